This design comes from an exercise in tuning for small area on the open sky130 flow, not from production work. Function was checked by simulation only, so behaviour that the tests miss may differ from the original. The runs stand in the order in which they began. Some may have run side by side, so a run need not build on the results above it, and the first need not be the original design. Not every run is shown, and edits may drop behaviour that the tests do not exercise. No driver is modelled on the clock port, so clock power and skew are understated where the tree is cut down; a real chip needs a root buffer or a tree. Power figures rest on the tool's default switching activity, not on a simulated workload.

$ cat design.v
`timescale  1ns/1ns
`default_nettype wire
module parser_wrapper #(
  parameter C_BUS_DATA_WIDTH = 512                 ,
  parameter C_BUS_KEEP_WIDTH = (C_BUS_DATA_WIDTH/8)
) (
  input  wire                        CLK              ,
  input  wire                        RST_N            ,
  input  wire [C_BUS_DATA_WIDTH-1:0] IN_PACKET_TDATA  ,
  output wire                        IN_PACKET_TREADY ,
  input  wire                        IN_PACKET_TVALID ,
  input  wire                        IN_PACKET_TLAST  ,
  input  wire [C_BUS_KEEP_WIDTH-1:0] IN_PACKET_TKEEP  ,
  output wire [C_BUS_DATA_WIDTH-1:0] OUT_PACKET_TDATA ,
  input  wire                        OUT_PACKET_TREADY,
  output wire                        OUT_PACKET_TVALID,
  output wire                        OUT_PACKET_TLAST ,
  output wire [C_BUS_KEEP_WIDTH-1:0] OUT_PACKET_TKEEP ,
  output wire                        RULE_TDATA       ,
  output wire                        RULE_TVALID
);
  assign OUT_PACKET_TDATA  = IN_PACKET_TDATA;
  assign IN_PACKET_TREADY  = OUT_PACKET_TREADY;
  assign OUT_PACKET_TVALID = IN_PACKET_TVALID;
  assign OUT_PACKET_TLAST  = IN_PACKET_TLAST;
  assign OUT_PACKET_TKEEP  = IN_PACKET_TKEEP;
  reg [C_BUS_DATA_WIDTH-1:0] data ;
  reg                        valid;
  reg                        last ;
  always @(posedge CLK or negedge RST_N) begin : proc_reg_data
    if(~RST_N) begin
      data  <= 0;
      valid <= 0;
      last  <= 0;
    end else begin
      if(IN_PACKET_TVALID&IN_PACKET_TREADY) begin
        last  <= IN_PACKET_TLAST;
        data  <= IN_PACKET_TDATA;
        valid <= 1'b1;
      end else begin
        valid <= 1'b0;
      end
    end
  end
  reg new_pkt;
  always @(posedge CLK or negedge RST_N) begin : proc_new_pkt
    if(~RST_N) begin
      new_pkt <= 1'b1;
    end else begin
      if(valid&last) begin
        new_pkt <= 1'b1;
      end else if(valid) begin
        new_pkt <= 1'b0;
      end
    end
  end
  localparam LENGTH_ETHERNET = 14*8                       ;
  localparam LENGTH_IPV4     = 20*8                       ;
  localparam LENGTH_TCP      = 20*8                       ;
  localparam OFFSET_IP       = LENGTH_ETHERNET            ;
  localparam OFFSET_TCP_IPV4 = LENGTH_ETHERNET+LENGTH_IPV4;
  reg        rule                                         ;
  reg        candidate                                    ;
  reg        rule_asserted                                ;
  reg        rule_valid                                   ;
  wire       has_vlan                                     ;
  wire is_ipv4;
  assign is_ipv4 = data[96+:16]==16'h0008;
  wire is_tcp_ipv4;
  assign is_tcp_ipv4 = data[OFFSET_IP+72+:8]==8'h06;
  wire is_tcp_ipv4_port_443;
  assign is_tcp_ipv4_port_443 = data[OFFSET_TCP_IPV4+:16]==16'hbb01||data[OFFSET_TCP_IPV4+16+:16]==16'hbb01;
  wire [8:0] tcp_offset;
  assign tcp_offset = {data[OFFSET_TCP_IPV4+100+:4], 5'h0};
  reg [7:0] ssl_offset_r;
  wire [7:0] ssl_offset;
  assign ssl_offset  = tcp_offset+OFFSET_TCP_IPV4;
  wire is_content_type_22;
  assign is_content_type_22  = data[ssl_offset_r+:8]==8'd22;
  wire is_handshake_type_01;
  assign is_handshake_type_01  = data[ssl_offset_r+40+:8]==8'd01;
  assign RULE_TDATA  = rule;
  assign RULE_TVALID = rule_valid;
  always @(posedge CLK or negedge RST_N) begin : proc_rule
    if(~RST_N) begin
      rule       <= 0;
      rule_valid <= 0;
      rule_asserted <= 0;
      ssl_offset_r  <= 0;
    end else begin
      if(valid&new_pkt) begin
        candidate <= (is_ipv4 && is_tcp_ipv4 && is_tcp_ipv4_port_443);  
        ssl_offset_r <= ssl_offset;
        rule_asserted <= 1'b0;
        if(last) begin  
          rule <= 1'b0;
          rule_valid <= 1'b1;
        end else begin
          rule_valid <= 1'b0;
        end
      end else if(valid&!rule_asserted) begin
        if(candidate) begin
          rule <= is_content_type_22 & is_handshake_type_01;
        end else begin
          rule <= 1'b0;
        end
        rule_valid <= 1'b1;
        rule_asserted <= 1'b1;
      end else if(rule_valid) begin
        rule_valid <= 1'b0;
      end
    end
  end
endmodule
$ cat run.sh
#!/bin/bash
# synth_recipe.tcl (not shown) runs the flow's synth.tcl, then flattens the netlist and writes it again
# the make line also repeats each setting of config.mk as NAME=value (left out here)
make -C /OpenROAD-flow-scripts/flow DESIGN_CONFIG=/design/flow/config.mk WORK_HOME=/design/flow/orfs CLKGATE_MAP_FILE= SYNTH_SCRIPT=/design/flow/synth_recipe.tcl finish
$ cat config.mk
export PLATFORM = sky130hd
export DESIGN_NAME = parser_wrapper
export DESIGN_NICKNAME = parser_wrapper
export VERILOG_FILES = /design/flow/design.v
export SDC_FILE = /design/flow/constraint.sdc
export NUM_CORES = 4
export LEC_CHECK = 0
export CAP_MARGIN = 20
export CORE_AREA = 5 5 435 435
export DIE_AREA = 0 0 440 440
export SLEW_MARGIN = 20
$ cat constraint.sdc
create_clock -name core_clock -period 5.0 [get_ports {CLK}]
set_input_delay 1.0000 -clock core_clock [delete_from_list [all_inputs] [get_ports {CLK}]]
set_output_delay 1.0000 -clock core_clock [all_outputs]
set_load 0.01 [all_outputs]
==> results by group, run 1 <==
Timing
  – Final Setup Violations: 0
  – Final hold viol count: 0
  – Actual transition at the worst max-transition pin: 1050 ps
  – Setup ws final: 1470 ps
  – Post-Route Skew: 26.9 ps
  – RSZ-0062 raised after global routing: false
  – Final setup TNS: 0 ps
  – F_max: 283 MHz
  – Worst slew margin relative to its limit: 29.6%
  – Time the final worst path needs with I/O delays and setup: 3530 ps
  – Final Slew Violations: 0
  – Final cycle utilization of the critical path: 70.6%

Drt
  – Via density per instance: 2.54
  – Sum of routed wire length over all layers: 91,400 um
  – DRC: 0
  – Drt first-iter violations: 483
  – Vias post-DR: 9,874
  – Antenna-violating nets left: 0
  – Wirelength per Cell: 23.5 um
  – Count of TritonRoute iterations in the first routing pass: 4

Critical path
  – Required time at the worst-slack endpoint: 4000 ps
  – CP delay by family, top: buffers and inverters
  – Worst path bufs/invs: 2
  – Maximum net fanout on the critical path: 2
  – Critical R2R Launch: data[153]
  – CP Launch Point: IN_PACKET_TDATA[98]
  – Cell-by-cell listing of the critical path: clkdlybuf4s50_1 > clkdlybuf4s50_1
  – Arrival time of the worst setup path: 2530 ps
  – Nature of the critical path startpoint: input port
  – Cell mode on critical path: sky130_fd_sc_hd__clkdlybuf4s50_1
  – Delay of the slowest cell on the worst path: 840 ps
  – Worst Setup Path Type: in -> out
  – Kind of capture point of the worst setup path: output pin
  – Critical path's slowest cell: sky130_fd_sc_hd__clkdlybuf4s50_1

Place
  – Post-Place Worst Slack: 1430 ps
  – IO Port Bufs: 575
  – Placed wire-length estimate after detailed placement: 79,000 um
  – Final weighted congestion of routability-driven global placement: 0.798
  – Inst Count DP: 3,822

Power
  – Peak supply drop: 0.000181 V
  – Leakage power total: 7.79 nW
  – Power per standard cell area: 323 mW/mm2

Synth
  – Mean cell area of the mapped netlist: 11.9 um2
  – Cell with the most instances after synthesis: sky130_fd_sc_hd__buf_4
  – Cell count after synthesis: 1,375
  – Fraction of synthesized cell area taken by the top area cell type: 44.7%
  – Async set-or-reset flop fraction in the synthesized netlist: 99.7%
  – Post-synth net total: 1,956
  – Post-synthesis cell type with the largest combined area: sky130_fd_sc_hd__dfrtp_1
  – Post-synthesis instance area: 0.0164 mm2
  – Most used DFF post-synth: sky130_fd_sc_hd__dfrtp_1
  – Sequential area share after synthesis: 45.0%
  – Count of flip-flops with a built-in enable after synthesis: 1
  – Top cells by instance count after synthesis: 581 x sky130_fd_sc_hd__buf_4, 292 x sky130_fd_sc_hd__dfrtp_1, 288 x sky130_fd_sc_hd__mux2_2
  – Yosys cell types: 48
  – Syn. warnings: 1
  – Leading cell types by total area after synthesis: sky130_fd_sc_hd__dfrtp_1 45%, sky130_fd_sc_hd__buf_4 27%, sky130_fd_sc_hd__mux2_2 20%
  – Synthesis-stage register bit count: 294

Global routing
  – Gr ovfl total: 0
  – Wire length of the first global-routing pass: 113,000 um
  – Number of global-route vias before repair: 10,900
  – Number of antenna violations at the first check in global routing: 11
  – Pin count of the biggest net entering global routing: 108
  – Global router's overall resource usage: 8.90%

Clocking
  – Deepest clock path buffer count: 3
  – Number of buffers inserted by post-CTS setup repair: 0
  – Root buffer cell: sky130_fd_sc_hd__clkbuf_16
  – Insertion delay to the later sink of the worst-skew pair: 580 ps
  – H-Tree Level Count: 2
  – Clock tree from TritonCTS: yes
  – Hold bufs inserted after CTS: 0
  – TritonCTS Buffers: 37
  – Clock slew at the register clock pins of the worst setup and hold paths: 50 ps
  – Sink Count: 294
  – Quantity of gates resized following cts: 0

Floorplanning
  – Die ar.: 0.194 mm2
  – Area inside the core boundary: 0.183 mm2
  – Die outline width: 440 um
  – Chip height: 440 um
  – Ports: 1,162
  – Initial core utilization: 8.91%
  – FP Rows: 157

Outcome
  – Status: finished clean

Min path
  – Hold Path Class: in -> async

Final layout
  – Number of fillers in the final layout: 20,800
  – Fin cells: 3,891
  – Area growth from synthesis to layout: 35.6%
  – Final net count: 1,978
  – Layout cells sized above 1: 27.7%

Job
  – Count of maximum capacitance violations: 0
-- cells in the final DEF, fill, tap and decap left out, drive strengths merged, types with 3 or more instances in the layout --
master           n
nor2             6
clkinv           7
mux2           288
nand3            3
dfrtp          292
nand4b           4
a21oi           11
clkdlybuf4s50  574
nor4            32
inv              6
nand3b           4
nand2           27
mux4             4
o21ai            7
clkbuf          50
nor4bb           9
nor3             9
nand4            3
diode            3
clkinvlp         3
nand2b           8
nor3b            3
buf             28
nor4b           17
-- area by class of cell --
type | count | area [um2] | area share, %
sequential | 294 | 7370 | 33.2
timing repair buffer | 602 | 6040 | 27.2
multi-input combinational | 460 | 4480 | 20.2
tap | 2464 | 3080 | 13.9
clock buffer | 50 | 1020 | 4.62
clock inverter | 16 | 171 | 0.773
inverter | 2 | 7.51 | 0.0338
antenna | 3 | 7.51 | 0.0338
-- sequential cells by signal, indices dropped and copies added, names as in the netlist --
signal,count
rule_asserted,1
data,283
new_pkt,1
rule_valid,1
candidate,1
valid,1
rule,1
last,1
ssl_offset_r,4
-- final timing paths --
kind	cells past startpoint	slack, ps	endpoint
worst max-delay path	2	1470	OUT_PACKET_TDATA[98]
worst min-delay path	1	410	data[238]
worst max register to register	7	2180	rule
worst min register to register	1	480	rule_asserted
max in group asynchronous	2	3420	data[81]
min in group core_clock	1	480	rule_asserted
-- per-stage QoR --
stage / total power [mW] / instance area (um2) / hold slack (ps) / utilization, %
5_1_grt: 7.57 / 22200 / 433 / 12.1
4_1_cts: 7.38 / 22200 / 405 / 12.1
2_1_floorplan: 3.97 / 16400 / 452 / -
3_5_place_dp: 4.60 / 21000 / 468 / 11.4
6_report: 7.16 / 22200 / 409 / 12.1
3_3_place_gp: 4.57 / 21000 / 464 / 11.4
-- report_power, final --
part | internal, mW | total, mW | switching (mW)
combinational | 0.803 | 1.48 | 0.678
sequential | 2.74 | 3.01 | 0.268
clock | 1.56 | 2.67 | 1.12
total | 5.10 | 7.16 | 2.06
-- routing by layer --
layer	track usage, %	wire (um)	vias to the layer above
li1	-	-	4174
met3	5.27	11700	237
met2	15.5	46600	569
met4	4.27	4340	4
met5	0.353	90	-
met1	8.26	28600	4890
-- cells by family (layout without fill, tap and decap cells) --
kind of cell	count (synthesis)	after routing	share of synthesized area (%)
compound gates	34	34	1.42
other cells	0	3	0
simple gates	134	134	5.37
flops	294	294	45.0
mux	292	292	20.4
buf+inv	621	670	27.8
==> run 2: changes to the inputs <==
==> design.v (replaced) <==
`timescale  1ns/1ns
`default_nettype wire
module parser_wrapper #(
  parameter C_BUS_DATA_WIDTH = 512                 ,
  parameter C_BUS_KEEP_WIDTH = (C_BUS_DATA_WIDTH/8)
) (
  input  wire                        CLK              ,
  input  wire                        RST_N            ,
  input  wire [C_BUS_DATA_WIDTH-1:0] IN_PACKET_TDATA  ,
  output wire                        IN_PACKET_TREADY ,
  input  wire                        IN_PACKET_TVALID ,
  input  wire                        IN_PACKET_TLAST  ,
  input  wire [C_BUS_KEEP_WIDTH-1:0] IN_PACKET_TKEEP  ,
  output wire [C_BUS_DATA_WIDTH-1:0] OUT_PACKET_TDATA ,
  input  wire                        OUT_PACKET_TREADY,
  output wire                        OUT_PACKET_TVALID,
  output wire                        OUT_PACKET_TLAST ,
  output wire [C_BUS_KEEP_WIDTH-1:0] OUT_PACKET_TKEEP ,
  output wire                        RULE_TDATA       ,
  output wire                        RULE_TVALID
);
  assign OUT_PACKET_TDATA  = IN_PACKET_TDATA;
  assign IN_PACKET_TREADY  = OUT_PACKET_TREADY;
  assign OUT_PACKET_TVALID = IN_PACKET_TVALID;
  assign OUT_PACKET_TLAST  = IN_PACKET_TLAST;
  assign OUT_PACKET_TKEEP  = IN_PACKET_TKEEP;
  wire [C_BUS_DATA_WIDTH-1:0] d = IN_PACKET_TDATA;
  wire take = IN_PACKET_TVALID & OUT_PACKET_TREADY;
  reg       first;       
  reg       second;      
  reg       candidate;
  reg [2:0] off;         
  reg       pend_valid, pend_rule;
  reg       rule_valid, rule;
  assign RULE_TDATA  = rule;
  assign RULE_TVALID = rule_valid;
  wire is_cand = (d[96+:16] == 16'h0008) && (d[184+:8] == 8'h06) &&
                 (d[272+:16] == 16'hbb01 || d[288+:16] == 16'hbb01);
  wire [7:0] hit;
  genvar k;
  generate
    for (k = 0; k < 8; k = k + 1) begin : g_hit
      assign hit[k] = (d[16+32*k+:8] == 8'd22) && (d[56+32*k+:8] == 8'd1);
    end
  endgenerate
  always @(posedge CLK or negedge RST_N) begin
    if (~RST_N) begin
      first      <= 1'b1;
      pend_valid <= 1'b0;
      rule_valid <= 1'b0;
    end else begin
      if (take)
        first <= IN_PACKET_TLAST;
      pend_valid <= take & (first ? IN_PACKET_TLAST : second);
      rule_valid <= pend_valid;
    end
  end
  always @(posedge CLK) begin
    if (take) begin
      second <= first & ~IN_PACKET_TLAST;
      if (first) begin
        candidate <= is_cand;
        off       <= d[372+:3];
      end
    end
    pend_rule <= ~first & candidate & hit[off];
    rule      <= pend_rule;
  end
endmodule
==> run 2 against run 1 <==
Combinational power down 62%. Global-route usage up 5.0 points. First-iteration DRC count up 7.2%. Worst setup slack worse by 48 ps. Synthesized cell count down 51%. Sequential power down 97%. Count of clock-buffer cells in the layout down 47. Clock skew down 26 ps. Critical path depth unchanged. Cell area down 66%.
==> results by group, run 2 <==
Global routing
  – Wire length of the first global-routing pass: 151,000 um
  – Pin count of the biggest net entering global routing: 7
  – Number of antenna violations at the first check in global routing: 45
  – Global router's overall resource usage: 13.9%
  – Gr ovfl total: 0
  – Number of global-route vias before repair: 3,727

Drt
  – Drt first-iter violations: 518
  – DRC: 0
  – Count of TritonRoute iterations in the first routing pass: 5
  – Wirelength per Cell: 48.8 um
  – Antenna-violating nets left: 0
  – Vias post-DR: 4,196
  – Sum of routed wire length over all layers: 142,000 um
  – Via density per instance: 1.44

Clocking
  – Clock slew at the register clock pins of the worst setup and hold paths: 40 ps
  – Sink Count: 10
  – TritonCTS Buffers: 3
  – Number of buffers inserted by post-CTS setup repair: 0
  – Root buffer cell: sky130_fd_sc_hd__clkbuf_16
  – H-Tree Level Count: 1
  – Clock tree from TritonCTS: yes
  – Insertion delay to the later sink of the worst-skew pair: 240 ps
  – Hold bufs inserted after CTS: 0
  – Quantity of gates resized following cts: 0
  – Deepest clock path buffer count: 2

Min path
  – Hold worst-path end: rule
  – Worst hold path startpoint: pend_rule
  – Number of cells on the worst hold path: 0
  – Hold Path Class: reg -> reg

Critical path
  – Delay of the slowest cell on the worst path: 980 ps
  – Critical path's slowest cell: sky130_fd_sc_hd__clkdlybuf4s50_1
  – Worst reg-to-reg setup slack: 2300 ps
  – Crit Reg-Reg Endpoint: pend_rule
  – Arrival time of the worst setup path: 2580 ps
  – Cell-by-cell listing of the critical path: clkdlybuf4s50_1 > clkdlybuf4s50_1
  – Worst Setup Path Type: in -> out
  – Worst path bufs/invs: 2
  – Maximum net fanout on the critical path: 2
  – CP delay by family, top: buffers and inverters
  – Critical R2R Launch: off[0]
  – Depth of the most critical reg-to-reg path: 6
  – Required time at the worst-slack endpoint: 4000 ps
  – Nature of the critical path startpoint: input port
  – Kind of capture point of the worst setup path: output pin
  – Cell mode on critical path: sky130_fd_sc_hd__clkdlybuf4s50_1

Final layout
  – Register with the most flip-flops: off
  – Area growth from synthesis to layout: 46.0%
  – Largest register FFs: 3
  – Leading cell type in the layout, fill and taps excluded: sky130_fd_sc_hd__clkdlybuf4s50_1
  – Layout cells sized above 1: 3.56%
  – Final net count: 1,031
  – Leading cell types in the layout, fill and taps excluded: 351 x sky130_fd_sc_hd__clkdlybuf4s50_1, 19 x sky130_fd_sc_hd__nor4b_1, 6 x sky130_fd_sc_hd__nor3_1, 6 x sky130_fd_sc_hd__nand3_1, 6 x sky130_fd_sc_hd__nand4_1

Floorplanning
  – Die ar.: 0.194 mm2
  – Initial core utilization: 2.85%
  – FP Rows: 157
  – Ports: 1,162
  – Area inside the core boundary: 0.183 mm2
  – Chip height: 440 um
  – Die outline width: 440 um

Synth
  – Most used DFF post-synth: sky130_fd_sc_hd__edfxtp_1
  – Syn. warnings: 1
  – Top cells by instance count after synthesis: 579 x sky130_fd_sc_hd__buf_4, 20 x sky130_fd_sc_hd__nor4b_1, 7 x sky130_fd_sc_hd__nor4_1
  – Cell with the most instances after synthesis: sky130_fd_sc_hd__buf_4
  – Synthesis-stage register bit count: 10
  – Async set-or-reset flop fraction in the synthesized netlist: 30.0%
  – Mean cell area of the mapped netlist: 7.81 um2
  – Post-synth net total: 1,251
  – Yosys cell types: 31
  – Leading cell types by total area after synthesis: sky130_fd_sc_hd__buf_4 83%, sky130_fd_sc_hd__nor4b_1 3.3%, sky130_fd_sc_hd__edfxtp_1 2.9%
  – Count of flip-flops with a built-in enable after synthesis: 5
  – Fraction of synthesized cell area taken by the top area cell type: 83.1%
  – Post-synthesis instance area: 0.00523 mm2
  – Cell count after synthesis: 670
  – Sequential area share after synthesis: 5.09%
  – Post-synthesis cell type with the largest combined area: sky130_fd_sc_hd__buf_4

Power
  – Leakage power total: 1.66 nW
  – Power per standard cell area: 106 mW/mm2
  – Peak supply drop: 0.0000763 V

Timing
  – Worst slew margin relative to its limit: 34.2%
  – Post-Route Skew: 1.22 ps
  – Final cycle utilization of the critical path: 71.6%
  – Smallest hold slack: 331 ps
  – Time the final worst path needs with I/O delays and setup: 3580 ps
  – Actual transition at the worst max-transition pin: 987 ps
  – Final Slew Violations: 0
  – Final hold viol count: 0
  – Final Setup Violations: 0
  – Final setup TNS: 0 ps
  – F_max: 279 MHz
  – RSZ-0062 raised after global routing: false

Place
  – Placed wire-length estimate after detailed placement: 138,000 um
  – Final weighted congestion of routability-driven global placement: 1.02
  – IO Port Bufs: 351

Outcome
  – Status: finished clean

Job
  – Count of maximum capacitance violations: 0
## run 2: changes by cell type after synthesis, sizes merged, moves of 4 or more
cell    change
nor4b       +5
dfrtp     -290
o21ai       -7
nand2b      -8
a21oi      -10
mux4        -4
edfxtp      +4
clkbuf     -10
buf        -30
nor4       -25
mux2      -287
nand2      -25
nor4bb      -5
## run 2: routing by layer
metal | vias up | GRT usage (%) | wire length [um] | part of all wire (%)
li1 | 1129 | - | - | -
met1 | 1779 | 7.88 | 27200 | 19
met2 | 1081 | 21.0 | 60300 | 42
met3 | 183 | 23.1 | 49900 | 35
met4 | 24 | 3.02 | 4530 | 3.2
met5 | - | 1.36 | 438 | 0.31
## run 2: worst max path at each step
stage / start / to / depth (start not counted) / slack, ps
5_1_grt: IN_PACKET_TDATA[51] / OUT_PACKET_TDATA[51] / 2 / 1390
3_5_place_dp: IN_PACKET_TDATA[51] / OUT_PACKET_TDATA[51] / 2 / 1330
6_report: IN_PACKET_TDATA[51] / OUT_PACKET_TDATA[51] / 2 / 1420
3_3_place_gp: IN_PACKET_TDATA[219] / pend_rule / 6 / 700
4_1_cts: IN_PACKET_TDATA[51] / OUT_PACKET_TDATA[51] / 2 / 1320
2_1_floorplan: OUT_PACKET_TREADY / IN_PACKET_TREADY / 1 / 2880
## run 2: layout make-up
cell class | count | area (um2)
multi-input combinational | 80 | 653
timing repair buffer | 354 | 3550
antenna | 3 | 7.51
inverter | 1 | 3.75
clock buffer | 3 | 75.1
sequential | 10 | 267
fill | 21800 | 176000
tap | 2464 | 3080
clock inverter | 1 | 3.75
## run 2: kinds of logic (layout without fill, tap and decap cells)
logic type	after synthesis	in the layout	share of synthesized area, %
AOI/OAI and AO/OA	5	5	0.836
buffers and inverters	580	359	83.1
DFF	10	10	5.09
muxes	2	2	0.406
other	0	3	0
and+or+nand+nor	73	73	10.5
## run 2: power by group
| group | internal (mW) | switching (mW) | total, mW |
|---|---|---|---|
| clock | 0.105 | 0.0429 | 0.148 |
| combinational | 0.254 | 0.308 | 0.562 |
| sequential | 0.0932 | 0.00750 | 0.101 |
| total | 0.452 | 0.359 | 0.811 |
## run 2: per-stage QoR
step,worst slack (ps),std cells,area (um2),utilization (%),power [mW]
after floorplan,2880,670,5230,-,0.593
after global placement,703,2907,7500,4.09,0.662
after detailed placement,1330,2909,7560,4.12,0.663
after CTS,1320,2913,7640,4.16,0.819
after global routing,1390,2913,7640,4.16,0.835
final,1420,2916,7640,4.17,0.811
==> run 3: changes to the inputs <==
==> flow/run.sh (new file) <==
#!/bin/bash
set -euo pipefail
bash standard.sh "BUFFER_PORTS_ARGS=-buffer_cell sky130_fd_sc_hd__buf_1" finish > flow_make.log 2>&1
==> standard.sh (new file) <==
#!/bin/bash
# synth_recipe.tcl (not shown) runs the flow's synth.tcl, then flattens the netlist and writes it again
# the make line also repeats each setting of config.mk as NAME=value (left out here)
make -C /OpenROAD-flow-scripts/flow DESIGN_CONFIG=/design/flow/config.mk WORK_HOME=/design/flow/orfs CLKGATE_MAP_FILE= SYNTH_SCRIPT=/design/flow/synth_recipe.tcl "${@:-finish}"
removed: run.sh
==> run 3 against run 2 <==
Combinational power is 31% lower. Final cell count is 0.31% higher. Sequential cell count is the same. Still clean on timing, DRC and antenna. Critical path type unchanged. Maximum frequency is 24% higher. Hold slack better by 21 ps. Worst setup slack improved by 690 ps.
==> results by group, run 3 <==
Floorplanning
  – Die ar.: 0.194 mm2
  – Ports: 1,162
  – Area inside the core boundary: 0.183 mm2
  – Die outline width: 440 um
  – Chip height: 440 um
  – FP Rows: 157
  – Initial core utilization: 2.85%

Critical path
  – Nature of the critical path startpoint: input port
  – Kind of capture point of the worst setup path: output pin
  – Critical path's slowest cell: sky130_fd_sc_hd__buf_1
  – CP Launch Point: IN_PACKET_TDATA[125]
  – Maximum net fanout on the critical path: 2
  – Cell mode on critical path: sky130_fd_sc_hd__buf_1
  – Critical R2R Launch: off[0]
  – Required time at the worst-slack endpoint: 4000 ps
  – CP delay by family, top: buffers and inverters
  – Crit Reg-Reg Endpoint: pend_rule
  – Arrival time of the worst setup path: 1890 ps
  – Cell-by-cell listing of the critical path: buf_1 > buf_1
  – Worst path bufs/invs: 2
  – Delay of the slowest cell on the worst path: 750 ps
  – Worst Setup Path Type: in -> out
  – Depth of the most critical reg-to-reg path: 6
  – Worst reg-to-reg setup slack: 2470 ps

Timing
  – Final Slew Violations: 0
  – Worst slew margin relative to its limit: 33.9%
  – Time the final worst path needs with I/O delays and setup: 2890 ps
  – Final hold viol count: 0
  – RSZ-0062 raised after global routing: false
  – Post-Route Skew: 1.67 ps
  – Smallest hold slack: 352 ps
  – Final cycle utilization of the critical path: 57.9%
  – Actual transition at the worst max-transition pin: 996 ps
  – Final setup TNS: 0 ps
  – Final Setup Violations: 0
  – F_max: 346 MHz

Global routing
  – Gr ovfl total: 0
  – Wire length of the first global-routing pass: 150,000 um
  – Pin count of the biggest net entering global routing: 7
  – Number of global-route vias before repair: 3,565
  – Number of antenna violations at the first check in global routing: 56
  – Global router's overall resource usage: 13.9%

Synth
  – Fraction of synthesized cell area taken by the top area cell type: 83.1%
  – Mean cell area of the mapped netlist: 7.81 um2
  – Cell with the most instances after synthesis: sky130_fd_sc_hd__buf_4
  – Synthesis-stage register bit count: 10
  – Syn. warnings: 1
  – Post-synthesis instance area: 0.00523 mm2
  – Async set-or-reset flop fraction in the synthesized netlist: 30.0%
  – Yosys cell types: 31
  – Post-synth net total: 1,251
  – Post-synthesis cell type with the largest combined area: sky130_fd_sc_hd__buf_4
  – Cell count after synthesis: 670
  – Leading cell types by total area after synthesis: sky130_fd_sc_hd__buf_4 83%, sky130_fd_sc_hd__nor4b_1 3.3%, sky130_fd_sc_hd__edfxtp_1 2.9%
  – Top cells by instance count after synthesis: 579 x sky130_fd_sc_hd__buf_4, 20 x sky130_fd_sc_hd__nor4b_1, 7 x sky130_fd_sc_hd__nor4_1
  – Sequential area share after synthesis: 5.09%
  – Count of flip-flops with a built-in enable after synthesis: 5
  – Most used DFF post-synth: sky130_fd_sc_hd__edfxtp_1

Place
  – Placed wire-length estimate after detailed placement: 138,000 um
  – Area after detailed placement: 0.00534 mm2
  – Final weighted congestion of routability-driven global placement: 0.972
  – Inst Count DP: 2,908
  – IO Port Bufs: 351

Final layout
  – Leading cell type in the layout, fill and taps excluded: sky130_fd_sc_hd__buf_1
  – Leading cell types in the layout, fill and taps excluded: 351 x sky130_fd_sc_hd__buf_1, 19 x sky130_fd_sc_hd__nor4b_1
  – Fin cells: 2,925
  – Area growth from synthesis to layout: 4.09%
  – Reg area: 267 um2
  – Final non-filler cell area: 0.00545 mm2
  – Layout cells sized above 1: 3.13%
  – Number of fillers in the final layout: 22,100
  – Final core area utilization: 2.97%
  – Register with the most flip-flops: off
  – Final net count: 1,030
  – Largest register FFs: 3
  – Area used by multi-input combinational logic: 647 um2

Drt
  – Antenna-violating nets left: 0
  – Sum of routed wire length over all layers: 142,000 um
  – Via density per instance: 1.52
  – Drt first-iter violations: 478
  – DRC: 0
  – Wirelength per Cell: 48.5 um
  – Vias post-DR: 4,437
  – Count of TritonRoute iterations in the first routing pass: 5

Clocking
  – H-Tree Level Count: 1
  – Deepest clock path buffer count: 2
  – Sink Count: 10
  – Clock slew at the register clock pins of the worst setup and hold paths: 50 ps
  – Root buffer cell: sky130_fd_sc_hd__clkbuf_16
  – TritonCTS Buffers: 3
  – Number of buffers inserted by post-CTS setup repair: 0
  – Clock tree from TritonCTS: yes
  – Insertion delay to the later sink of the worst-skew pair: 250 ps
  – Quantity of gates resized following cts: 0
  – Hold bufs inserted after CTS: 0

Min path
  – Number of cells on the worst hold path: 0
  – Hold worst-path end: rule_valid
  – Worst hold path startpoint: pend_valid
  – Hold Path Class: reg -> reg

Power
  – Power per standard cell area: 118 mW/mm2
  – Leakage power total: 0.691 nW
  – Peak supply drop: 0.0000779 V

Outcome
  – Status: finished clean

Job
  – Count of maximum capacitance violations: 0
-- run 3: changes by cell type in the layout (fill, tap and decap cells not counted), sizes merged --
cell and delta:
buf +350, clkdlybuf4s50 -351, diode +10
-- run 3: worst max path at each step --
stage	end	slack, ps	cells past startpoint
floorplan	IN_PACKET_TREADY	2880	1
global placement	pend_rule	1450	6
detailed placement	candidate	1920	5
CTS	OUT_PACKET_TDATA[125]	1980	2
global route	OUT_PACKET_TDATA[125]	2020	2
finish	OUT_PACKET_TDATA[125]	2110	2
-- run 3: per-layer routing --
layer | vias up | global-route usage, % | share of wire [%]
li1 | 1141 | - | -
met1 | 1887 | 7.87 | 19
met2 | 1196 | 21.2 | 43
met3 | 203 | 23.3 | 36
met4 | 10 | 1.96 | 2.1
met5 | - | 1.26 | 0.30
-- run 3: cell families (layout without fill, tap and decap cells) --
logic type | Yosys count | after routing | share of synthesized area, %
simple gates | 73 | 73 | 10.5
other cells | 0 | 13 | 0
compound gates | 5 | 5 | 0.836
mux | 2 | 2 | 0.406
flops | 10 | 10 | 5.09
buf+inv | 580 | 358 | 83.1
-- run 3: per-stage QoR --
step,setup slack [ps],total power [mW]
finish,2110,0.645
global route,2020,0.672
CTS,1980,0.656
global placement,1450,0.494
detailed placement,1920,0.495
floorplan,2880,0.593
-- run 3: final cells by class --
class | count | share of cell area, %
flip-flops and latches | 10 | 4.89
clock inverters | 1 | 0.0689
clock buffers | 3 | 1.38
repair buffers | 353 | 24.5
inverters | 1 | 0.0689
multi-input cells | 80 | 11.9
diodes | 13 | 0.597
well taps | 2464 | 56.6
-- run 3: where the power goes --
group	switching (mW)	leakage (nW)	internal, mW	total [mW]
clock	0.0484	0.0386	0.106	0.154
sequential	0.00823	0.0998	0.0932	0.101
combinational	0.318	0.553	0.0723	0.390
total	0.374	0.691	0.271	0.645
==> run 4: changes to the inputs <==
--- a/config.mk
+++ b/config.mk
@@ -6,6 +6,7 @@
 export NUM_CORES = 4
 export LEC_CHECK = 0
 export CAP_MARGIN = 20
-export CORE_AREA = 5 5 435 435
-export DIE_AREA = 0 0 440 440
+export CORE_AREA = 5 5 195 195
+export CTS_BUF_LIST = sky130_fd_sc_hd__clkbuf_4
+export DIE_AREA = 0 0 200 200
 export SLEW_MARGIN = 20
==> run 4 against run 3 <==
The run now fails in I/O pin placement (3_2_place_iop). Synthesized area unchanged. Synthesized cell count unchanged.
==> results by group, run 4 <==
Outcome
  – First logged error message: [ERROR PPL-0024] Number of IO pins (1162) exceeds maximum number of available positions (718). Increase the die perimeter from 800.00um to 1580.32um.
  – Status: stopped before the end
  – Stopping stage: I/O pin placement (3_2_place_iop)

Synth
  – Cell with the most instances after synthesis: sky130_fd_sc_hd__buf_4
  – Leading cell types by total area after synthesis: sky130_fd_sc_hd__buf_4 83%, sky130_fd_sc_hd__nor4b_1 3.3%, sky130_fd_sc_hd__edfxtp_1 2.9%
  – Count of flip-flops with a built-in enable after synthesis: 5
  – Yosys cell types: 31
  – Synthesis-stage register bit count: 10
  – Sequential area share after synthesis: 5.09%
  – Mean cell area of the mapped netlist: 7.81 um2
  – Post-synthesis cell type with the largest combined area: sky130_fd_sc_hd__buf_4
  – Post-synthesis instance area: 0.00523 mm2
  – Most used DFF post-synth: sky130_fd_sc_hd__edfxtp_1
  – Post-synth net total: 1,251
  – Async set-or-reset flop fraction in the synthesized netlist: 30.0%
  – Syn. warnings: 1
  – Top cells by instance count after synthesis: 579 x sky130_fd_sc_hd__buf_4, 20 x sky130_fd_sc_hd__nor4b_1, 7 x sky130_fd_sc_hd__nor4_1
  – Fraction of synthesized cell area taken by the top area cell type: 83.1%
  – Cell count after synthesis: 670

Floorplanning
  – Die outline width: 200 um
  – FP Rows: 69
  – Chip height: 200 um
  – Initial core utilization: 14.7%
## run 4: cell counts after synthesis
No cell type changed its count.
## run 4: cell families after synthesis
logic type / count (synthesis) / synth area share [%]
AND/OR/NAND/NOR: 73 / 10.5
AO/OA/AOI/OAI: 5 / 0.836
flip-flops: 10 / 5.09
multiplexers: 2 / 0.406
buffers and inverters: 580 / 83.1
==> run 5: changes to the inputs <==
--- a/config.mk
+++ b/config.mk
@@ -7,6 +7,6 @@
 export LEC_CHECK = 0
 export CAP_MARGIN = 20
 export CORE_AREA = 5 5 195 195
-export CTS_BUF_LIST = sky130_fd_sc_hd__clkbuf_4
+export CTS_BUF_LIST = sky130_fd_sc_hd__clkbuf_2
 export DIE_AREA = 0 0 200 200
 export SLEW_MARGIN = 20
==> run 5 against run 4 <==
The flow again stops in I/O pin placement (3_2_place_iop). Synthesized area is the same. Synthesized cell count unchanged.
==> results by group, run 5 <==
Synth
  – Yosys cell types: 31
  – Top cells by instance count after synthesis: 579 x sky130_fd_sc_hd__buf_4, 20 x sky130_fd_sc_hd__nor4b_1, 7 x sky130_fd_sc_hd__nor4_1
  – Cell with the most instances after synthesis: sky130_fd_sc_hd__buf_4
  – Async set-or-reset flop fraction in the synthesized netlist: 30.0%
  – Post-synthesis cell type with the largest combined area: sky130_fd_sc_hd__buf_4
  – Fraction of synthesized cell area taken by the top area cell type: 83.1%
  – Leading cell types by total area after synthesis: sky130_fd_sc_hd__buf_4 83%, sky130_fd_sc_hd__nor4b_1 3.3%, sky130_fd_sc_hd__edfxtp_1 2.9%
  – Cell count after synthesis: 670
  – Most used DFF post-synth: sky130_fd_sc_hd__edfxtp_1
  – Post-synthesis instance area: 0.00523 mm2
  – Post-synth net total: 1,251
  – Sequential area share after synthesis: 5.09%
  – Synthesis-stage register bit count: 10
  – Syn. warnings: 1
  – Mean cell area of the mapped netlist: 7.81 um2
  – Count of flip-flops with a built-in enable after synthesis: 5

Floorplanning
  – FP Rows: 69
  – Initial core utilization: 14.7%
  – Die outline width: 200 um
  – Chip height: 200 um

Outcome
  – Status: stopped before the end
  – Stopping stage: I/O pin placement (3_2_place_iop)
  – First logged error message: [ERROR PPL-0024] Number of IO pins (1162) exceeds maximum number of available positions (718). Increase the die perimeter from 800.00um to 1580.32um.
## run 5: cell counts after synthesis
No cell type changed its count.
## run 5: cell families after synthesis
| logic type | count (synthesis) | synth area share [%] |
|---|---|---|
| flops | 10 | 5.09 |
| buf+inv | 580 | 83.1 |
| simple gates | 73 | 10.5 |
| compound gates | 5 | 0.836 |
| mux | 2 | 0.406 |
==> run 6: changes to the inputs <==
--- a/config.mk
+++ b/config.mk
@@ -6,7 +6,7 @@
 export NUM_CORES = 4
 export LEC_CHECK = 0
 export CAP_MARGIN = 20
-export CORE_AREA = 5 5 195 195
-export CTS_BUF_LIST = sky130_fd_sc_hd__clkbuf_2
-export DIE_AREA = 0 0 200 200
+export CORE_AREA = 5 5 435 435
+export CTS_BUF_LIST = sky130_fd_sc_hd__clkbuf_4
+export DIE_AREA = 0 0 440 440
 export SLEW_MARGIN = 20
==> run 6 against run 5 <==
Now clean on timing, DRC and antenna. Synthesized cell count unchanged. Synthesized area unchanged.
==> results by group, run 6 <==
Outcome
  – Status: finished clean

Timing
  – RSZ-0062 raised after global routing: false
  – Final setup TNS: 0 ps
  – Final hold viol count: 0
  – Final cycle utilization of the critical path: 57.8%
  – Actual transition at the worst max-transition pin: 996 ps
  – Time the final worst path needs with I/O delays and setup: 2890 ps
  – Post-Route Skew: 6.54 ps
  – Worst slew margin relative to its limit: 33.8%
  – Final Slew Violations: 0
  – Setup ws final: 2110 ps
  – F_max: 346 MHz
  – Final Setup Violations: 0

Floorplanning
  – Ports: 1,162
  – Area inside the core boundary: 0.183 mm2
  – Die ar.: 0.194 mm2
  – Die outline width: 440 um
  – Initial core utilization: 2.85%
  – Chip height: 440 um
  – FP Rows: 157

Clocking
  – Clock tree from TritonCTS: yes
  – Root buffer cell: sky130_fd_sc_hd__clkbuf_4
  – Deepest clock path buffer count: 2
  – H-Tree Level Count: 1
  – Sink Count: 10
  – Quantity of gates resized following cts: 0
  – TritonCTS Buffers: 3
  – Insertion delay to the later sink of the worst-skew pair: 300 ps
  – Clock slew at the register clock pins of the worst setup and hold paths: 90 ps
  – Number of buffers inserted by post-CTS setup repair: 0
  – Hold bufs inserted after CTS: 0

Drt
  – Sum of routed wire length over all layers: 142,000 um
  – Count of TritonRoute iterations in the first routing pass: 5
  – Vias post-DR: 4,381
  – DRC: 0
  – Antenna-violating nets left: 0
  – Via density per instance: 1.50
  – Drt first-iter violations: 430
  – Wirelength per Cell: 48.5 um

Synth
  – Cell count after synthesis: 670
  – Fraction of synthesized cell area taken by the top area cell type: 83.1%
  – Syn. warnings: 1
  – Yosys cell types: 31
  – Async set-or-reset flop fraction in the synthesized netlist: 30.0%
  – Post-synthesis instance area: 0.00523 mm2
  – Synthesis-stage register bit count: 10
  – Sequential area share after synthesis: 5.09%
  – Most used DFF post-synth: sky130_fd_sc_hd__edfxtp_1
  – Cell with the most instances after synthesis: sky130_fd_sc_hd__buf_4
  – Post-synth net total: 1,251
  – Leading cell types by total area after synthesis: sky130_fd_sc_hd__buf_4 83%, sky130_fd_sc_hd__nor4b_1 3.3%, sky130_fd_sc_hd__edfxtp_1 2.9%
  – Count of flip-flops with a built-in enable after synthesis: 5
  – Post-synthesis cell type with the largest combined area: sky130_fd_sc_hd__buf_4
  – Top cells by instance count after synthesis: 579 x sky130_fd_sc_hd__buf_4, 20 x sky130_fd_sc_hd__nor4b_1, 7 x sky130_fd_sc_hd__nor4_1
  – Mean cell area of the mapped netlist: 7.81 um2

Global routing
  – Wire length of the first global-routing pass: 150,000 um
  – Global router's overall resource usage: 13.9%
  – Pin count of the biggest net entering global routing: 7
  – Gr ovfl total: 0
  – Number of global-route vias before repair: 3,555
  – Number of antenna violations at the first check in global routing: 58

Final layout
  – Leading cell type in the layout, fill and taps excluded: sky130_fd_sc_hd__buf_1
  – Final core area utilization: 2.94%
  – Area used by multi-input combinational logic: 647 um2
  – Leading cell types in the layout, fill and taps excluded: 351 x sky130_fd_sc_hd__buf_1, 19 x sky130_fd_sc_hd__nor4b_1
  – Area growth from synthesis to layout: 3.13%
  – Number of fillers in the final layout: 22,100
  – Register with the most flip-flops: off
  – Reg area: 267 um2
  – Final net count: 1,030
  – Layout cells sized above 1: 3.13%
  – Largest register FFs: 3

Critical path
  – Kind of capture point of the worst setup path: output pin
  – Nature of the critical path startpoint: input port
  – Cell-by-cell listing of the critical path: buf_1 > buf_1
  – Critical path's slowest cell: sky130_fd_sc_hd__buf_1
  – Worst path bufs/invs: 2
  – Worst Setup Path Type: in -> out
  – CP delay by family, top: buffers and inverters
  – Delay of the slowest cell on the worst path: 750 ps
  – Required time at the worst-slack endpoint: 4000 ps
  – Maximum net fanout on the critical path: 2
  – Cell mode on critical path: sky130_fd_sc_hd__buf_1
  – Arrival time of the worst setup path: 1890 ps

Power
  – Leakage power total: 0.668 nW
  – Peak supply drop: 0.0000713 V
  – Power per standard cell area: 104 mW/mm2

Place
  – Post-Place Worst Slack: 1920 ps
  – Final weighted congestion of routability-driven global placement: 0.972
  – IO Port Bufs: 351
  – Placed wire-length estimate after detailed placement: 138,000 um

Job
  – Count of maximum capacitance violations: 0

Min path
  – Hold Path Class: reg -> reg
-- run 6: cell counts after synthesis --
No cell type changed its count.
-- run 6: worst paths after layout --
kind	endpoint	depth (start not counted)	start	slack (ps)
max	OUT_PACKET_TDATA[125]	2	IN_PACKET_TDATA[125]	2110
min	rule	0	pend_rule	360
max reg2reg	pend_rule	6	off[0]	2430
min reg2reg	rule	0	pend_rule	360
max in group asynchronous	first	1	RST_N	4280
min in group asynchronous	rule_valid	1	RST_N	500
-- run 6: layer usage --
layer  vias up  wire, um  GRT usage, %
met5         -       306          1.26
met2      1204     61500          21.2
met3       205     50700          23.3
li1       1140         -             -
met4        10      2760          1.90
met1      1822     26800          7.87
-- run 6: logic make-up (layout without fill, tap and decap cells) --
logic type | after synthesis | after routing | share of synthesized area [%]
muxes | 2 | 2 | 0.406
buffers and inverters | 580 | 358 | 83.1
other | 0 | 14 | 0
DFF | 10 | 10 | 5.09
AOI/OAI and AO/OA | 5 | 5 | 0.836
and+or+nand+nor | 73 | 73 | 10.5
-- run 6: metrics by stage --
stage / hold slack, ps / total power, mW / instance area, um2 / cells
finish: 363 / 0.560 / 5400 / 2926
global placement: 346 / 0.494 / 5310 / 2907
floorplan: 310 / 0.593 / 5230 / 670
CTS: 366 / 0.571 / 5360 / 2912
global route: 374 / 0.588 / 5370 / 2915
detailed placement: 337 / 0.495 / 5340 / 2908
-- run 6: where the power goes --
group | internal [mW] | switching (mW)
Clock | 0.0291 | 0.0408
Combinational | 0.0723 | 0.317
Sequential | 0.0928 | 0.00811
-- run 6: area by class of cell --
class | count | area share, %
Sequential cell | 10 | 4.94
Timing Repair Buffer | 353 | 24.8
Inverter | 1 | 0.0695
Clock inverter | 1 | 0.0695
Antenna cell | 14 | 0.649
Multi-Input combinational cell | 80 | 12.0
Clock buffer | 3 | 0.417
Tap cell | 2464 | 57.1
==> run 7: changes to the inputs <==
--- a/config.mk
+++ b/config.mk
@@ -7,6 +7,6 @@
 export LEC_CHECK = 0
 export CAP_MARGIN = 20
 export CORE_AREA = 5 5 435 435
-export CTS_BUF_LIST = sky130_fd_sc_hd__clkbuf_4
+export CTS_BUF_LIST = sky130_fd_sc_hd__clkbuf_8
 export DIE_AREA = 0 0 440 440
 export SLEW_MARGIN = 20
==> run 7 against run 6 <==
Still clean on timing, DRC and antenna. Combinational power is essentially flat. First-iteration DRC count fell by 1.2%. Worst setup slack is essentially flat. Sequential power hardly changed. Sequential cell count is the same. Wire length about the same. Die area did not move. Via count grew 0.94%. Final cell count unchanged. Critical endpoint unchanged.
==> results by group, run 7 <==
Clocking
  – Root buffer cell: sky130_fd_sc_hd__clkbuf_8
  – Deepest clock path buffer count: 2
  – Insertion delay to the later sink of the worst-skew pair: 260 ps
  – Number of buffers inserted by post-CTS setup repair: 0
  – Sink Count: 10
  – Clock slew at the register clock pins of the worst setup and hold paths: 60 ps
  – Quantity of gates resized following cts: 0
  – TritonCTS Buffers: 3
  – Clock tree from TritonCTS: yes
  – Hold bufs inserted after CTS: 0
  – H-Tree Level Count: 1

Timing
  – RSZ-0062 raised after global routing: false
  – Final setup TNS: 0 ps
  – Final Setup Violations: 0
  – Setup ws final: 2110 ps
  – Worst slew margin relative to its limit: 33.8%
  – Final Slew Violations: 0
  – Actual transition at the worst max-transition pin: 996 ps
  – F_max: 346 MHz
  – Final hold viol count: 0
  – Final cycle utilization of the critical path: 57.8%
  – Post-Route Skew: 2.04 ps
  – Time the final worst path needs with I/O delays and setup: 2890 ps

Job
  – Count of maximum capacitance violations: 0

Drt
  – Vias post-DR: 4,422
  – DRC: 0
  – Via density per instance: 1.51
  – Wirelength per Cell: 48.5 um
  – Sum of routed wire length over all layers: 142,000 um
  – Drt first-iter violations: 425
  – Antenna-violating nets left: 0
  – Count of TritonRoute iterations in the first routing pass: 5

Synth
  – Post-synthesis instance area: 0.00523 mm2
  – Xor/xnor cell area share of the yosys netlist: 0%
  – Post-synthesis cell type with the largest combined area: sky130_fd_sc_hd__buf_4
  – Leading cell types by total area after synthesis: sky130_fd_sc_hd__buf_4 83%, sky130_fd_sc_hd__nor4b_1 3.3%, sky130_fd_sc_hd__edfxtp_1 2.9%
  – Cell with the most instances after synthesis: sky130_fd_sc_hd__buf_4
  – Sequential area share after synthesis: 5.09%
  – Syn. warnings: 1
  – Cell count after synthesis: 670
  – Most used DFF post-synth: sky130_fd_sc_hd__edfxtp_1
  – Yosys cell types: 31
  – Post-synth net total: 1,251
  – Synthesis-stage register bit count: 10
  – Synthesized-area fraction occupied by and/or/nand/nor cells: 10.5%
  – Share of synthesized area spent on multiplexers: 0.406%
  – Main combinational cell family by area after synthesis: buffers and inverters
  – Async set-or-reset flop fraction in the synthesized netlist: 30.0%
  – Count of flip-flops with a built-in enable after synthesis: 5
  – Fraction of synthesized cell area taken by the top area cell type: 83.1%
  – Top cells by instance count after synthesis: 579 x sky130_fd_sc_hd__buf_4, 20 x sky130_fd_sc_hd__nor4b_1, 7 x sky130_fd_sc_hd__nor4_1
  – Synthesized-area fraction occupied by adder cells: 0%
  – Compound-Gate Fraction of Synth Area: 0.837%
  – Mean cell area of the mapped netlist: 7.81 um2

Final layout
  – Leading cell types in the layout, fill and taps excluded: 351 x sky130_fd_sc_hd__buf_1, 19 x sky130_fd_sc_hd__nor4b_1
  – Final non-filler cell area: 0.00542 mm2
  – Number of fillers in the final layout: 22,100
  – Fin cells: 2,926
  – Area growth from synthesis to layout: 3.49%
  – Layout cells sized above 1: 3.13%
  – Largest register FFs: 3
  – Leading cell type in the layout, fill and taps excluded: sky130_fd_sc_hd__buf_1
  – Register with the most flip-flops: off
  – Final net count: 1,030

Floorplanning
  – FP Rows: 157
  – Die ar.: 0.194 mm2
  – Area inside the core boundary: 0.183 mm2
  – Chip height: 440 um
  – Initial core utilization: 2.85%
  – Ports: 1,162
  – Die outline width: 440 um

Global routing
  – Number of global-route vias before repair: 3,555
  – Wire length of the first global-routing pass: 150,000 um
  – Pin count of the biggest net entering global routing: 7
  – Number of antenna violations at the first check in global routing: 58
  – Global router's overall resource usage: 13.9%
  – Gr ovfl total: 0

Place
  – Area after detailed placement: 0.00534 mm2
  – Inst Count DP: 2,908
  – IO Port Bufs: 351
  – Placed wire-length estimate after detailed placement: 138,000 um
  – Post-Place Worst Slack: 1920 ps
  – Final weighted congestion of routability-driven global placement: 0.972

Critical path
  – Arrival time of the worst setup path: 1890 ps
  – Maximum net fanout on the critical path: 2
  – Cell mode on critical path: sky130_fd_sc_hd__buf_1
  – Critical path's slowest cell: sky130_fd_sc_hd__buf_1
  – CP delay by family, top: buffers and inverters
  – Required time at the worst-slack endpoint: 4000 ps
  – Kind of capture point of the worst setup path: output pin
  – Nature of the critical path startpoint: input port
  – Worst Setup Path Type: in -> out
  – Worst path bufs/invs: 2
  – Cell-by-cell listing of the critical path: buf_1 > buf_1
  – Delay of the slowest cell on the worst path: 750 ps

Min path
  – Hold Path Class: reg -> reg

Power
  – Leakage power total: 0.676 nW
  – Power per standard cell area: 109 mW/mm2
  – Total power: 590 uW
  – Peak supply drop: 0.0000715 V

Outcome
  – Status: finished clean
-- run 7: cell type report --
cell class / count / area, um2 / share of cell area (%)
diodes: 14 / 35.0 / 0.647
clock inverters: 1 / 3.75 / 0.0693
clock buffers: 3 / 41.3 / 0.762
repair buffers: 353 / 1340 / 24.7
inverters: 1 / 3.75 / 0.0693
flip-flops and latches: 10 / 267 / 4.92
well taps: 2464 / 3080 / 56.9
multi-input cells: 80 / 647 / 11.9
-- run 7: metrics by stage --
stage / utilization [%] / hold WS [ps]
3_3_place_gp: 2.89 / 346
2_1_floorplan: - / 310
5_1_grt: 2.94 / 369
6_report: 2.95 / 359
3_5_place_dp: 2.91 / 337
4_1_cts: 2.93 / 360
-- run 7: power by group --
part	switching (mW)	total [mW]	internal [mW]	leakage (nW)
clock	0.0444	0.0991	0.0546	0.0232
combinational	0.317	0.389	0.0723	0.553
sequential	0.00813	0.101	0.0929	0.0998
total	0.370	0.590	0.220	0.676
-- run 7: routing by layer --
metal  global-route usage, %  part of all wire [%]  up-vias
li1                        -                     -     1138
met1                    7.87                    19     1846
met2                    21.2                    43     1219
met3                    23.3                    35      205
met4                    1.90                   1.9       14
met5                    1.26                  0.32        -
-- run 7: path summary, 6_finish.rpt --
| kind | startpoint | end | slack, ps | cells past startpoint |
|---|---|---|---|---|
| worst min register to register | pend_rule | rule | 360 | 0 |
| worst min-delay path | pend_rule | rule | 360 | 0 |
| min in group asynchronous | RST_N | rule_valid | 540 | 1 |
| worst max-delay path | IN_PACKET_TDATA[125] | OUT_PACKET_TDATA[125] | 2110 | 2 |
| max in group asynchronous | RST_N | first | 4240 | 1 |
| worst max register to register | off[0] | pend_rule | 2440 | 6 |
-- run 7: cells by family (layout without fill, tap and decap cells) --
kind of cell | count (synthesis) | count (layout)
AOI/OAI and AO/OA | 5 | 5
buffers and inverters | 580 | 358
other | 0 | 14
DFF | 10 | 10
and+or+nand+nor | 73 | 73
muxes | 2 | 2
==> run 8: changes to the inputs <==
--- a/design.v
+++ b/design.v
@@ -1,5 +1,46 @@
 `timescale  1ns/1ns
 `default_nettype wire
+module ch_nor4 (input a, input b, input c, input d, output y);
+  assign y = ~(a | b | c | d);
+endmodule
+module ch_nand4 (input a, input b, input c, input d, output y);
+  assign y = ~(a & b & c & d);
+endmodule
+module ch_nand4b (input an, input b, input c, input d, output y);
+  assign y = ~(~an & b & c & d);
+endmodule
+module ch_nand4bb (input an, input bn, input c, input d, output y);
+  assign y = ~(~an & ~bn & c & d);
+endmodule
+module ch_and4bb (input an, input bn, input c, input d, output y);
+  assign y = ~an & ~bn & c & d;
+endmodule
+module ch_nand2 (input a, input b, output y);
+  assign y = ~(a & b);
+endmodule
+module ch_mux4 (input [3:0] a, input [1:0] s, output y);
+  assign y = a[s];
+endmodule
+module ch_mux2i (input a0, input a1, input s, output y);
+  assign y = ~(s ? a1 : a0);
+endmodule
+module ch_hit #(parameter P = 16) (input [511:0] d, output g);
+  localparam Q = P + 40;
+  wire h1, h2, h3, l1;
+  ch_nor4   u_h1 (.a(d[P+0]), .b(d[P+3]), .c(d[P+5]), .d(d[P+6]), .y(h1));
+  ch_nor4   u_h2 (.a(d[P+7]), .b(d[Q+1]), .c(d[Q+2]), .d(d[Q+3]), .y(h2));
+  ch_nor4   u_h3 (.a(d[Q+4]), .b(d[Q+5]), .c(d[Q+6]), .d(d[Q+7]), .y(h3));
+  ch_nand4  u_l1 (.a(d[P+1]), .b(d[P+2]), .c(d[P+4]), .d(d[Q+0]), .y(l1));
+  ch_nand4b u_g  (.an(l1), .b(h1), .c(h2), .d(h3), .y(g));
+endmodule
+module ch_port443 #(parameter P = 272) (input [511:0] d, output n);
+  wire w1, w2, l1, l2;
+  ch_nor4   u_w1 (.a(d[P+1]), .b(d[P+2]), .c(d[P+3]), .d(d[P+4]), .y(w1));
+  ch_nor4   u_w2 (.a(d[P+5]), .b(d[P+6]), .c(d[P+7]), .d(d[P+10]), .y(w2));
+  ch_nand4  u_l1 (.a(d[P+0]), .b(d[P+8]), .c(d[P+9]), .d(d[P+11]), .y(l1));
+  ch_nand4b u_l2 (.an(d[P+14]), .b(d[P+12]), .c(d[P+13]), .d(d[P+15]), .y(l2));
+  ch_nand4bb u_n (.an(l1), .bn(l2), .c(w1), .d(w2), .y(n));
+endmodule
 module parser_wrapper #(
   parameter C_BUS_DATA_WIDTH = 512                 ,
   parameter C_BUS_KEEP_WIDTH = (C_BUS_DATA_WIDTH/8)
@@ -24,7 +65,7 @@
   assign OUT_PACKET_TVALID = IN_PACKET_TVALID;
   assign OUT_PACKET_TLAST  = IN_PACKET_TLAST;
   assign OUT_PACKET_TKEEP  = IN_PACKET_TKEEP;
-  wire [C_BUS_DATA_WIDTH-1:0] d = IN_PACKET_TDATA;
+  wire [511:0] d = IN_PACKET_TDATA;
   wire take = IN_PACKET_TVALID & OUT_PACKET_TREADY;
   reg       first;       
   reg       second;      
@@ -34,15 +75,29 @@
   reg       rule_valid, rule;
   assign RULE_TDATA  = rule;
   assign RULE_TVALID = rule_valid;
-  wire is_cand = (d[96+:16] == 16'h0008) && (d[184+:8] == 8'h06) &&
-                 (d[272+:16] == 16'hbb01 || d[288+:16] == 16'hbb01);
-  wire [7:0] hit;
+  wire e1, e2, e3, e4, e5, le, n34, n36, p443, ne, is_cand;
+  ch_nor4    u_e1 (.a(d[96]),  .b(d[97]),  .c(d[98]),  .d(d[100]), .y(e1));
+  ch_nor4    u_e2 (.a(d[101]), .b(d[102]), .c(d[103]), .d(d[104]), .y(e2));
+  ch_nor4    u_e3 (.a(d[105]), .b(d[106]), .c(d[107]), .d(d[108]), .y(e3));
+  ch_nor4    u_e4 (.a(d[109]), .b(d[110]), .c(d[111]), .d(d[184]), .y(e4));
+  ch_nor4    u_e5 (.a(d[187]), .b(d[188]), .c(d[189]), .d(d[190]), .y(e5));
+  ch_nand4b  u_le (.an(d[191]), .b(d[99]), .c(d[185]), .d(d[186]), .y(le));
+  ch_port443 #(.P(272)) u_p34 (.d(d), .n(n34));
+  ch_port443 #(.P(288)) u_p36 (.d(d), .n(n36));
+  ch_nand2   u_p  (.a(n34), .b(n36), .y(p443));
+  ch_nand4   u_ne (.a(e1), .b(e2), .c(e3), .d(e4), .y(ne));
+  ch_and4bb  u_c  (.an(ne), .bn(le), .c(e5), .d(p443), .y(is_cand));
+  wire [7:0] g;
   genvar k;
   generate
     for (k = 0; k < 8; k = k + 1) begin : g_hit
-      assign hit[k] = (d[16+32*k+:8] == 8'd22) && (d[56+32*k+:8] == 8'd1);
+      ch_hit #(.P(16+32*k)) u_hit (.d(d), .g(g[k]));
     end
   endgenerate
+  wire m0, m1, hit;
+  ch_mux4  u_m0 (.a(g[3:0]), .s(off[1:0]), .y(m0));
+  ch_mux4  u_m1 (.a(g[7:4]), .s(off[1:0]), .y(m1));
+  ch_mux2i u_m  (.a0(m0), .a1(m1), .s(off[2]), .y(hit));
   always @(posedge CLK or negedge RST_N) begin
     if (~RST_N) begin
       first      <= 1'b1;
@@ -63,7 +118,7 @@
         off       <= d[372+:3];
       end
     end
-    pend_rule <= ~first & candidate & hit[off];
+    pend_rule <= ~first & candidate & hit;
     rule      <= pend_rule;
   end
 endmodule
==> flow/run.sh (replaced) <==
#!/bin/bash
# The standard layout with three changes:
#  - ports are buffered with the smallest buffer (buffer_ports -buffer_cell);
#  - after the floorplan, combinational cells are swapped for the smallest
#    cell of their family (flow/downsize.tcl); later repair sizes up as needed;
#  - CTS builds one cluster of sinks with small clock buffers.
# Each step's output goes to a log of its own in this folder.
set -euo pipefail
export RESULTS=$PWD/orfs/results/$FLOW_PLATFORM/parser_wrapper/base
ARGS=(
  "BUFFER_PORTS_ARGS=-buffer_cell sky130_fd_sc_hd__buf_1"
  "CTS_ARGS=-sink_clustering_enable -repair_clock_nets -buf_list sky130_fd_sc_hd__clkbuf_4 -sink_clustering_size 30 -sink_clustering_max_diameter 200 -dont_use_dummy_load"
)
bash standard.sh "${ARGS[@]}" floorplan > flow_floorplan.log 2>&1
openroad -no_init -exit flow/downsize.tcl > flow_downsize.log 2>&1
bash standard.sh "${ARGS[@]}" finish > flow_finish.log 2>&1
==> flow/downsize.tcl (new file) <==
# Swap every combinational cell of the floorplan for the smallest cell of the
# same family (nor4_2 -> nor4_1, ...): synthesis sizes them for a load they
# do not have here, and later repair sizes up whatever needs it.
# Flip-flops and the cells the flow itself places are left alone.
set odb $::env(RESULTS)/2_floorplan.odb
read_db $odb
set db [ord::get_db]
set block [ord::get_db_block]
set smallest [dict create]
foreach lib [$db getLibs] {
  foreach m [$lib getMasters] {
    if {![regexp {^(sky130_fd_sc_hd__[a-z0-9]+)_[0-9]+$} [$m getName] -> base]} { continue }
    if {[$m getType] ne "CORE"} { continue }
    set a [expr {[$m getWidth] * [$m getHeight]}]
    if {![dict exists $smallest $base] || $a < [lindex [dict get $smallest $base] 1]} {
      dict set smallest $base [list $m $a]
    }
  }
}
set n 0
foreach inst [$block getInsts] {
  set m [$inst getMaster]
  if {![regexp {^(sky130_fd_sc_hd__[a-z0-9]+)_[0-9]+$} [$m getName] -> base]} { continue }
  if {[regexp {__(s?e?df|dl|dfb|sdf|edf|conb|tap|fill|decap|diode)} $base]} { continue }
  if {![dict exists $smallest $base]} { continue }
  lassign [dict get $smallest $base] best a
  if {$a < [$m getWidth] * [$m getHeight]} {
    puts "downsize [$inst getName]: [$m getName] -> [$best getName]"
    $inst swapMaster $best
    incr n
  }
}
puts "downsized $n cells"
write_db $odb
--- a/config.mk
+++ b/config.mk
@@ -7,6 +7,7 @@
 export LEC_CHECK = 0
 export CAP_MARGIN = 20
 export CORE_AREA = 5 5 435 435
-export CTS_BUF_LIST = sky130_fd_sc_hd__clkbuf_8
 export DIE_AREA = 0 0 440 440
 export SLEW_MARGIN = 20
+export SYNTH_HIERARCHICAL = 1
+export SYNTH_MINIMUM_KEEP_SIZE = 0
==> run 8 against run 7 <==
Sequential share of layout area rose by 0.14 points. Clock power fell by about 20%. Critical path depth did not move. Non-clock buffer count rose by 1. Sequential cell count did not move. Final cell count fell by 0.62%. Combinational power rose by 4%. Total power fell by 1.2%. Register-to-register slack improved by 880 ps. Synthesized area rose by 2.1%.
==> results by group, run 8 <==
Outcome
  – Status: finished clean

Synth
  – Mean cell area of the mapped netlist: 8.10 um2
  – Post-synthesis instance area: 0.00535 mm2
  – Count of flip-flops with a built-in enable after synthesis: 5
  – Post-synthesis cell type with the largest combined area: sky130_fd_sc_hd__buf_4
  – Syn. warnings: 7
  – Leading cell types by total area after synthesis: sky130_fd_sc_hd__buf_4 81%, sky130_fd_sc_hd__nor4_2 7.7%, sky130_fd_sc_hd__edfxtp_1 2.8%
  – Cell with the most instances after synthesis: sky130_fd_sc_hd__buf_4
  – Cell count after synthesis: 660
  – Synthesis-stage register bit count: 10
  – Fraction of synthesized cell area taken by the top area cell type: 81.3%
  – Top cells by instance count after synthesis: 579 x sky130_fd_sc_hd__buf_4, 33 x sky130_fd_sc_hd__nor4_2, 11 x sky130_fd_sc_hd__nand4_1, 11 x sky130_fd_sc_hd__nand4b_1, 5 x sky130_fd_sc_hd__edfxtp_1
  – Most used DFF post-synth: sky130_fd_sc_hd__edfxtp_1
  – Post-synth net total: 1,241
  – Sequential area share after synthesis: 4.99%
  – Yosys cell types: 19
  – Async set-or-reset flop fraction in the synthesized netlist: 30.0%

Clocking
  – Deepest clock path buffer count: 2
  – TritonCTS Buffers: 3
  – Root buffer cell: sky130_fd_sc_hd__clkbuf_4
  – Quantity of gates resized following cts: 0
  – Hold bufs inserted after CTS: 0
  – Insertion delay to the later sink of the worst-skew pair: 330 ps
  – Sink Count: 10
  – Clock tree from TritonCTS: yes
  – H-Tree Level Count: 1
  – Clock slew at the register clock pins of the worst setup and hold paths: 100 ps
  – Number of buffers inserted by post-CTS setup repair: 0

Floorplanning
  – Initial core utilization: 2.91%
  – FP Rows: 157
  – Ports: 1,162
  – Die ar.: 0.194 mm2
  – Die outline width: 440 um
  – Area inside the core boundary: 0.183 mm2
  – Chip height: 440 um

Global routing
  – Met2 usage: 30.2%
  – Number of global-route vias before repair: 3,791
  – Wire length of the first global-routing pass: 203,000 um
  – GRT met3 Usage: 37.2%
  – Met1 track demand over resource: 7.27%
  – Number of antenna violations at the first check in global routing: 48
  – Global router's overall resource usage: 19.1%
  – Global route hottest layer: met3
  – Gr ovfl total: 0
  – Pin count of the biggest net entering global routing: 6

Drt
  – Antenna-violating nets left: 0
  – DRC: 0
  – Sum of routed wire length over all layers: 195,000 um
  – Vias post-DR: 4,638
  – Count of TritonRoute iterations in the first routing pass: 5
  – Wirelength per Cell: 67.0 um
  – Drt first-iter violations: 581
  – Via density per instance: 1.59

Power
  – Peak supply drop: 0.0000591 V
  – Power spent charging and discharging nets: 395 uW
  – Comb pwr share: 69.4%
  – Part of the power in registers: 17.1%
  – Internal power: 187 uW
  – Total power: 583 uW
  – Power per standard cell area: 111 mW/mm2
  – Leakage power total: 0.640 nW
  – Net switching fraction of the power: 67.9%
  – Proportion of power drawn by the clock network: 13.6%

Final layout
  – Area used by multi-input combinational logic: 539 um2
  – Reg area: 267 um2
  – Area growth from synthesis to layout: -1.40%
  – Register with the most flip-flops: off
  – Leading cell type in the layout, fill and taps excluded: sky130_fd_sc_hd__buf_1
  – Fin cells: 2,908
  – Number of fillers in the final layout: 22,100
  – Leading cell types in the layout, fill and taps excluded: 351 x sky130_fd_sc_hd__buf_1, 29 x sky130_fd_sc_hd__nor4_1, 11 x sky130_fd_sc_hd__nand4b_1, 11 x sky130_fd_sc_hd__nand4_1, 5 x sky130_fd_sc_hd__edfxtp_1
  – Layout cells sized above 1: 3.20%
  – Final net count: 1,021
  – Largest register FFs: 3

Timing
  – F_max: 335 MHz
  – Final hold viol count: 0
  – Post-Route Skew: 7.77 ps
  – Final setup TNS: 0 ps
  – Actual transition at the worst max-transition pin: 960 ps
  – Final Slew Violations: 0
  – Smallest hold slack: 374 ps
  – Time the final worst path needs with I/O delays and setup: 2990 ps
  – Worst slew margin relative to its limit: 35.4%
  – Final Setup Violations: 0
  – Setup ws final: 2010 ps
  – Final cycle utilization of the critical path: 59.7%
  – RSZ-0062 raised after global routing: false

Place
  – Final weighted congestion of routability-driven global placement: 1.00
  – Placed wire-length estimate after detailed placement: 190,000 um
  – Post-Place Worst Slack: 1800 ps
  – Inst Count DP: 2,899
  – IO Port Bufs: 351

Critical path
  – Worst Setup Path Type: in -> out
  – Maximum net fanout on the critical path: 3
  – Cell mode on critical path: sky130_fd_sc_hd__buf_1
  – Cell-by-cell listing of the critical path: buf_1 > buf_1
  – Delay of the slowest cell on the worst path: 630 ps
  – CP delay by family, top: buffers and inverters
  – Arrival time of the worst setup path: 1990 ps
  – Nature of the critical path startpoint: input port
  – Worst path bufs/invs: 2
  – Critical path's slowest cell: sky130_fd_sc_hd__buf_1
  – Required time at the worst-slack endpoint: 4000 ps
  – Kind of capture point of the worst setup path: output pin

Job
  – Count of maximum capacitance violations: 0

Min path
  – Hold Path Class: reg -> reg
==> run 8: cell count changes in the layout (fill, tap and decap cells not counted), moves of 5 or more <==
cell / previous run / this run
sky130_fd_sc_hd__nor3_1: 6 / 0
sky130_fd_sc_hd__nor4_1: 6 / 29
sky130_fd_sc_hd__nor4b_1: 19 / 0
sky130_fd_sc_hd__diode_2: 14 / 6
sky130_fd_sc_hd__nand4_1: 6 / 11
sky130_fd_sc_hd__nand3_1: 6 / 0
sky130_fd_sc_hd__nand4b_1: 2 / 11
==> run 8: metal layers <==
metal | up-vias | share of wire (%)
met5 | - | 0.34
met4 | 16 | 1.5
met3 | 140 | 41
met2 | 1556 | 45
met1 | 1817 | 13
li1 | 1109 | -
==> run 8: cell type report <==
class	count	share of cell area (%)
Tap cell	2464	58.5
Inverter	1	0.0712
Multi-Input combinational cell	70	10.2
Timing Repair Buffer	354	25.4
Sequential cell	10	5.06
Antenna cell	6	0.285
Clock buffer	3	0.427
==> run 8: worst paths after layout <==
check | from | slack, ps | depth (start not counted) | endpoint
max reg2reg | off[0] | 3320 | 4 | pend_rule
min | pend_rule | 370 | 0 | rule
max | IN_PACKET_TDATA[184] | 2010 | 2 | OUT_PACKET_TDATA[184]
min reg2reg | pend_rule | 370 | 0 | rule
max in group asynchronous | RST_N | 4310 | 1 | first
min in group asynchronous | RST_N | 460 | 1 | rule_valid
==> run 8: cells by family (layout without fill, tap and decap cells) <==
group / count (synthesis) / in the layout / synth area share (%)
buffers and inverters: 580 / 358 / 81.4
AND/OR/NAND/NOR: 65 / 65 / 12.1
flip-flops: 10 / 10 / 4.99
multiplexers: 5 / 5 / 1.50
other: 0 / 6 / 0
==> run 8: power groups by stage <==
| stage | registers, mW | logic (mW) | clock network, mW |
|---|---|---|---|
| 2_1_floorplan | 0.0957 | 0.494 | 0 |
| 3_3_place_gp | 0.101 | 0.397 | 0 |
| 3_5_place_dp | 0.101 | 0.399 | 0 |
| 4_1_cts | 0.0997 | 0.400 | 0.0892 |
| 5_1_grt | 0.0999 | 0.416 | 0.0930 |
| 6_report | 0.0994 | 0.404 | 0.0792 |
==> run 8: per-module statistics from Yosys, one instance, submodules excluded, excerpt <==
module,flops+latches,area (um2),times used
ch_nand4bb,0,11.3,2
parser_wrapper,10,4670,1
ch_mux4,0,22.5,2
ch_nand4,0,6.26,11
ch_nand2,0,3.75,1
ch_nand4b,0,8.76,11
ch_and4bb,0,12.5,1
ch_nor4,0,12.5,33
ch_mux2i,0,10.0,1
==> run 8: through the flow <==
stage	cell area (um2)	util [%]
floorplan	5350	-
global route	5260	2.87
detailed placement	5230	2.85
finish	5270	2.87
global placement	5200	2.83
CTS	5260	2.86
==> run 9: changes to the inputs <==
--- a/flow/run.sh
+++ b/flow/run.sh
@@ -8,6 +8,7 @@
 set -euo pipefail
 export RESULTS=$PWD/orfs/results/$FLOW_PLATFORM/parser_wrapper/base
 ARGS=(
+  "PRE_IO_PLACEMENT_TCL=$PWD/flow/pins.tcl"
   "BUFFER_PORTS_ARGS=-buffer_cell sky130_fd_sc_hd__buf_1"
   "CTS_ARGS=-sink_clustering_enable -repair_clock_nets -buf_list sky130_fd_sc_hd__clkbuf_4 -sink_clustering_size 30 -sink_clustering_max_diameter 200 -dont_use_dummy_load"
 )
==> flow/pins.tcl (new file) <==
# Put the ports that the logic uses (the data bits the filter reads, both
# their input and their output, the handshake, clock, reset and verdict) on
# the bottom edge, so that the logic sits close to them; the pure
# feed-through ports go anywhere else.
set bits {}
for {set k 0} {$k < 8} {incr k} {
  set p [expr {16 + 32 * $k}]
  for {set i 0} {$i < 8} {incr i} {
    lappend bits [expr {$p + $i}] [expr {$p + 40 + $i}]
  }
}
foreach {lo hi} {96 111 184 191 272 303 372 374} {
  for {set i $lo} {$i <= $hi} {incr i} { lappend bits $i }
}
set names {}
foreach b [lsort -integer -unique $bits] {
  lappend names "IN_PACKET_TDATA\[$b\]" "OUT_PACKET_TDATA\[$b\]"
}
lappend names CLK RST_N IN_PACKET_TVALID OUT_PACKET_TVALID IN_PACKET_TLAST \
  OUT_PACKET_TLAST OUT_PACKET_TREADY IN_PACKET_TREADY RULE_TDATA RULE_TVALID
puts "pins on the bottom edge: [llength $names]"
set_io_pin_constraint -pin_names $names -region bottom:*
==> run 9 against run 8 <==
The flow now stops in global placement (3_3_place_gp). Synthesized area unchanged. Synthesized cell count stayed put.
==> results by group, run 9 <==
Outcome
  – Status: stopped before the end
  – Stopping stage: global placement (3_3_place_gp)
  – First logged error message: [ERROR GPL-0305] RePlAce diverged during gradient descent calculation, resulting in an invalid step length (Inf or NaN). This is often caused by numerical instability ...

Synth
  – Post-synth net total: 1,241
  – Post-synthesis cell type with the largest combined area: sky130_fd_sc_hd__buf_4
  – Count of flip-flops with a built-in enable after synthesis: 5
  – Cell count after synthesis: 660
  – Post-synthesis instance area: 0.00535 mm2
  – Yosys cell types: 19
  – Sequential area share after synthesis: 4.99%
  – Syn. warnings: 7
  – Async set-or-reset flop fraction in the synthesized netlist: 30.0%
  – Fraction of synthesized cell area taken by the top area cell type: 81.3%
  – Mean cell area of the mapped netlist: 8.10 um2
  – Top cells by instance count after synthesis: 579 x sky130_fd_sc_hd__buf_4, 33 x sky130_fd_sc_hd__nor4_2, 11 x sky130_fd_sc_hd__nand4_1, 11 x sky130_fd_sc_hd__nand4b_1, 5 x sky130_fd_sc_hd__edfxtp_1
  – Most used DFF post-synth: sky130_fd_sc_hd__edfxtp_1
  – Synthesis-stage register bit count: 10
  – Leading cell types by total area after synthesis: sky130_fd_sc_hd__buf_4 81%, sky130_fd_sc_hd__nor4_2 7.7%, sky130_fd_sc_hd__edfxtp_1 2.8%
  – Cell with the most instances after synthesis: sky130_fd_sc_hd__buf_4

Floorplanning
  – FP Rows: 157
  – Chip height: 440 um
  – Ports: 1,162
  – Initial core utilization: 2.91%
  – Die outline width: 440 um

Place
  – IO Port Bufs: 351
[run 9: cell counts after synthesis]
Identical to the previous run, type by type.
[run 9: cells by family after synthesis]
family / count (synthesis) / synth area share, %
multiplexers: 5 / 1.50
AND/OR/NAND/NOR: 65 / 12.1
flip-flops: 10 / 4.99
buffers and inverters: 580 / 81.4
[run 9: modules after synthesis (local to each module, per instance), a selection]
module / area [um2] / cells / flip-flops and latches / copies in the design
ch_mux4: 22.5 / 1 / 0 / 2
ch_nand4: 6.26 / 1 / 0 / 11
ch_and4bb: 12.5 / 1 / 0 / 1
ch_nand4bb: 11.3 / 1 / 0 / 2
parser_wrapper: 4670 / 598 / 10 / 1
ch_nor4: 12.5 / 1 / 0 / 33
ch_nand2: 3.75 / 1 / 0 / 1
ch_mux2i: 10.0 / 1 / 0 / 1
ch_nand4b: 8.76 / 1 / 0 / 11
==> run 10: changes to the inputs <==
--- a/config.mk
+++ b/config.mk
@@ -8,6 +8,7 @@
 export CAP_MARGIN = 20
 export CORE_AREA = 5 5 435 435
 export DIE_AREA = 0 0 440 440
+export PLACE_DENSITY = 0.4
 export SLEW_MARGIN = 20
 export SYNTH_HIERARCHICAL = 1
 export SYNTH_MINIMUM_KEEP_SIZE = 0
==> run 10 against run 9 <==
Now clean on timing, DRC and antenna. Synthesized cell count unchanged. Synthesized area stayed put.
==> results by group, run 10 <==
Global routing
  – Wire length of the first global-routing pass: 121,000 um
  – Global router's overall resource usage: 11.2%
  – Pin count of the biggest net entering global routing: 7
  – Number of global-route vias before repair: 3,171
  – Gr ovfl total: 0
  – Number of antenna violations at the first check in global routing: 3

Synth
  – Most used DFF post-synth: sky130_fd_sc_hd__edfxtp_1
  – Cell count after synthesis: 660
  – Mean cell area of the mapped netlist: 8.10 um2
  – Syn. warnings: 7
  – Yosys cell types: 19
  – Fraction of synthesized cell area taken by the top area cell type: 81.3%
  – Cell with the most instances after synthesis: sky130_fd_sc_hd__buf_4
  – Synthesis-stage register bit count: 10
  – Async set-or-reset flop fraction in the synthesized netlist: 30.0%
  – Post-synth net total: 1,241
  – Post-synthesis instance area: 0.00535 mm2
  – Count of flip-flops with a built-in enable after synthesis: 5
  – Sequential area share after synthesis: 4.99%
  – Top cells by instance count after synthesis: 579 x sky130_fd_sc_hd__buf_4, 33 x sky130_fd_sc_hd__nor4_2, 11 x sky130_fd_sc_hd__nand4_1, 11 x sky130_fd_sc_hd__nand4b_1, 5 x sky130_fd_sc_hd__edfxtp_1
  – Post-synthesis cell type with the largest combined area: sky130_fd_sc_hd__buf_4
  – Leading cell types by total area after synthesis: sky130_fd_sc_hd__buf_4 81%, sky130_fd_sc_hd__nor4_2 7.7%, sky130_fd_sc_hd__edfxtp_1 2.8%

Power
  – Peak supply drop: 0.0000504 V
  – Leakage power total: 0.622 nW
  – Power per standard cell area: 82.8 mW/mm2

Place
  – Placed wire-length estimate after detailed placement: 112,000 um
  – Final weighted congestion of routability-driven global placement: 1.08
  – IO Port Bufs: 351
  – Inst Count DP: 2,896
  – Post-Place Worst Slack: 2060 ps

Drt
  – Vias post-DR: 3,334
  – Antenna-violating nets left: 0
  – DRC: 0
  – Drt first-iter violations: 250
  – Count of TritonRoute iterations in the first routing pass: 4
  – Sum of routed wire length over all layers: 115,000 um
  – Via density per instance: 1.15
  – Wirelength per Cell: 39.6 um

Critical path
  – Arrival time of the worst setup path: 1830 ps
  – CP delay by family, top: buffers and inverters
  – Cell mode on critical path: sky130_fd_sc_hd__buf_1
  – Instance count on the critical path: 2
  – Cell-by-cell listing of the critical path: buf_1 > buf_1
  – Worst Setup Path Type: in -> out
  – Maximum net fanout on the critical path: 2
  – Nature of the critical path startpoint: input port
  – Worst path bufs/invs: 2
  – Required time at the worst-slack endpoint: 4000 ps
  – Critical path's slowest cell: sky130_fd_sc_hd__buf_1
  – Kind of capture point of the worst setup path: output pin
  – Depth of the most critical reg-to-reg path: 4
  – Delay of the slowest cell on the worst path: 580 ps

Timing
  – Final Setup Violations: 0
  – Worst slew margin relative to its limit: 46.4%
  – Final Slew Violations: 0
  – Time the final worst path needs with I/O delays and setup: 2830 ps
  – RSZ-0062 raised after global routing: false
  – Final setup TNS: 0 ps
  – Setup ws final: 2170 ps
  – Final cycle utilization of the critical path: 56.5%
  – Actual transition at the worst max-transition pin: 805 ps
  – Final hold viol count: 0
  – Post-Route Skew: 11.9 ps
  – F_max: 354 MHz

Clocking
  – TritonCTS Buffers: 3
  – Clock slew at the register clock pins of the worst setup and hold paths: 100 ps
  – Insertion delay to the later sink of the worst-skew pair: 320 ps
  – Root buffer cell: sky130_fd_sc_hd__clkbuf_4
  – H-Tree Level Count: 1
  – Deepest clock path buffer count: 2
  – Hold bufs inserted after CTS: 0
  – Clock tree from TritonCTS: yes
  – Sink Count: 10
  – Quantity of gates resized following cts: 0
  – Number of buffers inserted by post-CTS setup repair: 0

Floorplanning
  – FP Rows: 157
  – Initial core utilization: 2.91%
  – Ports: 1,162
  – Die ar.: 0.194 mm2
  – Die outline width: 440 um
  – Area inside the core boundary: 0.183 mm2
  – Chip height: 440 um

Final layout
  – Fin cells: 2,899
  – Reg area: 267 um2
  – Final net count: 1,018
  – Register with the most flip-flops: off
  – Area growth from synthesis to layout: -2.57%
  – Final core area utilization: 2.84%
  – Layout cells sized above 1: 1.61%
  – Largest register FFs: 3
  – Area used by multi-input combinational logic: 514 um2
  – Leading cell type in the layout, fill and taps excluded: sky130_fd_sc_hd__buf_1
  – Number of fillers in the final layout: 22,100
  – Leading cell types in the layout, fill and taps excluded: 351 x sky130_fd_sc_hd__buf_1, 33 x sky130_fd_sc_hd__nor4_1, 11 x sky130_fd_sc_hd__nand4b_1, 11 x sky130_fd_sc_hd__nand4_1, 5 x sky130_fd_sc_hd__edfxtp_1
  – Antenna fix cells: 0

Job
  – Count of maximum capacitance violations: 0

Outcome
  – Status: finished clean

Min path
  – Number of cells on the worst hold path: 0
  – Hold Path Class: reg -> reg
-- run 10: cell counts after synthesis --
No cell type changed its count.
-- run 10: area by class of cell --
type | count | area share (%)
repair buffers | 351 | 25.3
clock buffers | 3 | 0.432
well taps | 2464 | 59.2
flip-flops and latches | 10 | 5.12
multi-input cells | 70 | 9.88
inverters | 1 | 0.0721
-- run 10: power by group --
part           leakage, nW  internal, mW  switching (mW)  total, mW
Combinational        0.509        0.0664           0.194      0.261
Clock               0.0138        0.0283          0.0475     0.0758
Sequential          0.0995        0.0916         0.00315     0.0948
Total                0.622         0.186           0.245      0.431
-- run 10: Yosys stat by module (local to each module, per instance), a selection --
module	times used	cells inside	flip-flops and latches	cell area, um2
ch_nand4	11	1	0	6.26
ch_and4bb	1	1	0	12.5
ch_mux4	2	1	0	22.5
ch_nand4b	11	1	0	8.76
ch_nand4bb	2	1	0	11.3
ch_nor4	33	1	0	12.5
-- run 10: cells by family after synthesis --
family	Yosys count	share of synthesized area, %
AND/OR/NAND/NOR	65	12.1
buffers and inverters	580	81.4
flip-flops	10	4.99
multiplexers	5	1.50
-- run 10: per-layer routing --
metal | part of all wire [%] | GRT usage [%] | vias up | wire, um
li1 | - | - | 1095 | -
met5 | 0.041 | 0.227 | - | 47
met1 | 13 | 4.50 | 1457 | 15400
met4 | 3.6 | 3.25 | 4 | 4080
met2 | 42 | 16.2 | 626 | 47700
met3 | 41 | 22.0 | 152 | 47500
-- run 10: worst paths after layout --
kind,from,slack (ps),to
min reg2reg,pend_valid,370,rule_valid
min in group asynchronous,RST_N,470,rule_valid
max reg2reg,off[0],3720,pend_rule
min,pend_valid,370,rule_valid
max,IN_PACKET_TDATA[90],2170,OUT_PACKET_TDATA[90]
max in group asynchronous,RST_N,4300,first
-- run 10: metrics by stage --
| stage | hold slack, ps | area, um2 | total power, mW |
|---|---|---|---|
| 2_1_floorplan | 310 | 5350 | 0.589 |
| 3_3_place_gp | 346 | 5180 | 0.352 |
| 3_5_place_dp | 349 | 5180 | 0.346 |
| 4_1_cts | 369 | 5210 | 0.425 |
| 5_1_grt | 374 | 5210 | 0.444 |
| 6_report | 372 | 5210 | 0.431 |
==> run 11: changes to the inputs <==
--- a/design.v
+++ b/design.v
@@ -24,13 +24,36 @@
 module ch_mux2i (input a0, input a1, input s, output y);
   assign y = ~(s ? a1 : a0);
 endmodule
-module ch_hit #(parameter P = 16) (input [511:0] d, output g);
+module ch_nor2 (input a, input b, output y);
+  assign y = ~(a | b);
+endmodule
+module ch_nor3 (input a, input b, input c, output y);
+  assign y = ~(a | b | c);
+endmodule
+module ch_and3 (input a, input b, input c, output y);
+  assign y = a & b & c;
+endmodule
+module ch_mux2 (input a0, input a1, input s, output y);
+  assign y = s ? a1 : a0;
+endmodule
+module ch_a21oi (input a1, input a2, input b1, output y);
+  assign y = ~((a1 & a2) | b1);
+endmodule
+module ch_hit #(parameter P = 16, parameter X = 0) (input [511:0] d, input hx, output g);
   localparam Q = P + 40;
   wire h1, h2, h3, l1;
-  ch_nor4   u_h1 (.a(d[P+0]), .b(d[P+3]), .c(d[P+5]), .d(d[P+6]), .y(h1));
-  ch_nor4   u_h2 (.a(d[P+7]), .b(d[Q+1]), .c(d[Q+2]), .d(d[Q+3]), .y(h2));
-  ch_nor4   u_h3 (.a(d[Q+4]), .b(d[Q+5]), .c(d[Q+6]), .d(d[Q+7]), .y(h3));
   ch_nand4  u_l1 (.a(d[P+1]), .b(d[P+2]), .c(d[P+4]), .d(d[Q+0]), .y(l1));
+  generate
+    if (X) begin : g_x
+      ch_nor4 u_h1 (.a(d[P+0]), .b(d[P+3]), .c(d[P+5]), .d(d[P+6]), .y(h1));
+      ch_nor4 u_h2 (.a(d[P+7]), .b(d[Q+1]), .c(d[Q+2]), .d(d[Q+7]), .y(h2));
+      assign h3 = hx;
+    end else begin : g_n
+      ch_nor4 u_h1 (.a(d[P+0]), .b(d[P+3]), .c(d[P+5]), .d(d[P+6]), .y(h1));
+      ch_nor4 u_h2 (.a(d[P+7]), .b(d[Q+1]), .c(d[Q+2]), .d(d[Q+3]), .y(h2));
+      ch_nor4 u_h3 (.a(d[Q+4]), .b(d[Q+5]), .c(d[Q+6]), .d(d[Q+7]), .y(h3));
+    end
+  endgenerate
   ch_nand4b u_g  (.an(l1), .b(h1), .c(h2), .d(h3), .y(g));
 endmodule
 module ch_port443 #(parameter P = 272) (input [511:0] d, output n);
@@ -66,16 +89,14 @@
   assign OUT_PACKET_TLAST  = IN_PACKET_TLAST;
   assign OUT_PACKET_TKEEP  = IN_PACKET_TKEEP;
   wire [511:0] d = IN_PACKET_TDATA;
-  wire take = IN_PACKET_TVALID & OUT_PACKET_TREADY;
-  reg       first;       
-  reg       second;      
-  reg       candidate;
+  wire         L = IN_PACKET_TLAST;
+  reg       s1, s0;
   reg [2:0] off;         
   reg       pend_valid, pend_rule;
   reg       rule_valid, rule;
   assign RULE_TDATA  = rule;
   assign RULE_TVALID = rule_valid;
-  wire e1, e2, e3, e4, e5, le, n34, n36, p443, ne, is_cand;
+  wire e1, e2, e3, e4, e5, le, n34, n36, p443, ne, not_cand;
   ch_nor4    u_e1 (.a(d[96]),  .b(d[97]),  .c(d[98]),  .d(d[100]), .y(e1));
   ch_nor4    u_e2 (.a(d[101]), .b(d[102]), .c(d[103]), .d(d[104]), .y(e2));
   ch_nor4    u_e3 (.a(d[105]), .b(d[106]), .c(d[107]), .d(d[108]), .y(e3));
@@ -86,39 +107,46 @@
   ch_port443 #(.P(288)) u_p36 (.d(d), .n(n36));
   ch_nand2   u_p  (.a(n34), .b(n36), .y(p443));
   ch_nand4   u_ne (.a(e1), .b(e2), .c(e3), .d(e4), .y(ne));
-  ch_and4bb  u_c  (.an(ne), .bn(le), .c(e5), .d(p443), .y(is_cand));
+  ch_nand4bb u_c  (.an(ne), .bn(le), .c(e5), .d(p443), .y(not_cand));
   wire [7:0] g;
   genvar k;
   generate
     for (k = 0; k < 8; k = k + 1) begin : g_hit
-      ch_hit #(.P(16+32*k)) u_hit (.d(d), .g(g[k]));
+      ch_hit #(.P(16+32*k), .X(k == 4)) u_hit (.d(d), .hx(e5), .g(g[k]));
     end
   endgenerate
   wire m0, m1, hit;
   ch_mux4  u_m0 (.a(g[3:0]), .s(off[1:0]), .y(m0));
   ch_mux4  u_m1 (.a(g[7:4]), .s(off[1:0]), .y(m1));
   ch_mux2i u_m  (.a0(m0), .a1(m1), .s(off[2]), .y(hit));
+  wire nt, first, s1_d, s0_d, s1_n, s0_n, ld, npv, pv_d, pr_d;
+  ch_nand2  u_nt  (.a(IN_PACKET_TVALID), .b(OUT_PACKET_TREADY), .y(nt));
+  ch_nor2   u_f   (.a(s1), .b(s0), .y(first));
+  ch_nor3   u_s1d (.a(L), .b(s1), .c(s0), .y(s1_d));           
+  ch_a21oi  u_s0d (.a1(first), .a2(not_cand), .b1(L), .y(s0_d));  
+  ch_mux2   u_s1n (.a0(s1_d), .a1(s1), .s(nt), .y(s1_n));
+  ch_mux2   u_s0n (.a0(s0_d), .a1(s0), .s(nt), .y(s0_n));
+  ch_nor3   u_ld  (.a(nt), .b(s1), .c(s0), .y(ld));             
+  ch_a21oi  u_npv (.a1(first), .a2(L), .b1(s1), .y(npv));
+  ch_nor2   u_pv  (.a(nt), .b(npv), .y(pv_d));
+  ch_and3   u_pr  (.a(s1), .b(s0), .c(hit), .y(pr_d));
   always @(posedge CLK or negedge RST_N) begin
     if (~RST_N) begin
-      first      <= 1'b1;
+      s1         <= 1'b0;
+      s0         <= 1'b0;
       pend_valid <= 1'b0;
       rule_valid <= 1'b0;
     end else begin
-      if (take)
-        first <= IN_PACKET_TLAST;
-      pend_valid <= take & (first ? IN_PACKET_TLAST : second);
+      s1         <= s1_n;
+      s0         <= s0_n;
+      pend_valid <= pv_d;
       rule_valid <= pend_valid;
     end
   end
   always @(posedge CLK) begin
-    if (take) begin
-      second <= first & ~IN_PACKET_TLAST;
-      if (first) begin
-        candidate <= is_cand;
-        off       <= d[372+:3];
-      end
-    end
-    pend_rule <= ~first & candidate & hit;
+    if (ld)
+      off <= d[372+:3];
+    pend_rule <= pr_d;
     rule      <= pend_rule;
   end
 endmodule
--- a/flow/run.sh
+++ b/flow/run.sh
@@ -3,11 +3,13 @@
 #  - ports are buffered with the smallest buffer (buffer_ports -buffer_cell);
 #  - after the floorplan, combinational cells are swapped for the smallest
 #    cell of their family (flow/downsize.tcl); later repair sizes up as needed;
-#  - CTS builds one cluster of sinks with small clock buffers.
+#  - the clock tree is one clkbuf_4 (flow/cts_post.tcl);
+#  - the ports the logic uses are on one edge (flow/pins.tcl).
 # Each step's output goes to a log of its own in this folder.
 set -euo pipefail
 export RESULTS=$PWD/orfs/results/$FLOW_PLATFORM/parser_wrapper/base
 ARGS=(
+  "POST_CTS_TCL=$PWD/flow/cts_post.tcl"
   "PRE_IO_PLACEMENT_TCL=$PWD/flow/pins.tcl"
   "BUFFER_PORTS_ARGS=-buffer_cell sky130_fd_sc_hd__buf_1"
   "CTS_ARGS=-sink_clustering_enable -repair_clock_nets -buf_list sky130_fd_sc_hd__clkbuf_4 -sink_clustering_size 30 -sink_clustering_max_diameter 200 -dont_use_dummy_load"
==> flow/cts_post.tcl (new file) <==
# After CTS: the design has ten flip-flops, so let the root clock buffer drive
# them all and remove the leaf buffers (and any dummy load) below it. The
# clock port still drives only the root buffer, and every flip-flop sees the
# same single buffer.
set block [ord::get_db_block]
set root [$block findInst clkbuf_0_CLK]
set rootnet [[$root findITerm X] getNet]
foreach it [$rootnet getITerms] {
  set inst [$it getInst]
  if {$inst eq $root} { continue }
  set m [[$inst getMaster] getName]
  if {![string match "sky130_fd_sc_hd__clk*" $m]} { continue }
  set out [$inst findITerm Y]
  if {$out eq "NULL"} { set out [$inst findITerm X] }
  set leafnet [$out getNet]
  if {$leafnet ne "NULL"} {
    foreach sink [$leafnet getITerms] {
      if {[$sink getInst] eq $inst} { continue }
      $sink disconnect
      $sink connect $rootnet
    }
  }
  puts "cts_post: removing [$inst getName] ($m)"
  odb::dbInst_destroy $inst
  if {$leafnet ne "NULL"} { odb::dbNet_destroy $leafnet }
}
if {[info exists ::env(CTS_ROOT_BUF)]} {
  $root swapMaster [[ord::get_db] findMaster $::env(CTS_ROOT_BUF)]
}
puts "cts_post: [$root getName] drives [llength [$rootnet getITerms]] pins"
detailed_placement
check_placement -verbose
estimate_parasitics -placement
report_clock_skew
report_checks -path_delay min
==> run 11 against run 10 <==
Total power shrank 0.58%. Worst setup slack lost 18 ps. Core utilization is essentially flat. Maximum frequency shrank 0.64%. Clock skew shrank 11 ps. Cell area shrank 0.65%. Sequential share of layout area shrank 0.67 points. Critical path type unchanged.
==> results by group, run 11 <==
Drt
  – Count of TritonRoute iterations in the first routing pass: 5
  – Via density per instance: 1.16
  – Sum of routed wire length over all layers: 137,000 um
  – DRC: 0
  – Vias post-DR: 3,372
  – Antenna-violating nets left: 0
  – Wirelength per Cell: 47.3 um
  – Drt first-iter violations: 291

Critical path
  – Cell mode on critical path: sky130_fd_sc_hd__buf_1
  – Required time at the worst-slack endpoint: 4000 ps
  – Nature of the critical path startpoint: input port
  – Maximum net fanout on the critical path: 2
  – Worst Setup Path Type: in -> out
  – CP delay by family, top: buffers and inverters
  – Critical path's slowest cell: sky130_fd_sc_hd__buf_1
  – Worst path bufs/invs: 2
  – Kind of capture point of the worst setup path: output pin
  – Arrival time of the worst setup path: 1850 ps
  – Cell-by-cell listing of the critical path: buf_1 > buf_1
  – Delay of the slowest cell on the worst path: 680 ps

Outcome
  – Status: finished clean

Global routing
  – Global router's overall resource usage: 13.4%
  – Wire length of the first global-routing pass: 144,000 um
  – Met1 track demand over resource: 5.08%
  – Met2 usage: 22.3%
  – Number of global-route vias before repair: 3,275
  – Number of antenna violations at the first check in global routing: 5
  – GRT met3 Usage: 24.0%
  – Gr ovfl total: 0
  – Pin count of the biggest net entering global routing: 10
  – Global route hottest layer: met3

Power
  – Internal power: 169 uW
  – Peak supply drop: 0.0000464 V
  – Leakage power total: 0.603 nW
  – Comb pwr share: 69.6%
  – Net switching fraction of the power: 60.6%
  – Power spent charging and discharging nets: 260 uW
  – Proportion of power drawn by the clock network: 6.6%
  – Part of the power in registers: 23.8%
  – Power per standard cell area: 82.9 mW/mm2
  – Total power: 429 uW

Final layout
  – Register with the most flip-flops: off
  – Final core area utilization: 2.82%
  – Area growth from synthesis to layout: -2.75%
  – Layout cells sized above 1: 0.694%
  – Final net count: 1,015
  – Leading cell types in the layout, fill and taps excluded: 351 x sky130_fd_sc_hd__buf_1, 32 x sky130_fd_sc_hd__nor4_1, 11 x sky130_fd_sc_hd__nand4b_1, 11 x sky130_fd_sc_hd__nand4_1, 4 x sky130_fd_sc_hd__dfrtp_1
  – Leading cell type in the layout, fill and taps excluded: sky130_fd_sc_hd__buf_1
  – Largest register FFs: 3

Floorplanning
  – Ports: 1,162
  – Die ar.: 0.194 mm2
  – Die outline width: 440 um
  – FP Rows: 157
  – Area inside the core boundary: 0.183 mm2
  – Initial core utilization: 2.90%
  – Chip height: 440 um

Timing
  – Actual transition at the worst max-transition pin: 875 ps
  – Final hold viol count: 0
  – Worst slew margin relative to its limit: 41.9%
  – Final Setup Violations: 0
  – Final cycle utilization of the critical path: 56.9%
  – Final setup TNS: 0 ps
  – Post-Route Skew: 0.797 ps
  – Time the final worst path needs with I/O delays and setup: 2850 ps
  – Final Slew Violations: 0
  – F_max: 351 MHz
  – Setup ws final: 2150 ps
  – Smallest hold slack: 364 ps
  – RSZ-0062 raised after global routing: false

Clocking
  – Clock slew at the register clock pins of the worst setup and hold paths: 100 ps
  – Sink Count: 9
  – Insertion delay to the later sink of the worst-skew pair: 160 ps

Place
  – Post-Place Worst Slack: 2080 ps
  – Final weighted congestion of routability-driven global placement: 0.932
  – Placed wire-length estimate after detailed placement: 135,000 um
  – IO Port Bufs: 351

Synth
  – Syn. warnings: 7
  – Most used DFF post-synth: sky130_fd_sc_hd__dfrtp_1
  – Synthesis-stage register bit count: 9
  – Yosys cell types: 16
  – Sequential area share after synthesis: 4.33%
  – Post-synth net total: 1,240
  – Top cells by instance count after synthesis: 579 x sky130_fd_sc_hd__buf_4, 32 x sky130_fd_sc_hd__nor4_2, 11 x sky130_fd_sc_hd__nand4_1, 11 x sky130_fd_sc_hd__nand4b_1, 4 x sky130_fd_sc_hd__dfrtp_1
  – Async set-or-reset flop fraction in the synthesized netlist: 44.4%
  – Fraction of synthesized cell area taken by the top area cell type: 81.7%
  – Count of flip-flops with a built-in enable after synthesis: 3
  – Cell with the most instances after synthesis: sky130_fd_sc_hd__buf_4
  – Post-synthesis cell type with the largest combined area: sky130_fd_sc_hd__buf_4
  – Cell count after synthesis: 659
  – Mean cell area of the mapped netlist: 8.07 um2
  – Leading cell types by total area after synthesis: sky130_fd_sc_hd__buf_4 82%, sky130_fd_sc_hd__nor4_2 7.5%, sky130_fd_sc_hd__dfrtp_1 1.9%
  – Post-synthesis instance area: 0.00532 mm2

Job
  – Count of maximum capacitance violations: 0

Min path
  – Hold Path Class: reg -> reg
[run 11: cell count changes in the layout (fill, tap and decap cells not counted), moves of 2 or more]
cell	change
sky130_fd_sc_hd__clkbuf_4	-2
sky130_fd_sc_hd__diode_2	+7
sky130_fd_sc_hd__a21oi_1	+2
sky130_fd_sc_hd__nor3_1	+2
sky130_fd_sc_hd__dfrtp_1	+2
sky130_fd_sc_hd__edfxtp_1	-2
[run 11: kinds of logic (layout without fill, tap and decap cells)]
group | count (synthesis) | count (layout) | share of synthesized area (%)
flip-flops | 9 | 9 | 4.33
other | 0 | 7 | 0
AO/OA/AOI/OAI | 2 | 2 | 0.329
AND/OR/NAND/NOR | 64 | 64 | 12.0
buffers and inverters | 579 | 352 | 81.7
multiplexers | 5 | 5 | 1.60
[run 11: layout make-up]
type                       instances  area (um2)
clock buffer                       1        7.51
antenna                            7        17.5
multi-input combinational         71         518
tap                             2464        3080
timing repair buffer             351        1320
fill                           22200      178000
sequential                         9         230
[run 11: power groups by stage]
stage	combinational, mW	sequential, mW	clock (mW)
floorplan	0.511	0.0991	0
global route	0.307	0.102	0.0313
detailed placement	0.297	0.102	0
finish	0.298	0.102	0.0284
global placement	0.307	0.103	0
[run 11: metrics by stage]
stage          cell area [um2]  std cells
6_report                  5170       2903
5_1_grt                   5160       2897
3_5_place_dp              5150       2895
3_3_place_gp              5150       2895
2_1_floorplan             5320        659
[run 11: path summary, 6_finish.rpt]
check                      slack, ps                 from  cells after the start              endpoint
max in group asynchronous       3920                RST_N                      1                    s0
max                             2150  IN_PACKET_TDATA[94]                      2  OUT_PACKET_TDATA[94]
min reg2reg                      360           pend_valid                      0            rule_valid
min                              360           pend_valid                      0            rule_valid
max reg2reg                     3650               off[0]                      3             pend_rule
min in group asynchronous        760                RST_N                      1            pend_valid
[run 11: layer usage]
metal / up-vias / wire length, um
met2: 659 / 64400
met4: 2 / 3610
li1: 1096 / -
met1: 1471 / 17300
met5: - / 66
met3: 144 / 52000
[run 11: Yosys stat by module (local to each module, per instance), excerpt]
module	flops+latches	cells inside	area, um2	copies in the design
ch_a21oi	0	1	8.76	2
ch_and3	0	1	6.26	1
ch_mux2	0	1	15.0	2
ch_mux2i	0	1	10.0	1
ch_mux4	0	1	22.5	2
ch_nand2	0	1	3.75	2
ch_nand4	0	1	6.26	11
ch_nand4bb	0	1	11.3	3
ch_nor2	0	1	3.75	2
ch_nor3	0	1	10.0	2
ch_nor4	0	1	12.5	32
parser_wrapper	9	588	4580	1
==> run 12: changes to the inputs <==
--- a/flow/run.sh
+++ b/flow/run.sh
@@ -1,5 +1,5 @@
 #!/bin/bash
-# The standard layout with three changes:
+# The standard layout with these changes:
 #  - ports are buffered with the smallest buffer (buffer_ports -buffer_cell);
 #  - after the floorplan, combinational cells are swapped for the smallest
 #    cell of their family (flow/downsize.tcl); later repair sizes up as needed;
==> run 12 against run 11 <==
Still clean on timing, DRC and antenna. Maximum frequency is the same. Global-route usage is the same. Hold slack is the same. Clock power is essentially flat. Cell area is the same. Register-to-register slack is essentially flat. Highest routed layer unchanged. Critical path type unchanged. Worst setup slack is the same.
==> results by group, run 12 <==
Critical path
  – CP delay by family, top: buffers and inverters
  – Critical R2R Launch: off[0]
  – Kind of capture point of the worst setup path: output pin
  – Worst reg-to-reg setup slack: 3650 ps
  – Crit Reg-Reg Endpoint: pend_rule
  – Worst path bufs/invs: 2
  – Critical path's slowest cell: sky130_fd_sc_hd__buf_1
  – Required time at the worst-slack endpoint: 4000 ps
  – Cell mode on critical path: sky130_fd_sc_hd__buf_1
  – Critical path destination: OUT_PACKET_TDATA[94]
  – Depth of the most critical reg-to-reg path: 3
  – CP Launch Point: IN_PACKET_TDATA[94]
  – Cell-by-cell listing of the critical path: buf_1 > buf_1
  – Maximum net fanout on the critical path: 2
  – Worst Setup Path Type: in -> out
  – Instance count on the critical path: 2
  – Nature of the critical path startpoint: input port
  – Delay of the slowest cell on the worst path: 680 ps
  – Arrival time of the worst setup path: 1850 ps

Drt
  – Vias post-DR: 3,372
  – DRC: 0
  – Drt first-iter violations: 291
  – Antenna-violating nets left: 0
  – Via density per instance: 1.16
  – Wirelength per Cell: 47.3 um
  – Sum of routed wire length over all layers: 137,000 um
  – Count of TritonRoute iterations in the first routing pass: 5

Synth
  – Top cells by instance count after synthesis: 579 x sky130_fd_sc_hd__buf_4, 32 x sky130_fd_sc_hd__nor4_2, 11 x sky130_fd_sc_hd__nand4_1, 11 x sky130_fd_sc_hd__nand4b_1, 4 x sky130_fd_sc_hd__dfrtp_1
  – Mean cell area of the mapped netlist: 8.07 um2
  – Post-synthesis cell type with the largest combined area: sky130_fd_sc_hd__buf_4
  – Cell with the most instances after synthesis: sky130_fd_sc_hd__buf_4
  – Count of flip-flops with a built-in enable after synthesis: 3
  – Fraction of synthesized cell area taken by the top area cell type: 81.7%
  – Post-synthesis instance area: 0.00532 mm2
  – Synthesis-stage register bit count: 9
  – Syn. warnings: 7
  – Cell count after synthesis: 659
  – Leading cell types by total area after synthesis: sky130_fd_sc_hd__buf_4 82%, sky130_fd_sc_hd__nor4_2 7.5%, sky130_fd_sc_hd__dfrtp_1 1.9%
  – Yosys cell types: 16
  – Async set-or-reset flop fraction in the synthesized netlist: 44.4%
  – Most used DFF post-synth: sky130_fd_sc_hd__dfrtp_1
  – Sequential area share after synthesis: 4.33%
  – Post-synth net total: 1,240

Place
  – IO Port Bufs: 351
  – Placed wire-length estimate after detailed placement: 135,000 um
  – Final weighted congestion of routability-driven global placement: 0.932
  – Inst Count DP: 2,895

Final layout
  – Leading cell type in the layout, fill and taps excluded: sky130_fd_sc_hd__buf_1
  – Largest register FFs: 3
  – Leading cell types in the layout, fill and taps excluded: 351 x sky130_fd_sc_hd__buf_1, 32 x sky130_fd_sc_hd__nor4_1, 11 x sky130_fd_sc_hd__nand4b_1, 11 x sky130_fd_sc_hd__nand4_1, 4 x sky130_fd_sc_hd__dfrtp_1
  – Register with the most flip-flops: off
  – Final core area utilization: 2.82%
  – Final net count: 1,015
  – Layout cells sized above 1: 0.694%
  – Area growth from synthesis to layout: -2.75%
  – Fin cells: 2,903

Floorplanning
  – Ports: 1,162
  – Area inside the core boundary: 0.183 mm2
  – FP Rows: 157
  – Die ar.: 0.194 mm2
  – Die outline width: 440 um
  – Chip height: 440 um
  – Initial core utilization: 2.90%

Timing
  – Post-Route Skew: 0.797 ps
  – F_max: 351 MHz
  – Smallest hold slack: 364 ps
  – Final cycle utilization of the critical path: 56.9%
  – Worst slew margin relative to its limit: 41.9%
  – Final setup TNS: 0 ps
  – RSZ-0062 raised after global routing: false
  – Final Setup Violations: 0
  – Final hold viol count: 0
  – Time the final worst path needs with I/O delays and setup: 2850 ps
  – Final Slew Violations: 0
  – Actual transition at the worst max-transition pin: 875 ps

Global routing
  – Number of global-route vias before repair: 3,275
  – Wire length of the first global-routing pass: 144,000 um
  – Pin count of the biggest net entering global routing: 10
  – Number of antenna violations at the first check in global routing: 5
  – Global router's overall resource usage: 13.4%
  – Gr ovfl total: 0

Min path
  – Hold Path Class: reg -> reg
  – Number of cells on the worst hold path: 0
  – Worst hold path startpoint: pend_valid

Clocking
  – Insertion delay to the later sink of the worst-skew pair: 160 ps
  – Clock slew at the register clock pins of the worst setup and hold paths: 100 ps
  – Sink Count: 9

Power
  – Internal power: 169 uW
  – Part of the power in registers: 23.8%
  – Power spent charging and discharging nets: 260 uW
  – Net switching fraction of the power: 60.6%
  – Peak supply drop: 0.0000464 V
  – Power per standard cell area: 82.9 mW/mm2
  – Proportion of power drawn by the clock network: 6.6%
  – Leakage power total: 0.603 nW
  – Comb pwr share: 69.6%

Job
  – Count of maximum capacitance violations: 0

Outcome
  – Status: finished clean
[run 12: cell counts in the layout (fill, tap and decap cells not counted)]
Identical to the previous run, type by type.
[run 12: worst min-delay path by stage]
stage	end
3_3_place_gp	rule_valid
3_5_place_dp	rule_valid
2_1_floorplan	rule
5_1_grt	rule_valid
6_report	rule_valid
[run 12: final cells by class]
class | instances | area [um2]
antenna | 7 | 17.5
fill | 22200 | 178000
multi-input combinational | 71 | 518
sequential | 9 | 230
clock buffer | 1 | 7.51
tap | 2464 | 3080
timing repair buffer | 351 | 1320
[run 12: routing by layer]
| layer | part of all wire [%] | wire length [um] | GRT usage, % | vias to the layer above |
|---|---|---|---|---|
| met3 | 38 | 52000 | 24.0 | 144 |
| met4 | 2.6 | 3610 | 2.94 | 2 |
| li1 | - | - | - | 1096 |
| met5 | 0.048 | 66 | 0.252 | - |
| met2 | 47 | 64400 | 22.3 | 659 |
| met1 | 13 | 17300 | 5.08 | 1471 |
[run 12: cells by family (layout without fill, tap and decap cells)]
group                  count (synthesis)  in the layout  synth area share [%]
buffers and inverters                579            352                  81.7
and+or+nand+nor                       64             64                  12.0
other                                  0              7                     0
AOI/OAI and AO/OA                      2              2                 0.329
muxes                                  5              5                  1.60
DFF                                    9              9                  4.33
[run 12: stage by stage]
stage / area (um2) / setup WS (ps) / total power [mW]
2_1_floorplan: 5320 / 2850 / 0.610
6_report: 5170 / 2150 / 0.429
5_1_grt: 5160 / 2220 / 0.441
3_3_place_gp: 5150 / 2090 / 0.410
3_5_place_dp: 5150 / 2080 / 0.399
[run 12: Yosys stat by module (local to each module, per instance), excerpt]
module	flops+latches	cells inside	copies in the design
ch_mux4	0	1	2
ch_mux2	0	1	2
ch_nand4bb	0	1	3
ch_and3	0	1	1
parser_wrapper	9	588	1
ch_a21oi	0	1	2
ch_nor3	0	1	2
ch_mux2i	0	1	1
ch_nor2	0	1	2
ch_nand2	0	1	2
ch_nand4	0	1	11
ch_nand4b	0	1	11
[run 12: power by group through the flow]
stage | Clock, mW | Sequential (mW) | Combinational [mW]
6_report | 0.0284 | 0.102 | 0.298
5_1_grt | 0.0313 | 0.102 | 0.307
3_5_place_dp | 0 | 0.102 | 0.297
3_3_place_gp | 0 | 0.103 | 0.307
2_1_floorplan | 0 | 0.0991 | 0.511

## re-timing with driven ports
The flow's constraints put no driver on any port. The routed layouts listed below were extracted and timed again, unchanged, in two steps. Step 1 sets driving cells, clkbuf_16 on the clock port and buf_2 on the other inputs (assumed; they add their load-dependent delay and slew). Step 2 times the ports against the registers' clock, not the clock port: input delays grow and output delays shrink by t, the midpoint of the rising clock arrivals with the driver on. Slacks: ideal ports / drivers / drivers and shift; pairs: ideal ports / drivers.
run | t, ns | setup WS [ns] | worst slew at a driven data input, ns
run 1 | 0.619 | 1.468 / 1.432 / 1.432 | 0.40
run 2 | 0.299 | 1.421 / 1.352 / 1.352 | 0.50
run 3 | 0.311 | 2.106 / 2.012 / 1.927 | 0.52
run 6 | 0.347 | 2.109 / 2.014 / 1.937 | 0.52
run 7 | 0.312 | 2.109 / 2.014 / 1.929 | 0.52
run 8 | 0.383 | 2.014 / 1.984 / 1.713 | 0.53
run 10 | 0.355 | 2.173 / 2.131 / 2.008 | 0.59
run 11 | 0.196 | 2.154 / 2.125 / 2.026 | 0.64
run 12 | 0.196 | 2.154 / 2.125 / 2.026 | 0.64
After both steps setup and hold are still met in every run listed. The setup slack of run 8, which loses most, moves by -0.030 ns with the drivers and by -0.301 ns with both steps.
